This design comes from an exercise in tuning for a short achievable clock period and few clock cycles on the open sky130 flow, not from production work.
In this exercise RTL edits were held to simulation tests only and were not proved equivalent to the original.
Order is by start time. A run may have started before the one above it ended, and the first run may already hold edits.
Some runs may be left out. An edit can pass the tests and still lose a function that they never use.
Power is estimated from default activity; no workload was simulated.

==> design/flow/run.sh <==
#!/bin/bash
# synth_recipe.tcl (not shown) runs the flow's synth.tcl, then flattens the netlist and writes it again
# the make line also repeats each setting of config.mk as NAME=value (left out here)
make -C /OpenROAD-flow-scripts/flow DESIGN_CONFIG=/design/flow/config.mk WORK_HOME=/design/flow/orfs CLKGATE_MAP_FILE= SYNTH_SCRIPT=/design/flow/synth_recipe.tcl finish
==> design/flow/constraint.sdc <==
create_clock -name core_clock -period 9.0 [get_ports {clk_i}]
set_input_delay 1.8000 -clock core_clock [delete_from_list [all_inputs] [get_ports {clk_i}]]
set_output_delay 1.8000 -clock core_clock [all_outputs]
set_load 0.01 [all_outputs]
==> design/flow/config.mk <==
export PLATFORM = sky130hd
export DESIGN_NAME = core
export DESIGN_NICKNAME = core
export VERILOG_FILES = /design/flow/design.v
export SDC_FILE = /design/flow/constraint.sdc
export NUM_CORES = 4
export LEC_CHECK = 0
export CAP_MARGIN = 20
export CORE_MARGIN = 2
export CORE_UTILIZATION = 40
export SLEW_MARGIN = 20
==> design/flow/design.v <==
package alu_pkg;
  typedef enum logic [2:0] {
    ALU_ADD = 3'b000,
    ALU_SUB = 3'b001,
    ALU_XOR = 3'b100,
    ALU_OR  = 3'b110,
    ALU_AND = 3'b111
  } alu_type_t;
endpackage
package comparer_pkg;
  typedef enum logic [2:0] {
    CMP_EQ   = 3'b000,
    CMP_NE   = 3'b001,
    CMP_LT2  = 3'b010,
    CMP_LTU2 = 3'b011,
    CMP_LT   = 3'b100,
    CMP_GE   = 3'b101,
    CMP_LTU  = 3'b110,
    CMP_GEU  = 3'b111
  } comparer_type_t;
endpackage
package shifter_pkg;
  typedef enum logic [1:0] {
    SHIFT_LEFT  = 2'b00,
    SHIFT_RIGHT = 2'b01,
    SHIFT_ARITH = 2'b10
  } shifter_type_t;
endpackage
package immediate_decoder_pkg;
  typedef enum logic [2:0] {
    IMM_I = 3'b000,
    IMM_S = 3'b001,
    IMM_B = 3'b010,
    IMM_U = 3'b011,
    IMM_J = 3'b100
  } immediate_decoder_type_t;
endpackage
package load_memory_decoder_pkg;
  typedef enum logic [2:0] {
    LOAD_B  = 3'b000,
    LOAD_H  = 3'b001,
    LOAD_W  = 3'b010,
    LOAD_BU = 3'b100,
    LOAD_HU = 3'b101
  } load_memory_decoder_type_t;
endpackage
package store_memory_encoder_pkg;
  typedef enum logic [1:0] {
    STORE_B = 2'b00,
    STORE_H = 2'b01,
    STORE_W = 2'b10
  } store_memory_encoder_type_t;
endpackage
package csr_pkg;
  typedef enum logic [1:0] {
    CSR_READ_ONLY = 2'b00,
    CSR_WRITE     = 2'b01,
    CSR_SET       = 2'b10,
    CSR_CLEAR     = 2'b11
  } csr_access_type_t;
  typedef enum logic [30:0] {
    INSTRUCTION_ADDRESS_MISALIGNED_CODE = 0,
    ILLEGAL_INSTRUCTION_CODE            = 2,
    BREAKPOINT_CODE                     = 3,
    LOAD_ADDRESS_MISALIGNED_CODE        = 4,
    STORE_ADDRESS_MISALIGNED_CODE       = 6,
    ECALL_CODE                          = 11
  } exception_cause_t;
endpackage
package controller_pkg;
  typedef enum logic {
    READ  = 1'b0,
    WRITE = 1'b1
  } memory_command_type_t;
  typedef enum logic {
    ZERO           = 1'b0,
    EXECUTE_RESULT = 1'b1
  } trap_value_type_t;
endpackage
module alu #(
    parameter N = 32
) (
    input  logic [  2:0] type_,
    input  logic [N-1:0] in1,
    input  logic [N-1:0] in2,
    output logic [N-1:0] out
);
  always_comb
    case (type_)
      alu_pkg::ALU_ADD: out = in1 + in2;
      alu_pkg::ALU_SUB: out = in1 - in2;
      alu_pkg::ALU_XOR: out = in1 ^ in2;
      alu_pkg::ALU_OR:  out = in1 | in2;
      alu_pkg::ALU_AND: out = in1 & in2;
      default:          out = 'bx;
    endcase
endmodule
module comparer #(
    parameter N = 32
) (
    input  logic [  2:0] type_,
    input  logic [N-1:0] in1,
    input  logic [N-1:0] in2,
    output logic         out
);
  always_comb
    case (type_)
      comparer_pkg::CMP_EQ:   out = in1 == in2;
      comparer_pkg::CMP_NE:   out = in1 != in2;
      comparer_pkg::CMP_LT2:  out = $signed(in1) < $signed(in2);
      comparer_pkg::CMP_LTU2: out = in1 < in2;
      comparer_pkg::CMP_LT:   out = $signed(in1) < $signed(in2);
      comparer_pkg::CMP_GE:   out = $signed(in1) >= $signed(in2);
      comparer_pkg::CMP_LTU:  out = in1 < in2;
      comparer_pkg::CMP_GEU:  out = in1 >= in2;
    endcase
endmodule
module shifter #(
    parameter N = 32
) (
    input  logic [  1:0] type_,
    input  logic [N-1:0] in,
    input  logic [  4:0] shift,
    output logic [N-1:0] out
);
  always_comb
    case (type_)
      shifter_pkg::SHIFT_LEFT: out = in << shift;
      shifter_pkg::SHIFT_RIGHT: out = in >> shift;
      shifter_pkg::SHIFT_ARITH: out = $signed(in) >>> shift;
      default: out = 'bx;
    endcase
endmodule
module immediate_decoder (
    input  logic [ 2:0] type_,
    input  logic [31:0] in,
    output logic [31:0] out
);
  always_comb
    case (type_)
      immediate_decoder_pkg::IMM_I: out = {{21{in[31]}}, in[30:25], in[24:21], in[20]};
      immediate_decoder_pkg::IMM_S: out = {{21{in[31]}}, in[30:25], in[11:8], in[7]};
      immediate_decoder_pkg::IMM_B: out = {{20{in[31]}}, in[7], in[30:25], in[11:8], 1'b0};
      immediate_decoder_pkg::IMM_U: out = {in[31], in[30:20], in[19:12], 12'b0};
      immediate_decoder_pkg::IMM_J:
      out = {{12{in[31]}}, in[19:12], in[20], in[30:25], in[24:21], 1'b0};
      default: out = 'bx;
    endcase
endmodule
module load_memory_decoder (
    input logic [2:0] type_,
    input logic [1:0] offset,
    input logic [31:0] in,
    output logic [31:0] out,
    output logic misaligned_exception
);
  always_comb begin
    misaligned_exception = 0;
    out = 'bx;
    case (type_)
      load_memory_decoder_pkg::LOAD_B:
      case (offset)
        0: out = {{24{in[7]}}, in[7:0]};
        1: out = {{24{in[15]}}, in[15:8]};
        2: out = {{24{in[23]}}, in[23:16]};
        3: out = {{24{in[31]}}, in[31:24]};
      endcase
      load_memory_decoder_pkg::LOAD_H:
      case (offset)
        0: out = {{16{in[15]}}, in[15:0]};
        1: out = {{16{in[23]}}, in[23:8]};
        2: out = {{16{in[31]}}, in[31:16]};
        default: misaligned_exception = 1;
      endcase
      load_memory_decoder_pkg::LOAD_W:
      case (offset)
        0: out = in;
        default: misaligned_exception = 1;
      endcase
      load_memory_decoder_pkg::LOAD_BU:
      case (offset)
        0: out = {24'b0, in[7:0]};
        1: out = {24'b0, in[15:8]};
        2: out = {24'b0, in[23:16]};
        3: out = {24'b0, in[31:24]};
      endcase
      load_memory_decoder_pkg::LOAD_HU:
      case (offset)
        0: out = {16'b0, in[15:0]};
        1: out = {16'b0, in[23:8]};
        2: out = {16'b0, in[31:16]};
        default: misaligned_exception = 1;
      endcase
      default: ;
    endcase
  end
endmodule
module store_memory_encoder (
    input logic [1:0] type_,
    input logic [1:0] offset,
    input logic [31:0] in,
    output logic [31:0] out,
    output logic [3:0] sel,
    output logic misaligned_exception
);
  always_comb begin
    misaligned_exception = 0;
    out = 'bx;
    sel = 4'bx;
    case (type_)
      store_memory_encoder_pkg::STORE_B:
      case (offset)
        0: begin
          out = {24'bx, in[7:0]};
          sel = 4'b0001;
        end
        1: begin
          out = {16'bx, in[7:0], 8'bx};
          sel = 4'b0010;
        end
        2: begin
          out = {8'bx, in[7:0], 16'bx};
          sel = 4'b0100;
        end
        3: begin
          out = {in[7:0], 24'bx};
          sel = 4'b1000;
        end
      endcase
      store_memory_encoder_pkg::STORE_H:
      case (offset)
        0: begin
          out = {16'bx, in[15:0]};
          sel = 4'b0011;
        end
        1: begin
          out = {8'bx, in[15:0], 8'bx};
          sel = 4'b0110;
        end
        2: begin
          out = {in[15:0], 16'bx};
          sel = 4'b1100;
        end
        default: misaligned_exception = 1;
      endcase
      store_memory_encoder_pkg::STORE_W:
      case (offset)
        0: begin
          out = in;
          sel = 4'b1111;
        end
        default: misaligned_exception = 1;
      endcase
      default: ;
    endcase
  end
endmodule
module regcell #(
    parameter N = 32
) (
    input  logic         clk,
    input  logic [N-1:0] in,
    input  logic         write_enable,
    output logic [N-1:0] out
);
  always_ff @(posedge clk) if (write_enable) out <= in;
endmodule
module regcell_reset #(
    parameter RESET_VALUE = 0
) (
    input  logic        clk,
    input  logic        reset,
    input  logic [31:0] in,
    input  logic        write_enable,
    output logic [31:0] out
);
  always_ff @(posedge clk)
    if (reset) out <= RESET_VALUE;
    else if (write_enable) out <= in;
endmodule
module register_file (
    input  logic        clk,
    input  logic [ 4:0] read_address1,
    input  logic [ 4:0] read_address2,
    input  logic [ 4:0] write_address,
    input  logic [31:0] write_data,
    input  logic        write_enable,
    output logic [31:0] read_data1,
    output logic [31:0] read_data2
);
  logic [31:0] rf[31:0];
  logic [31:0] d1, d2;
  always_ff @(posedge clk)
    if (write_enable) rf[write_address] <= write_data;
    else begin
      d1 <= rf[read_address1];
      d2 <= rf[read_address2];
    end
  assign read_data1 = read_address1 == 0 ? 0 : d1;
  assign read_data2 = read_address2 == 0 ? 0 : d2;
endmodule
typedef enum logic [11:0] {
  MSTATUS   = 12'h300,
  MISA      = 12'h301,
  MIE       = 12'h304,
  MTVEC     = 12'h305,
  MSCRATCH  = 12'h340,
  MEPC      = 12'h341,
  MCAUSE    = 12'h342,
  MTVAL     = 12'h343,
  MVENDORID = 12'hf11,
  MARCHID   = 12'hf12,
  MIMPID    = 12'hf13,
  MHARTID   = 12'hf14
} csr_id_t;
module csr (
    input  logic        clk,
    input  logic        reset,
    input  logic [11:0] csr_id,
    input  logic [ 1:0] access_type,
    input  logic [31:0] in,
    output logic [31:0] out,
    input  logic        external_interrupt,
    input  logic        timer_interrupt,
    input  logic        software_interrupt,
    input  logic        exception,
    input  logic [30:0] exception_cause,
    input  logic [31:0] trap_value,
    input  logic        exit_trap,
    input  logic [31:0] current_pc,
    output logic [31:0] trap_pc,
    output logic [31:0] ret_pc,
    input  logic        handle_trap,
    output logic        interrupted
);
  logic [29:0] mtvec;
  logic [31:0] mscratch;
  logic [29:0] mepc;
  logic [31:0] mcause;
  logic [31:0] mtval;
  logic        mie_meie;
  logic        mie_mtie;
  logic        mie_msie;
  logic        mstatus_mie;
  logic        mstatus_mpie;
  logic        write_enable;
  logic [31:0] current;
  logic [31:0] next;
  assign write_enable = access_type != csr_pkg::CSR_READ_ONLY;
  assign interrupted = (mstatus_mie && (external_interrupt && mie_meie || timer_interrupt &&
                                        mie_mtie || software_interrupt && mie_msie));
  always_ff @(posedge clk)
    if (reset) begin
      mepc <= 0;
      mtvec <= 0;
      mcause <= 0;
      mie_meie <= 0;
      mie_mtie <= 0;
      mie_msie <= 0;
      mstatus_mie <= 0;
      mstatus_mpie <= 0;
    end else if (handle_trap) begin
      mepc <= current_pc[31:2];
      mstatus_mpie <= mstatus_mie;
      mstatus_mie <= 0;
      mcause[31] <= exception ? 0 : 1;
      mtval <= trap_value;
      case (1'b1)
        mstatus_mie && external_interrupt && mie_meie: mcause[30:0] <= 11;
        mstatus_mie && software_interrupt && mie_msie: mcause[30:0] <= 3;
        mstatus_mie && timer_interrupt && mie_mtie: mcause[30:0] <= 7;
        default: mcause[30:0] <= exception_cause;
      endcase
    end else if (exit_trap) begin
      mstatus_mie  <= mstatus_mpie;
      mstatus_mpie <= 1;
    end else if (write_enable)
      case (csr_id)
        MTVEC: mtvec <= next[31:2];
        MSCRATCH: mscratch <= next;
        MEPC: mepc <= next[31:2];
        MCAUSE: mcause <= next;
        MIE: begin
          mie_meie <= next[11];
          mie_mtie <= next[7];
          mie_msie <= next[3];
        end
        MSTATUS: begin
          mstatus_mie  <= next[3];
          mstatus_mpie <= next[7];
        end
        default: ;
      endcase
  assign out = current;
  assign trap_pc = {mtvec, 2'b0};
  assign ret_pc = {mepc, 2'b0};
  always_comb
    case (csr_id)
      MISA: current = 32'h40000000    | (32'b1 << 8)   ;
      MVENDORID: current = 32'b0;
      MARCHID: current = 32'b0;
      MIMPID: current = 32'b0;
      MHARTID: current = 32'b0;
      MSTATUS: begin
        current = 32'b0;
        current[7] = mstatus_mpie;
        current[3] = mstatus_mie;
      end
      MIE: begin
        current = 32'b0;
        current[11] = mie_meie;
        current[7] = mie_mtie;
        current[3] = mie_msie;
      end
      MTVEC: current = {mtvec, 2'b0};
      MSCRATCH: current = mscratch;
      MEPC: current = {mepc, 2'b0};
      MCAUSE: current = mcause;
      MTVAL: current = mtval;
      default: current = 32'b0;
    endcase
  always_comb
    case (access_type)
      csr_pkg::CSR_WRITE: next = in;
      csr_pkg::CSR_SET: next = current | in;
      csr_pkg::CSR_CLEAR: next = current & ~in;
      default: next = 'bx;
    endcase
endmodule
typedef enum logic [6:0] {
  LUI    = 7'b0110111,
  AUIPC  = 7'b0010111,
  JAR    = 7'b1101111,
  JALR   = 7'b1100111,
  BRANCH = 7'b1100011,
  LOAD   = 7'b0000011,
  STORE  = 7'b0100011,
  CALCI  = 7'b0010011,
  CALCR  = 7'b0110011,
  FENCE  = 7'b0001111,
  SYSTEM = 7'b1110011
} opcode_t;
typedef enum logic [31:0] {
  MRET   = 32'b0011000_00010_00000_000_00000_1110011,
  ECALL  = 32'b000000000000_00000_000_00000_1110011,
  EBREAK = 32'b000000000001_00000_000_00000_1110011
} system_instruction_t;
module controller (
    input logic clk,
    input logic reset,
    input logic [31:0] next_pc,
    input logic [31:0] instruction,
    input logic [31:0] read_memory_address,
    input logic [31:0] write_memory_address,
    input logic ack_i,
    input logic interrupted,
    input logic misaligned_exception,
    output logic execute_result_write_enable,
    output logic load_memory_data_write_enable,
    output logic pc_write_enable,
    output logic instruction_write_enable,
    output logic register_file_write_enable,
    output logic memory_command,
    output logic [31:0] adr_o,
    output logic stb_o,
    output logic write_immediate_to_register_file,
    output logic write_pc_inc_to_register_file,
    output logic write_execute_result_to_pc,
    output logic clear_pc_lsb,
    output logic write_execute_result_to_pc_if_compare_met,
    output logic write_load_memory_to_register_file,
    output logic use_execute_result_for_read_memory,
    output logic execute_alu,
    output logic execute_compare,
    output logic execute_shift,
    output logic execute_csr,
    output logic use_immediate,
    output logic use_immediate_for_compare,
    output logic use_pc_for_alu,
    output logic [2:0] immediate_type,
    output logic [2:0] alu_type,
    output logic [1:0] shift_type,
    output logic [2:0] compare_type,
    output logic [2:0] load_memory_decoder_type,
    output logic [1:0] store_memory_encoder_type,
    output logic [1:0] csr_access_type,
    output logic [11:0] csr_id,
    output logic        handle_trap,
    output logic        exit_trap,
    output logic        trap_value_type,
    output logic [ 2:0] debug_state,
    output logic        exception,
    output logic [30:0] exception_cause
);
  logic [6:0] opcode;
  logic [2:0] funct3;
  logic [6:0] funct7;
  typedef enum logic [2:0] {
    state_fetch,
    state_decode,
    state_execute,
    state_memory,
    state_write_back,
    state_trap
  } state;
  state current_state;
  state next_state;
  logic next_exception;
  logic [30:0] next_exception_cause;
  logic next_trap_value_type;
  always_ff @(posedge clk)
    if (reset) begin
      current_state <= state_fetch;
      exception <= 0;
      exception_cause <= 0;
      trap_value_type <= controller_pkg::ZERO;
    end else begin
      current_state <= next_state;
      exception <= next_exception;
      exception_cause <= next_exception_cause;
      trap_value_type <= next_trap_value_type;
    end
  assign opcode = instruction[6:0];
  assign funct3 = instruction[14:12];
  assign funct7 = instruction[31:25];
  always_comb begin
    execute_result_write_enable = 0;
    load_memory_data_write_enable = 0;
    pc_write_enable = 0;
    instruction_write_enable = 0;
    register_file_write_enable = 0;
    memory_command = 1'bx;
    adr_o = 32'bx;
    stb_o = 0;
    write_immediate_to_register_file = 0;
    write_pc_inc_to_register_file = 0;
    write_execute_result_to_pc = 0;
    clear_pc_lsb = 0;
    write_execute_result_to_pc_if_compare_met = 0;
    write_load_memory_to_register_file = 0;
    use_execute_result_for_read_memory = 0;
    execute_alu = 0;
    execute_compare = 0;
    execute_shift = 0;
    execute_csr = 0;
    use_immediate = 0;
    use_immediate_for_compare = 0;
    use_pc_for_alu = 0;
    immediate_type = 3'bx;
    alu_type = 3'bx;
    compare_type = 3'bx;
    shift_type = 2'bx;
    load_memory_decoder_type = funct3;
    store_memory_encoder_type = funct3[1:0];
    csr_access_type = csr_pkg::CSR_READ_ONLY;
    csr_id = instruction[31:20];
    handle_trap = 0;
    exit_trap = 0;
    next_exception = exception;
    next_exception_cause = exception_cause;
    next_trap_value_type = trap_value_type;
    case (current_state)
      state_fetch: begin
        next_state = state_fetch;
        next_exception = 0;
        next_exception_cause = 0;
        next_trap_value_type = controller_pkg::ZERO;
        memory_command = controller_pkg::READ;
        adr_o = read_memory_address;
        stb_o = 1;
        if (ack_i) begin
          next_state = state_decode;
          instruction_write_enable = 1;
        end
      end
      state_decode: begin
        next_state = state_execute;
        if (interrupted) next_state = state_trap;
      end
      state_execute: begin
        next_state = state_write_back;
        execute_result_write_enable = 1;
        case (opcode)
          LUI:   ;
          AUIPC, JAR, BRANCH: begin
            execute_alu = 1;
            alu_type = alu_pkg::ALU_ADD;
            use_pc_for_alu = 1;
            use_immediate = 1;
            case (opcode)
              AUIPC: immediate_type = immediate_decoder_pkg::IMM_U;
              JAR: immediate_type = immediate_decoder_pkg::IMM_J;
              BRANCH: begin
                immediate_type = immediate_decoder_pkg::IMM_B;
                compare_type   = funct3;
              end
              default: immediate_type = 3'bx;
            endcase
          end
          JALR: begin
            execute_alu = 1;
            alu_type = alu_pkg::ALU_ADD;
            use_immediate = 1;
            immediate_type = immediate_decoder_pkg::IMM_I;
          end
          LOAD, STORE: begin
            execute_alu = 1;
            alu_type = alu_pkg::ALU_ADD;
            use_immediate = 1;
            immediate_type = (opcode == LOAD) ? immediate_decoder_pkg::IMM_I :
                immediate_decoder_pkg::IMM_S;
            next_state = state_memory;
          end
          CALCI, CALCR: begin
            if (opcode == CALCI) begin
              use_immediate = 1;
              use_immediate_for_compare = 1;
              immediate_type = immediate_decoder_pkg::IMM_I;
            end
            casez (funct3)
              3'b01?: begin
                execute_compare = 1;
                compare_type = funct3;
              end
              3'b?01: begin
                execute_shift = 1;
                case ({
                  funct3[2], funct7
                })
                  8'b00000000: shift_type = shifter_pkg::SHIFT_LEFT;
                  8'b10000000: shift_type = shifter_pkg::SHIFT_RIGHT;
                  8'b10100000: shift_type = shifter_pkg::SHIFT_ARITH;
                  default: begin
                    next_exception = 1;
                    next_exception_cause = csr_pkg::ILLEGAL_INSTRUCTION_CODE;
                  end
                endcase
              end
              default: begin
                execute_alu = 1;
                alu_type = (opcode == CALCR && funct7 == 7'b0100000) ? alu_pkg::ALU_SUB : funct3;
              end
            endcase
          end
          FENCE: begin
            next_state = state_write_back;
          end
          SYSTEM: begin
            case (funct3)
              3'b000, 3'b100: begin
                case (instruction)
                  MRET: exit_trap = 1;
                  EBREAK: begin
                    next_exception = 1;
                    next_exception_cause = csr_pkg::BREAKPOINT_CODE;
                  end
                  ECALL: begin
                    next_exception = 1;
                    next_exception_cause = csr_pkg::ECALL_CODE;
                  end
                  default: begin
                    next_exception = 1;
                    next_exception_cause = csr_pkg::ILLEGAL_INSTRUCTION_CODE;
                  end
                endcase
              end
              default: begin
                execute_csr   = 1;
                use_immediate = funct3[2];
                case (funct3[1:0])
                  2'b01:   csr_access_type = csr_pkg::CSR_WRITE;
                  2'b10:   csr_access_type = csr_pkg::CSR_SET;
                  2'b11:   csr_access_type = csr_pkg::CSR_CLEAR;
                  default: ;
                endcase
              end
            endcase
            next_state = state_write_back;
          end
          default: begin
            next_exception = 1;
            next_exception_cause = csr_pkg::ILLEGAL_INSTRUCTION_CODE;
          end
        endcase
        if (next_exception) next_state = state_trap;
      end
      state_memory: begin
        next_state = state_memory;
        if (opcode == LOAD) begin
          use_execute_result_for_read_memory = 1;
          memory_command = controller_pkg::READ;
          adr_o = read_memory_address;
        end else begin
          memory_command = controller_pkg::WRITE;
          adr_o = write_memory_address;
        end
        if (misaligned_exception) begin
          next_state = state_trap;
          next_exception = 1;
          next_exception_cause = (opcode == LOAD) ? csr_pkg::LOAD_ADDRESS_MISALIGNED_CODE :
              csr_pkg::STORE_ADDRESS_MISALIGNED_CODE;
          next_trap_value_type = controller_pkg::EXECUTE_RESULT;
        end else begin
          stb_o = 1;
          if (ack_i) begin
            next_state = state_write_back;
            if (opcode == LOAD) begin
              load_memory_data_write_enable = 1;
            end
          end
        end
      end
      state_write_back: begin
        case (opcode)
          LUI: begin
            write_immediate_to_register_file = 1;
            immediate_type = immediate_decoder_pkg::IMM_U;
          end
          JAR, JALR: begin
            write_pc_inc_to_register_file = 1;
            write_execute_result_to_pc = 1;
            clear_pc_lsb = opcode == JALR;
          end
          BRANCH: write_execute_result_to_pc_if_compare_met = 1;
          LOAD: write_load_memory_to_register_file = 1;
          SYSTEM: if (instruction == MRET) write_execute_result_to_pc = 1;
          default: ;
        endcase
        if ((opcode == JAR || opcode == JALR || opcode == BRANCH) && next_pc[1:0] != 0) begin
          next_state = state_trap;
          next_exception = 1;
          next_exception_cause = csr_pkg::INSTRUCTION_ADDRESS_MISALIGNED_CODE;
        end else begin
          next_state = state_fetch;
          pc_write_enable = 1;
          case (opcode)
            LUI, AUIPC, JAR, JALR, LOAD, CALCI, CALCR: register_file_write_enable = 1;
            SYSTEM: begin
              if (funct3 != 3'b000 && funct3 != 3'b100) register_file_write_enable = 1;
            end
            default: ;
          endcase
        end
      end
      state_trap: begin
        next_state = state_fetch;
        pc_write_enable = 1;
        handle_trap = 1;
      end
      default: next_state = state_fetch;   
    endcase
  end
  assign debug_state = current_state;
endmodule
module data_path #(
    parameter START_ADDRESS = 0
) (
    input logic clk,
    input logic reset,
    input logic memory_command,
    input logic [31:0] read_memory_data,
    output logic [31:0] read_memory_address,
    output logic [31:0] write_memory_data,
    output logic [31:0] write_memory_address,
    output logic [3:0] sel_o,
    input logic execute_result_write_enable,
    input logic load_memory_data_write_enable,
    input logic pc_write_enable,
    input logic instruction_write_enable,
    input logic register_file_write_enable,
    input logic write_immediate_to_register_file,
    input logic write_load_memory_to_register_file,
    input logic write_execute_result_to_pc,
    input logic clear_pc_lsb,
    input logic write_execute_result_to_pc_if_compare_met,
    input logic write_pc_inc_to_register_file,
    input logic use_execute_result_for_read_memory,
    input logic execute_alu,
    input logic execute_compare,
    input logic execute_shift,
    input logic execute_csr,
    input logic use_immediate,
    input logic use_immediate_for_compare,
    input logic use_pc_for_alu,
    input logic handle_trap,
    input logic exit_trap,
    input logic [2:0] immediate_type,
    input logic [2:0] alu_type,
    input logic [1:0] shift_type,
    input logic [2:0] compare_type,
    input logic [2:0] load_memory_decoder_type,
    input logic [1:0] store_memory_encoder_type,
    output logic [31:0] instruction,
    output logic [31:0] current_pc,
    output logic [31:0] next_pc,
    input  logic [31:0] csr_trap_pc,
    input  logic [31:0] csr_ret_pc,
    output logic [31:0] csr_in,
    input  logic [31:0] csr_out,
    output logic misaligned_exception,
    input logic trap_value_type,
    output logic [31:0] trap_value,
    output logic [31:0] debug_in1,
    output logic [31:0] debug_in2,
    output logic [31:0] debug_result
);
  logic        use_execute_result_to_pc;
  logic [31:0] pc_inc;
  logic [31:0] register_file_write_data;
  logic [31:0] register_file_read_data1;
  logic [31:0] register_file_read_data2;
  logic [31:0] immediate;
  logic [31:0] alu_in1;
  logic [31:0] alu_in2;
  logic [31:0] alu_out;
  logic [31:0] compare_in2;
  logic        compare_out;
  logic [31:0] compare_out_extended;
  logic        compare_result;
  logic [ 4:0] shift_count;
  logic [31:0] shift_out;
  logic [31:0] execute_result_in;
  logic [31:0] execute_result;
  logic [31:0] load_memory_decoder_out;
  logic [31:0] load_memory_data;
  logic        load_misaligned_exception;
  logic        store_misaligned_exception;
  regcell_reset #(START_ADDRESS) reg_pc (
      clk,
      reset,
      next_pc,
      pc_write_enable,
      current_pc
  );
  regcell reg_instruction (
      clk,
      read_memory_data,
      instruction_write_enable,
      instruction
  );
  register_file register_file (
      clk,
      instruction[19:15],
      instruction[24:20],
      instruction[11:7],
      register_file_write_data,
      register_file_write_enable,
      register_file_read_data1,
      register_file_read_data2
  );
  immediate_decoder immediate_decoder (
      immediate_type,
      instruction,
      immediate
  );
  alu alu (
      alu_type,
      alu_in1,
      alu_in2,
      alu_out
  );
  comparer comparer (
      compare_type,
      register_file_read_data1,
      compare_in2,
      compare_out
  );
  regcell #(1) reg_compare_result (
      clk,
      compare_out,
      execute_result_write_enable,
      compare_result
  );
  shifter shifter (
      shift_type,
      register_file_read_data1,
      shift_count,
      shift_out
  );
  regcell reg_execute_result (
      clk,
      execute_result_in,
      execute_result_write_enable,
      execute_result
  );
  load_memory_decoder load_memory_decoder (
      load_memory_decoder_type,
      execute_result[1:0],
      read_memory_data,
      load_memory_decoder_out,
      load_misaligned_exception
  );
  regcell reg_load_memory_data (
      clk,
      load_memory_decoder_out,
      load_memory_data_write_enable,
      load_memory_data
  );
  store_memory_encoder store_memory_encoder (
      store_memory_encoder_type,
      execute_result[1:0],
      register_file_read_data2,
      write_memory_data,
      sel_o,
      store_misaligned_exception
  );
  assign debug_result = execute_result_in;
  assign debug_in1 = alu_in1;
  assign debug_in2 = alu_in2;
  assign pc_inc = current_pc + 4;
  assign use_execute_result_to_pc = (
      write_execute_result_to_pc || (write_execute_result_to_pc_if_compare_met && compare_result));
  always_comb
    case (1'b1)
      use_execute_result_to_pc: next_pc = {execute_result[31:1], execute_result[0] & ~clear_pc_lsb};
      handle_trap: next_pc = csr_trap_pc;
      default: next_pc = pc_inc;
    endcase
  always_comb
    case (1'b1)
      write_pc_inc_to_register_file: register_file_write_data = pc_inc;
      write_immediate_to_register_file: register_file_write_data = immediate;
      write_load_memory_to_register_file: register_file_write_data = load_memory_data;
      default: register_file_write_data = execute_result;
    endcase
  assign alu_in1 = use_pc_for_alu ? current_pc : register_file_read_data1;
  assign alu_in2 = use_immediate ? immediate : register_file_read_data2;
  assign compare_in2 = use_immediate_for_compare ? immediate : register_file_read_data2;
  assign compare_out_extended = {31'b0, compare_out};
  assign shift_count = use_immediate ? instruction[24:20] : register_file_read_data2[4:0];
  always_comb
    case (1'b1)
      execute_alu: execute_result_in = alu_out;
      execute_compare: execute_result_in = compare_out_extended;
      execute_shift: execute_result_in = shift_out;
      execute_csr: execute_result_in = csr_out;
      exit_trap: execute_result_in = csr_ret_pc;
      default: execute_result_in = 'bx;
    endcase
  assign read_memory_address = use_execute_result_for_read_memory ? execute_result : current_pc;
  assign write_memory_address = execute_result;
  assign csr_in = use_immediate ? {27'b0, instruction[19:15]} : register_file_read_data1;
  assign misaligned_exception = (memory_command == controller_pkg::READ && load_misaligned_exception
      ) || (memory_command == controller_pkg::WRITE && store_misaligned_exception);
  always_comb
    case (trap_value_type)
      controller_pkg::ZERO: trap_value = 0;
      controller_pkg::EXECUTE_RESULT: trap_value = execute_result;
      default: trap_value = 'bx;
    endcase
endmodule
module core #(
    parameter START_ADDRESS = 0
) (
    input logic clk_i,
    input logic rst_i,
    input  logic        ack_i,
    input  logic [31:0] data_i,
    output logic [31:0] adr_o,
    output logic [31:0] data_o,
    output logic [ 3:0] sel_o,
    output logic        we_o,
    output logic        stb_o,
    input logic external_interrupt,
    input logic timer_interrupt,
    input logic software_interrupt
);
  logic [ 2:0] debug_state;
  logic [31:0] debug_in1;
  logic [31:0] debug_in2;
  logic [31:0] debug_result;
  logic                      [31:0] instruction;
  logic                             interrupted;
  logic                             misaligned_exception;
  logic                             memory_command;
  logic                      [31:0] read_memory_address;
  logic                      [31:0] write_memory_address;
  logic                             execute_result_write_enable;
  logic                             load_memory_data_write_enable;
  logic                             pc_write_enable;
  logic                             instruction_write_enable;
  logic                             register_file_write_enable;
  logic                             write_immediate_to_register_file;
  logic                             write_pc_inc_to_register_file;
  logic                             write_execute_result_to_pc;
  logic                             clear_pc_lsb;
  logic                             write_execute_result_to_pc_if_compare_met;
  logic                             write_load_memory_to_register_file;
  logic                             use_execute_result_for_read_memory;
  logic                             execute_alu;
  logic                             execute_compare;
  logic                             execute_shift;
  logic                             execute_csr;
  logic                             use_immediate;
  logic                             use_immediate_for_compare;
  logic                             use_pc_for_alu;
  logic                      [ 2:0] immediate_type;
  logic                      [ 2:0] alu_type;
  logic                      [ 1:0] shift_type;
  logic                      [ 2:0] compare_type;
  logic                      [ 2:0] load_memory_decoder_type;
  logic                      [ 1:0] store_memory_encoder_type;
  csr_pkg::csr_access_type_t        csr_access_type;
  logic                      [11:0] csr_id;
  logic                             handle_trap;
  logic                             exit_trap;
  logic                      [31:0] current_pc;
  logic                      [31:0] next_pc;
  logic                      [31:0] csr_trap_pc;
  logic                      [31:0] csr_ret_pc;
  logic                             exception;
  logic                      [30:0] exception_cause;
  logic                             trap_value_type;
  logic                      [31:0] trap_value;
  logic                      [31:0] csr_in;
  logic                      [31:0] csr_out;
  controller controller (
      clk_i,
      rst_i,
      next_pc,
      instruction,
      read_memory_address,
      write_memory_address,
      ack_i,
      interrupted,
      misaligned_exception,
      execute_result_write_enable,
      load_memory_data_write_enable,
      pc_write_enable,
      instruction_write_enable,
      register_file_write_enable,
      memory_command,
      adr_o,
      stb_o,
      write_immediate_to_register_file,
      write_pc_inc_to_register_file,
      write_execute_result_to_pc,
      clear_pc_lsb,
      write_execute_result_to_pc_if_compare_met,
      write_load_memory_to_register_file,
      use_execute_result_for_read_memory,
      execute_alu,
      execute_compare,
      execute_shift,
      execute_csr,
      use_immediate,
      use_immediate_for_compare,
      use_pc_for_alu,
      immediate_type,
      alu_type,
      shift_type,
      compare_type,
      load_memory_decoder_type,
      store_memory_encoder_type,
      csr_access_type,
      csr_id,
      handle_trap,
      exit_trap,
      trap_value_type,
      debug_state,
      exception,
      exception_cause
  );
  data_path #(START_ADDRESS) data_path (
      clk_i,
      rst_i,
      memory_command,
      data_i,
      read_memory_address,
      data_o,
      write_memory_address,
      sel_o,
      execute_result_write_enable,
      load_memory_data_write_enable,
      pc_write_enable,
      instruction_write_enable,
      register_file_write_enable,
      write_immediate_to_register_file,
      write_load_memory_to_register_file,
      write_execute_result_to_pc,
      clear_pc_lsb,
      write_execute_result_to_pc_if_compare_met,
      write_pc_inc_to_register_file,
      use_execute_result_for_read_memory,
      execute_alu,
      execute_compare,
      execute_shift,
      execute_csr,
      use_immediate,
      use_immediate_for_compare,
      use_pc_for_alu,
      handle_trap,
      exit_trap,
      immediate_type,
      alu_type,
      shift_type,
      compare_type,
      load_memory_decoder_type,
      store_memory_encoder_type,
      instruction,
      current_pc,
      next_pc,
      csr_trap_pc,
      csr_ret_pc,
      csr_in,
      csr_out,
      misaligned_exception,
      trap_value_type,
      trap_value,
      debug_in1,
      debug_in2,
      debug_result
  );
  csr csr (
      clk_i,
      rst_i,
      csr_id,
      csr_access_type,
      csr_in,
      csr_out,
      external_interrupt,
      timer_interrupt,
      software_interrupt,
      exception,
      exception_cause,
      trap_value,
      exit_trap,
      current_pc,
      csr_trap_pc,
      csr_ret_pc,
      handle_trap,
      interrupted
  );
  assign we_o = memory_command == controller_pkg::WRITE;
endmodule
==> results of run 1 <==
## cell families after synthesis
family | after synthesis
flip-flops | 1387
AND/OR/NAND/NOR | 1496
buffers and inverters | 618
adder cells (fa/ha/maj) | 143
multiplexers | 864
AO/OA/AOI/OAI | 1464
XOR/XNOR | 83
## worst max-delay path: cells and delay by family (launching register included)
kind                     cells  cell delay (ns)
adder cells (fa/ha/maj)      3             1.18
flip-flops                   1             0.52
buffers and inverters        1             0.20
AO/OA/AOI/OAI                8             1.92
XOR/XNOR                     2             0.34
AND/OR/NAND/NOR             11             3.33
## per-layer routing
| metal | track usage (%) | up-vias | part of all wire [%] |
|---|---|---|---|
| li1 | - | 23900 | - |
| met1 | 41.0 | 29800 | 37 |
| met2 | 49.3 | 3757 | 45 |
| met3 | 5.87 | 849 | 9.6 |
| met4 | 21.2 | 10 | 8.1 |
| met5 | 0 | - | 0.019 |
## through the flow
step,power [mW],cells
2_1_floorplan,11.4,6055
3_3_place_gp,14.0,8411
3_5_place_dp,14.0,8415
4_1_cts,20.3,8696
5_1_grt,21.1,8700
6_report,20.5,8707
## worst paths after layout
path | endpoint
max | data_path.reg_execute_result.out[26]$_DFFE_PP_
min | csr.mcause[15]$_SDFFE_PP0P_
max reg2reg | data_path.reg_execute_result.out[26]$_DFFE_PP_
min reg2reg | csr.mcause[15]$_SDFFE_PP0P_
## power by group
group          internal (mW)  switching (mW)  leakage (nW)
clock                   3.65            2.74          2.46
sequential              7.25           0.425          12.5
combinational           2.24            4.19          14.2
total                   13.1            7.36          29.2
## flip-flops by register name, indices dropped and copies added (netlist names), 3 cells and up
name                                flops
csr.mscratch                           32
csr.mtvec                              30
data_path.register_file.d2             32
data_path.reg_load_memory_data.out     32
csr.mepc                               30
csr.mcause                             32
csr.mtval                              32
controller.exception_cause              4
data_path.register_file.d1             32
data_path.register_file.rf           1024
data_path.reg_execute_result.out       32
controller.current_state                3
data_path.reg_instruction.out          32
data_path.reg_pc.out                   32
## synthesized netlist by cell type, types with 118 or more instances
library cell / instances
sky130_fd_sc_hd__dfxtp_1: 138
sky130_fd_sc_hd__clkbuf_1: 327
sky130_fd_sc_hd__ha_1: 142
sky130_fd_sc_hd__edfxtp_1: 1249
sky130_fd_sc_hd__a21oi_1: 395
sky130_fd_sc_hd__mux2i_1: 243
sky130_fd_sc_hd__nor2_1: 439
sky130_fd_sc_hd__nand2_1: 631
sky130_fd_sc_hd__mux4_2: 565
sky130_fd_sc_hd__nand3_1: 118
sky130_fd_sc_hd__o21ai_0: 245
sky130_fd_sc_hd__inv_1: 139
## cell type report
| cell class | count | area, sq um | area share, % |
|---|---|---|---|
| antenna | 8 | 20.0 | 0.0230 |
| clock buffer | 190 | 4020 | 4.62 |
| clock inverter | 91 | 1080 | 1.24 |
| inverter | 141 | 536 | 0.615 |
| multi-input combinational | 4050 | 35200 | 40.4 |
| sequential | 1387 | 40300 | 46.2 |
| tap | 2526 | 3160 | 3.63 |
| timing repair buffer | 314 | 2780 | 3.19 |
==> summary.md, run 1 <==
In this run, synthesis inferred 1249 flip-flops with an integrated enable. The run gives 108 as the number of I/O pins. Summed over all failing endpoints, the final setup total negative slack is 0 ns. The final route contains 58300 vias. The clock passes through at most 3 buffers. Routability-driven placement finished with a final weighted congestion of 1.06. In this design, the critical path's most frequently occurring cell is sky130_fd_sc_hd__ha_1.

A synthesized cell averages 12.8 sq um. The H-tree was split into 4 levels. Once detail routing completed, the nets flagged for antenna violations numbered 0.

Setup repair after global routing left no endpoint under its margin. In this run the worst path has a maximum fanout of 18. The starting density of the core came out at 40.2%. The die covers 197000 sq um. The worst hold path depth is 2.

The clock drives 1387 sinks. The category of the worst setup path launch point is a flip-flop. Summing the areas of all and, or, nand and nor instances in the mapped netlist gives 8.54% of the synthesized area.

The xor/xnor share of the synthesized area works out to 0.941%. Global routing used 31.9% of the available tracks. After floorplanning, the core was divided into 161 placement rows. The fraction of the core area covered by cells at the end of the flow came out at 45.3%. The first global-routing pass estimated 443000 um of wire. The proportion of netlist area held by the largest area contributor was 48.6%; the placed standard-cell area was 81900 sq um.

The count of buffers added on input and output ports is 107. Cells with a size suffix above 1 make up 19.3% of the layout. The most common cell after layout, fill and taps aside is sky130_fd_sc_hd__edfxtp_1.

The transition time at the pin with the least slew margin came out at 1.15 ns. On the final layout, the worst hold slack is 0.463 ns. The most used flip-flop cell after synthesis is sky130_fd_sc_hd__edfxtp_1. The count of buffers added by post-CTS timing repair for setup is 0, and the number of distinct standard cells referenced by the synthesized netlist is 107. The power density normalized to cell area works out to 235 nW/um^2. After synthesis, the cell types taking the most area are sky130_fd_sc_hd__edfxtp_1 (49%), sky130_fd_sc_hd__mux4_2 (16%), sky130_fd_sc_hd__dfxtp_1 (3.6%). The total iterations of the first detailed-routing run is 7. The logs give 0 for the overall overflow remaining after global route and 152 for the CTS buffer count. Number of instances in the synthesized netlist: 6055. The biggest cell delay along the critical path was 0.63 ns.

The worst setup path is captured at a flip-flop. The path depth of the worst reg2reg path was 25. Based on the critical path, the design can be clocked at up to 130 MHz.

The cell area that synthesis handed to floorplanning was 77200 sq um. The tools report the headroom to the max-slew limit as 22.8%. Once detailed placement completed, the half-perimeter wirelength came to 222000 um. The area growth from synthesis to layout came out at 12.7%. The max-cap violation count was 0; the area fraction in compound gates after synthesis was 12.5%. After clock tree synthesis, the repair step resized 0 gates. The run gives 56100 as the number of global-route vias before repair. Dividing the detail-routed via count by the number of cells gives 6.70. STA puts the critical path data required time at 9.58 ns.

The worst min-delay path category is flip-flop to flip-flop. Once layout is done, the placed cells without fillers occupy 87100 sq um. Counting the fill cells in the layout gives 17300. For the worst vdd rail ir drop, the log shows 0.168 mV.

Prior to clock tree synthesis, the placed netlist has a worst setup slack of 1.33 ns. The flip-flop and latch count after synthesis is 1387. The register-to-register setup slack was 1.29 ns. On the critical path, the stage with the largest delay is an instance of sky130_fd_sc_hd__or4_1. The tools report the total count of hold-check failures in the final report as 0.

The final net count is 6227, and the share of synthesized cell area in full adder, half adder and majority cells is 2.33%. The pin count of the biggest net entering global routing came out at 119. For this run, design rule violations remaining after detail routing come to 0. The run gives 319000 um as the routed wire length.

The run gives 0.84 ns as the source-to-sink clock delay at the later pin of the worst-skew pair. The flow ran to the end and the layout has no timing, DRC or antenna violations. For this block, the initial DRC count from the detailed router was 8462.

The startpoint identified for the worst hold timing path is csr.mcause[15]$_SDFFE_PP0P_. Between clock sinks in the finished design, the worst skew comes to 0.0801 ns. Counting flops with an async set or reset pin after synthesis yields a share of 0%. After synthesis, the largest family of logic cells by area is multiplexers. The startpoint identified for the worst register-to-register timing path is data_path.reg_instruction.out[13]$_DFFE_PP_.

The worst setup path is of the flip-flop to flip-flop kind. The total of warnings raised by yosys was 13. The number of antenna violations at the first check in global routing came out at 16. The tools report the total count of max-transition violations in the final report as 0. The origin of the worst setup path is data_path.reg_instruction.out[13]$_DFFE_PP_.

The worst path in the final design needs a cycle of 7.71 ns, including I/O delays and setup. Hold repair after CTS inserted 0 buffers. The cell type with the largest total area after synthesis is sky130_fd_sc_hd__edfxtp_1.

TritonCTS built the clock tree. The average wire length per cell after detail routing is 36.6 um. Clock-pin slew was measured on the worst setup and hold paths at 0.06 ns. Data arrives at the worst endpoint at 8.29 ns.

For this run, the register share of the synthesized area comes to 52.1%. The library cell used as clock root buffer was sky130_fd_sc_hd__clkbuf_16. The die is 443 um wide.

From bottom edge to top edge, the die measures 443 um. The number of setup violations in the final report is 0. The library cells used most frequently in the layout, excluding fill and tap cells, are sky130_fd_sc_hd__edfxtp_1 (1249), sky130_fd_sc_hd__nand2_1 (629), sky130_fd_sc_hd__mux4_2 (565).

The post-layout worst setup margin came out at 1.29 ns. The core area is 192000 sq um. The period utilization works out to 85.7%. Multiplexer cells account for 20.4% of the synthesized area. The tools report the total leakage power as 29.2 nW.
Testbench counts, summed over its fixed seeds: cycles 2,376,083.
==> run 2: changes to the inputs <==
==> design/flow/design.v (replaced) <==
module core #(
    parameter START_ADDRESS = 0
) (
    input logic clk_i,
    input logic rst_i,
    input  logic        ack_i,
    input  logic [31:0] data_i,
    output logic [31:0] adr_o,
    output logic [31:0] data_o,
    output logic [ 3:0] sel_o,
    output logic        we_o,
    output logic        stb_o,
    input logic external_interrupt,
    input logic timer_interrupt,
    input logic software_interrupt
);
  localparam logic [31:0] START = START_ADDRESS;
  localparam int IW = 6;   
  localparam int N = 1 << IW;
  localparam int TW = 14 - IW;   
  logic [31:2] fpc;   
  logic        fetch_live;   
  logic        ld_ph;   
  logic [31:0] dc_adr;   
  logic        lm;   
  logic        lm_issued;   
  logic        lm_wr;
  logic [ 4:0] lm_rd;
  logic [ 2:0] lm_f3;
  logic [31:0] lm_adr;
  logic [ 1:0] bus_kind;   
  logic [11:0] idle;   
  logic        ir_valid;
  logic [31:0] ir;
  logic [31:2] xpc;
  logic        ir_pred;   
  logic [31:0] a;
  logic [31:0] op2;   
  logic [31:0] imm;
  logic d_lui, d_auipc, d_jal, d_jalr, d_branch, d_load, d_store, d_calci, d_csr, d_mret;
  logic d_sub, d_wr, d_exc;
  logic [3:0] d_cause;
  logic        wb_we;
  logic [ 4:0] wb_rd;
  logic [31:0] wb_d;
  logic [31:0] rf[32];
  logic [31:0] ic_data[N];
  logic [TW-1:0] ic_tag[N];
  logic [N-1:0] ic_valid;
  logic [N-1:0] ic_pred;   
  logic [15:2] ic_ptgt[N];   
  logic [31:0] dc_data[N];
  logic [TW-1:0] dc_tag[N];
  logic [N-1:0] dc_valid;
  logic [31:2] mtvec;
  logic [31:0] mscratch;
  logic [31:2] mepc;
  logic [31:0] mcause;
  logic [31:0] mtval;
  logic mie_meie, mie_mtie, mie_msie;
  logic mstatus_mie, mstatus_mpie;
  logic [4:0] rd;
  logic [2:0] f3;
  logic [6:0] f7;
  assign rd = ir[11:7];
  assign f3 = ir[14:12];
  assign f7 = ir[31:25];
  logic [31:0] pc;
  assign pc = {xpc, 2'b00};
  logic [32:0] diff;   
  assign diff = {1'b0, a} - {1'b0, op2};
  logic lt_u, lt_s, eq;
  assign lt_u = diff[32];
  assign lt_s = (a[31] ^ op2[31]) ? a[31] : diff[32];
  assign eq   = a == op2;
  logic [4:0] shamt;
  assign shamt = op2[4:0];
  logic [31:0] sll_out, srl_out, sra_out;
  assign sll_out = a << shamt;
  assign srl_out = a >> shamt;
  assign sra_out = $signed(a) >>> shamt;
  logic [31:0] alu_out;
  always_comb
    if (d_sub) alu_out = diff[31:0];
    else
      case (f3)
        3'b000:  alu_out = a + op2;
        3'b001:  alu_out = sll_out;
        3'b010:  alu_out = {31'b0, lt_s};
        3'b011:  alu_out = {31'b0, lt_u};
        3'b100:  alu_out = a ^ op2;
        3'b101:  alu_out = f7[5] ? sra_out : srl_out;
        3'b110:  alu_out = a | op2;
        default: alu_out = a & op2;
      endcase
  logic br_cond;
  always_comb
    case (f3)
      3'b000: br_cond = eq;
      3'b001: br_cond = !eq;
      3'b010, 3'b100: br_cond = lt_s;
      3'b011, 3'b110: br_cond = lt_u;
      3'b101: br_cond = !lt_s;
      default: br_cond = !lt_u;
    endcase
  logic [31:0] tgt, ea, pc4;
  assign tgt = pc + imm;
  assign ea  = a + imm;
  assign pc4 = pc + 4;
  logic [1:0] off;
  assign off = ea[1:0];
  logic ld_misaligned, st_misaligned;
  assign ld_misaligned = ((f3 == 3'b001 || f3 == 3'b101) && off == 2'b11) ||
      (f3 == 3'b010 && off != 2'b00);
  assign st_misaligned = (f3[1:0] == 2'b01 && off == 2'b11) || (f3[1:0] == 2'b10 && off != 2'b00);
  logic [3:0] st_sel;
  logic [31:0] st_data;
  always_comb
    case (f3[1:0])
      2'b00: begin
        st_sel  = 4'b0001 << off;
        st_data = {4{op2[7:0]}};
      end
      2'b01: begin
        st_sel  = 4'b0011 << off;
        st_data = (off == 2'b01) ? {op2[7:0], op2[15:0], op2[15:8]} : {op2[15:0], op2[15:0]};
      end
      default: begin
        st_sel  = 4'b1111;
        st_data = op2;
      end
    endcase
  logic [IW-1:0] dc_idx;
  assign dc_idx = dc_adr[IW+1:2];
  logic dc_hit;
  assign dc_hit = dc_valid[dc_idx] && dc_tag[dc_idx] == dc_adr[15:IW+2] && dc_adr[31:16] == 16'b0;
  logic [31:0] ld_word;
  assign ld_word = dc_data[dc_idx];
  logic [31:0] ld_shifted;
  assign ld_shifted = ld_word >> {dc_adr[1:0], 3'b000};
  logic [31:0] ld_data;
  always_comb
    case (f3)
      3'b000:  ld_data = {{24{ld_shifted[7]}}, ld_shifted[7:0]};
      3'b001:  ld_data = {{16{ld_shifted[15]}}, ld_shifted[15:0]};
      3'b100:  ld_data = {24'b0, ld_shifted[7:0]};
      3'b101:  ld_data = {16'b0, ld_shifted[15:0]};
      default: ld_data = ld_word;
    endcase
  logic [31:0] lm_shifted;
  assign lm_shifted = data_i >> {lm_adr[1:0], 3'b000};
  logic [31:0] lm_data;
  always_comb
    case (lm_f3)
      3'b000:  lm_data = {{24{lm_shifted[7]}}, lm_shifted[7:0]};
      3'b001:  lm_data = {{16{lm_shifted[15]}}, lm_shifted[15:0]};
      3'b100:  lm_data = {24'b0, lm_shifted[7:0]};
      3'b101:  lm_data = {16'b0, lm_shifted[15:0]};
      default: lm_data = data_i;
    endcase
  logic [11:0] csr_id;
  assign csr_id = ir[31:20];
  logic [31:0] csr_cur, csr_in, csr_next;
  always_comb
    case (csr_id)
      12'h300: csr_cur = {24'b0, mstatus_mpie, 3'b0, mstatus_mie, 3'b0};
      12'h301: csr_cur = 32'h40000100;
      12'h304: csr_cur = {20'b0, mie_meie, 3'b0, mie_mtie, 3'b0, mie_msie, 3'b0};
      12'h305: csr_cur = {mtvec, 2'b00};
      12'h340: csr_cur = mscratch;
      12'h341: csr_cur = {mepc, 2'b00};
      12'h342: csr_cur = mcause;
      12'h343: csr_cur = mtval;
      default: csr_cur = 32'b0;
    endcase
  assign csr_in = f3[2] ? {27'b0, ir[19:15]} : a;
  always_comb
    case (f3[1:0])
      2'b01:   csr_next = csr_in;
      2'b10:   csr_next = csr_cur | csr_in;
      default: csr_next = csr_cur & ~csr_in;
    endcase
  logic irq;
  assign irq = mstatus_mie && (external_interrupt && mie_meie || timer_interrupt && mie_mtie ||
                               software_interrupt && mie_msie);
  logic [3:0] irq_cause;
  always_comb
    if (external_interrupt && mie_meie) irq_cause = 4'd11;
    else if (software_interrupt && mie_msie) irq_cause = 4'd3;
    else irq_cause = 4'd7;
  logic ld_trap, st_trap, tgt_trap;
  assign ld_trap  = d_load && ld_misaligned;
  assign st_trap  = d_store && st_misaligned;
  assign tgt_trap = (d_jal && imm[1]) || (d_branch && imm[1] && br_cond) || (d_jalr && ea[1]);
  logic xv;   
  assign xv = ir_valid && !lm;
  logic x_trap, x_int;
  assign x_int  = xv && irq;
  assign x_trap = xv && (irq || d_exc || ld_trap || st_trap || tgt_trap);
  logic [3:0] exc_cause;
  always_comb
    if (d_exc) exc_cause = d_cause;
    else if (ld_trap) exc_cause = 4'd4;
    else if (st_trap) exc_cause = 4'd6;
    else exc_cause = 4'd0;
  logic bus_free;
  assign bus_free = !stb_o || ack_i;
  logic ack_fetch, ack_load;
  assign ack_fetch = stb_o && ack_i && bus_kind == 2'd0;
  assign ack_load  = stb_o && ack_i && bus_kind == 2'd1;
  logic x_ld_go, lm_issue, x_st_issue, x_retire, x_redirect;
  logic [31:2] x_target;
  assign x_ld_go = xv && !x_trap && d_load && ld_ph;   
  assign lm_issue = lm && !lm_issued && bus_free;
  assign x_st_issue = xv && !x_trap && d_store && bus_free;
  logic x_wants_bus;   
  assign x_wants_bus = xv && (d_load || d_store) || lm && !lm_issued;
  assign x_retire = xv && (x_trap || !(d_store && !bus_free || d_load && !ld_ph));
  always_comb begin
    x_redirect = 1'b0;
    x_target   = tgt[31:2];
    if (x_trap) begin
      x_redirect = 1'b1;
      x_target   = mtvec;
    end else if (xv) begin
      if (d_jal) begin
        x_redirect = !ir_pred;
        x_target   = tgt[31:2];
      end else if (d_branch) begin
        x_redirect = br_cond ^ ir_pred;
        x_target   = br_cond ? tgt[31:2] : pc4[31:2];
      end else if (d_jalr) begin
        x_redirect = 1'b1;
        x_target   = ea[31:2];
      end else if (d_mret) begin
        x_redirect = 1'b1;
        x_target   = mepc;
      end
    end
  end
  logic x_fwd;   
  assign x_fwd = xv && d_wr && !d_load;
  logic [31:0] rf_wd;
  always_comb
    if (d_lui) rf_wd = imm;
    else if (d_auipc) rf_wd = tgt;
    else if (d_jal || d_jalr) rf_wd = pc4;
    else if (d_csr) rf_wd = csr_cur;
    else rf_wd = alu_out;
  logic rf_we;
  assign rf_we = xv && d_wr && !x_trap && (!d_load || dc_hit);
  always_ff @(posedge clk_i) begin
    wb_rd <= lm ? lm_rd : rd;
    wb_d  <= lm ? lm_data : d_load ? ld_data : rf_wd;
    if (wb_we) rf[wb_rd] <= wb_d;
  end
  logic [IW-1:0] f_idx;
  assign f_idx = fpc[IW+1:2];
  logic f_hit;
  assign f_hit = ic_valid[f_idx] && ic_tag[f_idx] == fpc[15:IW+2] && fpc[31:16] == 16'b0 && !idle[11];
  logic st_block;
  assign st_block = x_st_issue && ea[IW+1:2] == f_idx;
  logic ir_free;
  assign ir_free = !ir_valid || x_retire;
  logic fill_pred;
  logic [31:2] fill_tgt;
  assign fill_pred = (data_i[6:0] == 7'b1101111 || (data_i[6:0] == 7'b1100011 && data_i[31])) &&
      fill_tgt[31:16] == 16'b0;
  assign fill_tgt = adr_o[31:2] + ((data_i[2]) ?
      {{12{data_i[31]}}, data_i[19:12], data_i[20], data_i[30:22]} :
      {{19{data_i[31]}}, data_i[31], data_i[7], data_i[30:25], data_i[11:9]});
  logic f_bypass;   
  assign f_bypass = fetch_live && ack_fetch;
  logic [31:0] w;
  assign w = f_bypass ? data_i : ic_data[f_idx];
  logic [6:0] w_op;
  logic [2:0] w_f3;
  logic [6:0] w_f7;
  logic [4:0] w_rd, w_rs1, w_rs2;
  assign w_op  = w[6:0];
  assign w_rd  = w[11:7];
  assign w_f3  = w[14:12];
  assign w_rs1 = w[19:15];
  assign w_rs2 = w[24:20];
  assign w_f7  = w[31:25];
  logic w_lui, w_auipc, w_jal, w_jalr, w_branch, w_load, w_store, w_calci, w_calcr, w_fence;
  logic w_system;
  assign w_lui    = w_op == 7'b0110111;
  assign w_auipc  = w_op == 7'b0010111;
  assign w_jal    = w_op == 7'b1101111;
  assign w_jalr   = w_op == 7'b1100111;
  assign w_branch = w_op == 7'b1100011;
  assign w_load   = w_op == 7'b0000011;
  assign w_store  = w_op == 7'b0100011;
  assign w_calci  = w_op == 7'b0010011;
  assign w_calcr  = w_op == 7'b0110011;
  assign w_fence  = w_op == 7'b0001111;
  assign w_system = w_op == 7'b1110011;
  logic w_priv, w_mret, w_ecall, w_ebreak, w_csr;
  assign w_priv   = w_system && w_f3[1:0] == 2'b00;   
  assign w_mret   = w == 32'b0011000_00010_00000_000_00000_1110011;
  assign w_ecall  = w == 32'b000000000000_00000_000_00000_1110011;
  assign w_ebreak = w == 32'b000000000001_00000_000_00000_1110011;
  assign w_csr    = w_system && !w_priv;
  logic w_shift_illegal;
  assign w_shift_illegal = (w_f3 == 3'b001 && w_f7 != 7'b0000000) ||
      (w_f3 == 3'b101 && w_f7 != 7'b0000000 && w_f7 != 7'b0100000);
  logic w_illegal;
  assign w_illegal = !(w_lui || w_auipc || w_jal || w_jalr || w_branch || w_load || w_store ||
                       w_calci || w_calcr || w_fence || w_system) ||
      ((w_calci || w_calcr) && w_shift_illegal) || (w_priv && !w_mret && !w_ecall && !w_ebreak);
  logic [3:0] w_cause;
  always_comb
    if (w_illegal) w_cause = 4'd2;
    else if (w_ebreak) w_cause = 4'd3;
    else w_cause = 4'd11;
  logic [31:0] w_imm;
  always_comb
    if (w_lui || w_auipc) w_imm = {w[31:12], 12'b0};
    else if (w_jal) w_imm = {{12{w[31]}}, w[19:12], w[20], w[30:21], 1'b0};
    else if (w_branch) w_imm = {{20{w[31]}}, w[7], w[30:25], w[11:8], 1'b0};
    else if (w_store) w_imm = {{21{w[31]}}, w[30:25], w[11:7]};
    else w_imm = {{21{w[31]}}, w[30:20]};
  logic w_sub;
  assign w_sub = w_calcr && w_f7 == 7'b0100000 &&
      (w_f3 == 3'b000 || w_f3 == 3'b100 || w_f3[2:1] == 2'b11);
  logic w_wr;
  assign w_wr = w_rd != 0 && (w_lui || w_auipc || w_jal || w_jalr || w_calci || w_calcr || w_csr ||
                              w_load);
  logic [31:0] f_a, f_b;
  always_comb begin
    if (w_rs1 == 0) f_a = 32'b0;
    else if (x_fwd && rd == w_rs1) f_a = rf_wd;
    else if (wb_we && wb_rd == w_rs1) f_a = wb_d;
    else f_a = rf[w_rs1];
    if (w_rs2 == 0) f_b = 32'b0;
    else if (x_fwd && rd == w_rs2) f_b = rf_wd;
    else if (wb_we && wb_rd == w_rs2) f_b = wb_d;
    else f_b = rf[w_rs2];
  end
  logic ld_use;
  assign ld_use = xv && d_load && d_wr && (rd == w_rs1 || rd == w_rs2);
  logic f_take_hit, f_take_bus, f_take;
  assign f_take_hit = ir_free && !lm && !ld_use && !x_redirect && !st_block && f_hit;
  assign f_take_bus = ir_free && !lm && !ld_use && !x_redirect && !st_block && f_bypass;
  assign f_take = f_take_hit || f_take_bus;
  logic f_issue;
  assign f_issue = !f_hit && !fetch_live && bus_free && !x_wants_bus;
  always_ff @(posedge clk_i)
    if (rst_i) begin
      fpc <= START[31:2];
      fetch_live <= 1'b0;
      ir_valid <= 1'b0;
      lm <= 1'b0;
      ld_ph <= 1'b0;
      stb_o <= 1'b0;
      idle <= 0;
      ic_valid <= 0;
      dc_valid <= 0;
      wb_we <= 1'b0;
    end else begin
      idle  <= (stb_o && ack_i) ? 12'd0 : idle + {11'd0, !idle[11]};
      wb_we <= lm ? ack_load && lm_wr : rf_we;
      if (stb_o && ack_i) stb_o <= 1'b0;
      if (lm_issue) begin
        stb_o <= 1'b1;
        we_o <= 1'b0;
        adr_o <= lm_adr;
        bus_kind <= 2'd1;
      end else if (x_st_issue) begin
        stb_o <= 1'b1;
        we_o <= 1'b1;
        adr_o <= ea;
        sel_o <= st_sel;
        data_o <= st_data;
        bus_kind <= 2'd2;
      end else if (f_issue) begin
        stb_o <= 1'b1;
        we_o <= 1'b0;
        adr_o <= {fpc, 2'b00};
        bus_kind <= 2'd0;
      end
      if (xv && !x_trap && d_load) ld_ph <= !ld_ph;
      if (x_ld_go && !dc_hit) begin
        lm <= 1'b1;
        lm_issued <= 1'b0;
      end else if (lm) begin
        if (lm_issue) lm_issued <= 1'b1;
        if (ack_load) lm <= 1'b0;
      end
      if (ack_fetch) ic_valid[adr_o[IW+1:2]] <= adr_o[31:16] == 16'b0;
      if (x_st_issue) ic_valid[ea[IW+1:2]] <= 1'b0;
      if (ack_load) dc_valid[adr_o[IW+1:2]] <= adr_o[31:16] == 16'b0;
      if (x_st_issue) dc_valid[ea[IW+1:2]] <= st_sel == 4'b1111 && ea[31:16] == 16'b0;
      if (x_redirect) begin
        fpc <= x_target;
        ir_valid <= 1'b0;
        fetch_live <= 1'b0;
      end else if (f_take_hit && ic_pred[f_idx]) begin
        fpc <= {16'b0, ic_ptgt[f_idx]};
        ir_valid <= 1'b1;
        fetch_live <= 1'b0;
      end else if (f_take) begin
        fpc <= fpc + 1'b1;
        ir_valid <= 1'b1;
        fetch_live <= 1'b0;
      end else begin
        if (ir_free) ir_valid <= 1'b0;
        if (f_issue) fetch_live <= 1'b1;
        else if (ack_fetch) fetch_live <= 1'b0;
      end
    end
  always_ff @(posedge clk_i) begin
    if (ack_load) begin
      dc_data[adr_o[IW+1:2]] <= data_i;
      dc_tag[adr_o[IW+1:2]]  <= adr_o[15:IW+2];
    end else if (x_st_issue) begin
      for (int k = 0; k < 4; k++) if (st_sel[k]) dc_data[ea[IW+1:2]][8*k+:8] <= st_data[8*k+:8];
      dc_tag[ea[IW+1:2]] <= ea[15:IW+2];
    end
    if (xv && d_load && !ld_ph) dc_adr <= ea;
    if (x_ld_go) begin
      lm_wr  <= d_wr;
      lm_rd  <= rd;
      lm_f3  <= f3;
      lm_adr <= dc_adr;
    end
    if (ack_fetch) begin
      ic_data[adr_o[IW+1:2]] <= data_i;
      ic_tag[adr_o[IW+1:2]]  <= adr_o[15:IW+2];
      ic_pred[adr_o[IW+1:2]] <= fill_pred;
      ic_ptgt[adr_o[IW+1:2]] <= fill_tgt[15:2];
    end
    if (f_take) begin
      ir <= w;
      xpc <= fpc;
      ir_pred <= f_take_hit && ic_pred[f_idx];
      a <= f_a;
      op2 <= w_calci ? w_imm : f_b;
      imm <= w_imm;
      d_lui <= w_lui;
      d_auipc <= w_auipc;
      d_jal <= w_jal;
      d_jalr <= w_jalr;
      d_branch <= w_branch;
      d_load <= w_load;
      d_store <= w_store;
      d_calci <= w_calci;
      d_csr <= w_csr;
      d_mret <= w_mret;
      d_sub <= w_sub;
      d_wr <= w_wr;
      d_exc <= w_illegal || w_ecall || w_ebreak;
      d_cause <= w_cause;
    end
  end
  always_ff @(posedge clk_i)
    if (rst_i) begin
      mepc <= 0;
      mtvec <= 0;
      mcause <= 0;
      mie_meie <= 0;
      mie_mtie <= 0;
      mie_msie <= 0;
      mstatus_mie <= 0;
      mstatus_mpie <= 0;
    end else if (x_trap) begin
      mepc <= xpc;
      mstatus_mpie <= mstatus_mie;
      mstatus_mie <= 1'b0;
      mcause <= x_int ? {1'b1, 27'b0, irq_cause} : {28'b0, exc_cause};
      mtval <= (!x_int && (ld_trap || st_trap)) ? ea : 32'b0;
    end else if (xv && d_mret) begin
      mstatus_mie  <= mstatus_mpie;
      mstatus_mpie <= 1'b1;
    end else if (xv && d_csr)
      case (csr_id)
        12'h305: mtvec <= csr_next[31:2];
        12'h340: mscratch <= csr_next;
        12'h341: mepc <= csr_next[31:2];
        12'h342: mcause <= csr_next;
        12'h304: begin
          mie_meie <= csr_next[11];
          mie_mtie <= csr_next[7];
          mie_msie <= csr_next[3];
        end
        12'h300: begin
          mstatus_mie  <= csr_next[3];
          mstatus_mpie <= csr_next[7];
        end
        default: ;
      endcase
endmodule
--- a/design/flow/config.mk
+++ b/design/flow/config.mk
@@ -6,6 +6,8 @@
 export NUM_CORES = 4
 export LEC_CHECK = 0
+export ABC_CLOCK_PERIOD_IN_PS = 3500
 export CAP_MARGIN = 20
 export CORE_MARGIN = 2
 export CORE_UTILIZATION = 40
+export SETUP_SLACK_MARGIN = 4.0
 export SLEW_MARGIN = 20
==> run 2 against run 1 <==
Net effect:
- via count grew to 3.7 times the previous value
- register-to-register slack gained 2.5 ns
- global-route usage shrank 4.1 points
- still clean
- routed wire length grew to 3.8 times the previous value
- synthesized area grew to 4.3 times the previous value
- critical endpoint is now wb_d[12]$_DFF_P_
- critical path type unchanged
==> summary.md, run 2 <==
The total count of hold-check failures in the final report was 0. Number of enable-type register cells in the synthesized netlist: 7477. The run finished with no timing, DRC or antenna violations. The top cell types in the final layout, fill and taps aside, are sky130_fd_sc_hd__edfxtp_1 (7477), sky130_fd_sc_hd__nand2_1 (2769), sky130_fd_sc_hd__mux4_2 (1907). The largest fanout on the critical path was 26; the endpoint arrival time on the critical path was 6.22 ns. The tools report the number of distinct standard cells referenced by the synthesized netlist as 109. The tools report the critical register-to-register path startpoint as op2[0]$_DFFE_PP_. The total of warnings raised by yosys came out at 1.

Worst setup path category: flip-flop to flip-flop. At the end of routability-driven placement, the weighted congestion stood at 0.997. Of the post-synthesis cell area, the dominant cell type holds 67.0%. For hold timing, the worst endpoint is lm_adr[16]$_DFFE_PP_.

The clock sink count is 7799. In the routed design, unresolved DRC markers number 0. Power density normalized to cell area: 201 nW/um^2.

STA classifies the critical path startpoint as a flip-flop. Total via count after detailed routing: 217000. Buffers placed on the I/O ports in this run total 107. Counting instances, the worst hold path has a depth of 0. The tools report the number of global-route vias before repair as 204000.

Final net count: 22300. The library cell used as clock root buffer was sky130_fd_sc_hd__clkbuf_16. Once the floorplan was initialized, standard cells occupied 40.1% of the core.

The register-to-register setup slack came out at 3.82 ns. Setup repair after global routing could not meet its margin everywhere. In the final layout, the multi-input gates occupy 103000 sq um. The CTS buffer count came out at 779. Across the routed clock network, the largest skew measured is 0.0727 ns. The final HPWL from detailed placement was 721000 um. TritonCTS built the clock tree.

Maximum frequency from static timing analysis: 193 MHz. Leaving out fill and tap cells, the most frequent cell in the layout is sky130_fd_sc_hd__edfxtp_1. The commonest cells after synthesis are sky130_fd_sc_hd__edfxtp_1 (7477), sky130_fd_sc_hd__nand2_1 (2821), sky130_fd_sc_hd__mux4_2 (1907).

Sorting the synthesized cells by area gives the leading types as sky130_fd_sc_hd__edfxtp_1 (67%), sky130_fd_sc_hd__mux4_2 (13%), sky130_fd_sc_hd__nand2_1 (3.2%). Traced cell by cell, the critical path runs through buf_12 > o21ai_0 > mux2i_1 > o21ai_0 > mux2i_1 > o221ai_1 > o22ai_1 > mux2_2 > nor3_1 > o22a_1 > nor2_1 > o31ai_1. The die boundary height works out to 919 um. Global routing used 27.8% of the available tracks across all layers.

Cell type with the largest total area after synthesis: sky130_fd_sc_hd__edfxtp_1. The later pin in the worst-skew pair is clocked with a latency of 1.20 ns. The register area is 231000 sq um.

During I/O placement, the number of pins put on the boundary was 108. Summed over all failing endpoints, the final setup total negative slack is 0 ns. Each instance of the synthesized netlist takes up on average 16.0 sq um.

The transition time at the pin with the least slew margin was 1.30 ns; the residual antenna-violating net count after detailed routing was 0. Global routing finished with a remaining overflow of 0. The total leakage power came out at 127 nW. Entering global routing, the biggest net connects 117 pins. The average wire length per cell after detail routing was 36.1 um; the floorplan die area was 845000 sq um. For this run, the leading register cell type out of synthesis is sky130_fd_sc_hd__edfxtp_1. Measured against its own limit, the worst slew margin works out to 11.0%.

The post-route netlist has 24.9% of its cells at a drive strength greater than 1. The buffering stage count on the worst path with inverters included was 1; the post-synthesis instance area was 335000 sq um. The site row count is 336. Sequential cells were found to cover 68.9% of the synthesized design area. Among all stages on the critical path, the largest delay is contributed by sky130_fd_sc_hd__o21ai_0. The clock passes through at most 4 buffers. The total area inside the core boundary comes to 836000 sq um.

The path depth of the worst reg2reg path is 12. The worst-case IR drop observed on VDD is 0.241 mV. The number of antenna violations at the first check in global routing is 81, and the total of hold buffers inserted after clock tree synthesis is 0. The tool flagged a number of max-cap violations equal to 0. The worst setup path is captured at a flip-flop. The die is 919 um wide.

The startpoint identified for the worst hold timing path is dc_adr[16]$_DFFE_PP_. For the wire length of the first global-routing pass, the log shows 1660000 um. Synthesis handed over a netlist of 21000 instances.

At the worst endpoint, the required time is 10.04 ns. The worst register-to-register path ends at wb_d[12]$_DFF_P_. The cell class contributing the biggest share of worst-path delay was compound AO/OA/AOI/OAI gates.

The run gives 6 as the number of H-tree levels. The cell with the most instances after synthesis was sky130_fd_sc_hd__edfxtp_1. The total count of max-transition violations in the final report is 0, and the minimum period implied by the final worst setup slack is 5.18 ns. Counting the fill cells in the layout gives 70500.

For the fraction of the core area covered by cells at the end of the flow, the log shows 47.1%. The clock slew at the register clock pins of the worst setup and hold paths came out at 0.06 ns. The worst path uses 57.5% of the clock period.

The largest single stage delay on the critical path is 0.76 ns. For this block, the initial DRC count from the detailed router was 35300. Dividing the detail-routed via count by the number of cells gives 6.38. Before antenna repair, the detailed router went through 9 iterations. Counting flops and latches in the post-synthesis netlist gives 7799. Wires add up to 1220000 um. The worst min-delay path category is flip-flop to flip-flop. The share of async-settable or async-resettable flops after synthesis is 0%. From synthesis to final layout, the design area changed by 17.4%.

Setup violations remaining at the end of the flow were counted as 0.
==> run 2: cell type report <==
cell class | count | share of cell area, %
Clock inverter | 467 | 1.28
Timing Repair Buffer | 1686 | 4.74
Antenna cell | 67 | 0.0426
Tap cell | 11200 | 3.55
Timing Repair inverter | 5 | 0.0111
Sequential cell | 7799 | 58.7
Clock buffer | 968 | 5.18
Inverter | 277 | 0.307
Multi-Input combinational cell | 11500 | 26.2
==> run 2: how the worst max path moves through the flow <==
stage               cells past startpoint        startpoint             endpoint  slack, ns
global route                           20         flip-flop  a[23]$_SDFFCE_PN0P_       3.86
global placement                       17             ack_i   a[8]$_SDFFCE_PN0P_       0.94
CTS                                    16  ir[13]$_DFFE_PP_    op2[24]$_DFFE_PP_       3.89
detailed placement                     17             ack_i   a[8]$_SDFFCE_PN0P_       0.92
floorplan                              17             ack_i   a[0]$_SDFFCE_PN0P_       2.05
finish                                 12  op2[0]$_DFFE_PP_     wb_d[12]$_DFF_P_       3.82
==> run 2: repair_timing <==
action | in CTS | in global routing
endpoints found under the setup margin | 6713 | 5092
gates cloned | 61 | 26
pin swaps | 90 | 126
setup buffers | 268 | 175
gates resized for setup | 694 | 603
==> run 2: through the flow <==
stage / area (sq um) / std cells / hold slack [ns] / total power, mW / setup WS [ns]
2_1_floorplan: 336000 / 21000 / 0.406 / 44.0 / 2.05
3_3_place_gp: 355000 / 31900 / 0.429 / 46.4 / 0.940
3_5_place_dp: 356000 / 31900 / 0.437 / 46.4 / 0.923
4_1_cts: 388000 / 33700 / 0.448 / 79.1 / 3.89
5_1_grt: 393000 / 33900 / 0.469 / 81.1 / 3.86
6_report: 393000 / 34000 / 0.445 / 79.3 / 3.82
==> run 2: logic make-up after synthesis <==
group | share of synthesized area [%]
flip-flops | 68.9
AND/OR/NAND/NOR | 7.59
AO/OA/AOI/OAI | 5.56
multiplexers | 14.4
buffers and inverters | 2.13
XOR/XNOR | 0.565
adder cells (fa/ha/maj) | 0.784
==> run 2: metal layers <==
layer / up-vias / wire [um] / GRT usage (%)
met5: - / 612 / 0.174
met4: 56 / 74500 / 13.5
met3: 3060 / 153000 / 7.32
met2: 15300 / 540000 / 41.6
met1: 113000 / 456000 / 37.8
li1: 85400 / - / -
==> run 2: power breakdown <==
part	internal (mW)	switching [mW]	total (mW)
logic	1.92	4.43	6.36
clock network	18.3	14.5	32.7
registers	40.1	0.0990	40.2
Testbench counts for the RTL of run 2, summed over its fixed seeds: cycles 523,299.
==> run 3: changes to the inputs <==
--- a/design/flow/design.v
+++ b/design/flow/design.v
@@ -211,7 +211,7 @@
   logic x_ld_go, lm_issue, x_st_issue, x_retire, x_redirect;
   logic [31:2] x_target;
-  assign x_ld_go = xv && !x_trap && d_load && ld_ph;   
+  assign x_ld_go = xv && d_load && ld_ph;
   assign lm_issue = lm && !lm_issued && bus_free;
-  assign x_st_issue = xv && !x_trap && d_store && bus_free;
+  assign x_st_issue = xv && d_store && !irq && !st_misaligned && bus_free;
   logic x_wants_bus;   
   assign x_wants_bus = xv && (d_load || d_store) || lm && !lm_issued;
@@ -381,5 +381,5 @@
         bus_kind <= 2'd0;
       end
-      if (xv && !x_trap && d_load) ld_ph <= !ld_ph;
+      if (xv && d_load && (ld_ph || !irq && !ld_misaligned)) ld_ph <= !ld_ph;
       if (x_ld_go && !dc_hit) begin
         lm <= 1'b1;
--- a/design/flow/config.mk
+++ b/design/flow/config.mk
@@ -6,8 +6,9 @@
 export NUM_CORES = 4
 export LEC_CHECK = 0
-export ABC_CLOCK_PERIOD_IN_PS = 3500
+export ABC_CLOCK_PERIOD_IN_PS = 3000
 export CAP_MARGIN = 20
 export CORE_MARGIN = 2
 export CORE_UTILIZATION = 40
-export SETUP_SLACK_MARGIN = 4.0
+export SETUP_SLACK_MARGIN = 5.0
 export SLEW_MARGIN = 20
+export TNS_END_PERCENT = 20
==> run 3 against run 2 <==
Net effect:
- critical path type unchanged
- cell area rose by 4.9%
- clock power barely moved
- total power rose by 4.8%
- critical endpoint is now a[16]$_SDFFCE_PN0P_
- critical path depth rose by 5
- register-to-register slack barely moved
- synthesized cell count rose by 1.0%
- routed wire length rose by 12%
- maximum frequency barely moved
- setup slack improved by 0.0030 ns
- non-clock buffer count rose by 670
- clock skew rose by 0.0093 ns
- final cell count rose by 2.6%
==> summary.md, run 3 <==
Input and output buffers added on the ports amount to 107. Clock slew at the register clock pins of the worst setup and hold paths: 0.07 ns. In this run the count of I/O pins placed on the die edge is 108. For this block, the initial DRC count from the detailed router was 39100. The path class of the tightest hold or removal check is flip-flop to flip-flop. Timing would allow up to 193 MHz. The worst setup path is launched from a flip-flop. The most common cell after layout, fill and taps aside was sky130_fd_sc_hd__edfxtp_1. The largest single stage delay on the critical path is 0.51 ns. TritonCTS built the clock tree. The H-tree was split into 6 levels. The floorplan step set the die width to 920 um.

The total iterations of the first detailed-routing run came out at 12. The initial utilization of the core area, before any placement, comes to 40.1%. In the finished design, the share of the clock period the worst path needs comes to 57.5%. For the worst-skew pair, the clock arrives at the later sink with an insertion delay of 1.24 ns. In the layout the commonest cells are sky130_fd_sc_hd__edfxtp_1 (7477), sky130_fd_sc_hd__nand2_1 (2927), sky130_fd_sc_hd__mux4_2 (1801). The largest fanout on the critical path is 6.

For the total of warnings raised by yosys, the log shows 1. Cell with the largest stage delay on the worst path: sky130_fd_sc_hd__mux4_2. Among all flip-flop cells after synthesis, the most frequent one is sky130_fd_sc_hd__edfxtp_1. The clock period could shrink to 5.17 ns. The final estimated routing congestion in global placement is 1.00, and the proportion of netlist area held by the largest area contributor is 66.9%. The number of global-route vias before repair was 212000. The tools report the total leakage power as 134 nW.

In the final timing run, aggregate negative setup slack is 0 ns. The run gives 774000 um as the final HPWL from detailed placement. From synthesis to final layout, the design area changed by 23.0%. After detailed routing, the total wire length is 1370000 um.

Dividing the detail-routed wire length by the instance count gives 39.2 um. The number of instances in the synthesized netlist came out at 21200. The setup check on the worst reg-to-reg path leaves a slack of 3.83 ns.

In the routed layout, each cell is associated on average with a via count of 6.53. Clock tree synthesis found a total of 7799 sinks. The die is 920 um tall. Across the routed clock network, the largest skew measured is 0.0820 ns. For the number of setup violations in the final report, the log shows 0. Cell with the most instances after synthesis: sky130_fd_sc_hd__edfxtp_1. At the pin with the least slew margin, the transition time is 1.29 ns.

The logs give 102 for the number of antenna violations at the first check in global routing and 0 for the total count of max-transition violations in the final report. The number of different library cells used by synthesis comes to 102. The worst setup path category is flip-flop to flip-flop.

Buffers inserted to repair hold after CTS numbered 0. Buffers inserted during clock tree synthesis total 779. The commonest cells after synthesis are sky130_fd_sc_hd__edfxtp_1 (7477), sky130_fd_sc_hd__nand2_1 (3078), sky130_fd_sc_hd__mux4_2 (1791). The tools report the pin count of the biggest net entering global routing as 105. The synthesized design spends more area on one cell type than any other, namely sky130_fd_sc_hd__edfxtp_1. For the total count of hold-check failures in the final report, the log shows 0. The region available for standard cell placement spans 836000 sq um. Overall overflow remaining after global route: 0. The data required time of the critical path is 10.06 ns. In this design, the largest share of critical-path delay is due to simple AND/OR/NAND/NOR gates. The average instance area after synthesis was 15.8 sq um. The share of post-route cells with drive strength above 1 was 29.8%; the flip-flop and latch count after synthesis was 7799.

For the worst setup path, the data arrival time is 6.23 ns. Ranked by total cell area, the synthesized netlist is headed by sky130_fd_sc_hd__edfxtp_1 (67%), sky130_fd_sc_hd__mux4_2 (12%), sky130_fd_sc_hd__nand2_1 (3.4%). For the sequential fraction of the synthesis area, the log shows 68.9%. After synthesis the cells add up to 335000 sq um. The root buffer cell chosen for the clock tree is sky130_fd_sc_hd__clkbuf_16.

Setup repair after global routing could not meet its margin everywhere. In this run, synthesis inferred 7477 flip-flops with an integrated enable. The buffering stage count on the worst path with inverters included is 5. For the worst vdd rail ir drop, the log shows 0.200 mV.

The total via count after detailed routing is 228000. Total power for the finished layout comes to 83.1 mW. The first global-routing pass estimated 1810000 um of wire. The share of async-settable or async-resettable flops after synthesis came out at 0%. The floorplan step defined a die boundary enclosing 846000 sq um. The run gives 0 as the residual antenna-violating net count after detailed routing. Traced cell by cell, the critical path runs through buf_12 > buf_6 > buf_16 > mux4_2 > a22o_4 > a31oi_2 > nand4_1 > nand3_4 > and2_4 > buf_12 > xnor2_2 > nor4_4 > buf_4 > or3_4 > nor2_4 > o211ai_1 > o211ai_1. The tool flagged a number of max-cap violations equal to 0. The power density normalized to cell area works out to 201 nW/um^2. The critical path endpoint category was a flip-flop. In the routed design, unresolved DRC markers number 0.

Headroom to the max-slew limit came out at 13.1%. The flow ran to the end and the layout has no timing, DRC or antenna violations. In the global route stage, overall resource usage came out at 30.6%. The run gives 336 as the site row count. Counting along the longest clock path gives a buffer depth of 4. The net count of the finished layout is 23200.
[run 3: changes by cell type after synthesis, moves of 63 or more]
cell / delta
sky130_fd_sc_hd__a311o_1: +63
sky130_fd_sc_hd__buf_2: -140
sky130_fd_sc_hd__a311oi_1: +103
sky130_fd_sc_hd__nor3_1: -71
sky130_fd_sc_hd__nand2_1: +257
sky130_fd_sc_hd__clkbuf_1: +116
sky130_fd_sc_hd__nand3_1: -209
sky130_fd_sc_hd__mux4_2: -116
sky130_fd_sc_hd__a21oi_1: +69
sky130_fd_sc_hd__and3_1: +70
[run 3: layout make-up]
type	count	area (sq um)
fill	68500	424000
sequential	7799	231000
multi-input combinational	11700	109000
timing repair buffer	2356	31700
clock buffer	960	20500
tap	11200	14000
clock inverter	486	4910
inverter	307	1560
antenna	70	175
timing repair inverter	5	43.8
[run 3: cell families (layout without fill, tap and decap cells)]
group	after synthesis	count (layout)	share of synthesized area (%)
AOI/OAI and AO/OA	3077	3080	6.14
other	0	70	0
buffers and inverters	1710	4114	2.18
muxes	2358	2358	14.0
adders and majority gates	207	207	0.783
xor gates and xnor gates	220	220	0.575
and+or+nand+nor	5827	5835	7.46
DFF	7799	7799	68.9
[run 3: timing repair]
action	CTS	global route
gates cloned	212	84
setup endpoints to repair	9834	7383
setup buffers	693	397
resized for setup	2081	1286
pin swaps	437	449
[run 3: worst register-to-register path: cells and delay by family, from the launching register on]
family	cells	cell delay [ns]
and+or+nand+nor	6	2.03
buffers and inverters	5	0.91
xor gates and xnor gates	1	0.15
AOI/OAI and AO/OA	4	1.03
DFF	1	0.43
muxes	1	0.52
[run 3: routing by layer]
metal / vias up / part of all wire, % / track usage [%]
li1: 87700 / - / -
met1: 117000 / 35 / 40.1
met2: 17900 / 43 / 44.8
met3: 4495 / 13 / 9.22
met4: 60 / 8.3 / 19.4
met5: - / 0.038 / 0.118
[run 3: through the flow]
stage | setup slack [ns] | hold WS [ns] | instances | utilization, % | instance area [sq um]
after floorplan | 0.277 | 0.406 | 21200 | - | 335000
after global placement | 0.468 | 0.432 | 31900 | 42.3 | 354000
after detailed placement | 0.607 | 0.444 | 31900 | 42.3 | 354000
after CTS | 4.11 | 0.407 | 34300 | 48.0 | 402000
after global routing | 3.83 | 0.451 | 34800 | 49.3 | 413000
final | 3.83 | 0.462 | 34800 | 49.4 | 413000
[run 3: where the power goes]
part           switching (mW)  total [mW]  internal, mW
Sequential              0.131        40.3          40.2
Clock                    14.6        32.9          18.3
Combinational            6.44        9.85          3.41
[run 3: final timing paths]
kind,cells past startpoint,from,to
min reg2reg,0,dc_adr[18]$_DFFE_PP_,lm_adr[18]$_DFFE_PP_
min,0,dc_adr[18]$_DFFE_PP_,lm_adr[18]$_DFFE_PP_
max reg2reg,17,flip-flop,a[16]$_SDFFCE_PN0P_
max,17,flip-flop,a[16]$_SDFFCE_PN0P_
Testbench counts for the RTL of run 3, summed over its fixed seeds: cycles 523,299.
==> run 4: changes to the inputs <==
--- a/design/flow/design.v
+++ b/design/flow/design.v
@@ -31,4 +31,8 @@
   logic [ 1:0] bus_kind;   
   logic [11:0] idle;   
+  logic        f2_valid;
+  logic [31:0] f2_w;
+  logic [31:2] f2_pc;
+  logic        f2_pred;
   logic        ir_valid;
   logic [31:0] ir;
@@ -236,4 +240,7 @@
         x_redirect = 1'b1;
         x_target   = mepc;
+      end else if (d_store) begin
+        x_redirect = x_st_issue && st_hazard;
+        x_target   = pc4[31:2];
       end
     end
@@ -259,6 +266,6 @@
   logic f_hit;
   assign f_hit = ic_valid[f_idx] && ic_tag[f_idx] == fpc[15:IW+2] && fpc[31:16] == 16'b0 && !idle[11];
-  logic st_block;
-  assign st_block = x_st_issue && ea[IW+1:2] == f_idx;
+  logic st_hazard;
+  assign st_hazard = ea[IW+1:2] == f_idx || f2_valid && ea[IW+1:2] == f2_pc[IW+1:2];
   logic ir_free;
   assign ir_free = !ir_valid || x_retire;
@@ -272,6 +279,8 @@
   logic f_bypass;   
   assign f_bypass = fetch_live && ack_fetch;
+  logic [31:0] w1;
+  assign w1 = f_bypass ? data_i : ic_data[f_idx];
   logic [31:0] w;
-  assign w = f_bypass ? data_i : ic_data[f_idx];
+  assign w = f2_w;
   logic [6:0] w_op;
   logic [2:0] w_f3;
@@ -341,8 +350,11 @@
   logic ld_use;
   assign ld_use = xv && d_load && d_wr && (rd == w_rs1 || rd == w_rs2);
-  logic f_take_hit, f_take_bus, f_take;
-  assign f_take_hit = ir_free && !lm && !ld_use && !x_redirect && !st_block && f_hit;
-  assign f_take_bus = ir_free && !lm && !ld_use && !x_redirect && !st_block && f_bypass;
-  assign f_take = f_take_hit || f_take_bus;
+  logic x_stall, ir_en;
+  assign x_stall = lm || d_store && !bus_free || d_load && !ld_ph;
+  assign ir_en = !ir_valid || !x_stall;
+  logic f2_take, f2_free, f1_fire;
+  assign f2_take = f2_valid && ir_free && !lm && !ld_use && !x_redirect;
+  assign f2_free = !f2_valid || f2_take;
+  assign f1_fire = (f_hit || f_bypass) && f2_free && !x_redirect;
   logic f_issue;
   assign f_issue = !f_hit && !fetch_live && bus_free && !x_wants_bus;
@@ -352,4 +364,5 @@
       fetch_live <= 1'b0;
       ir_valid <= 1'b0;
+      f2_valid <= 1'b0;
       lm <= 1'b0;
       ld_ph <= 1'b0;
@@ -395,19 +408,15 @@
       if (x_redirect) begin
         fpc <= x_target;
-        ir_valid <= 1'b0;
         fetch_live <= 1'b0;
-      end else if (f_take_hit && ic_pred[f_idx]) begin
-        fpc <= {16'b0, ic_ptgt[f_idx]};
-        ir_valid <= 1'b1;
+      end else if (f1_fire) begin
+        fpc <= (!f_bypass && ic_pred[f_idx]) ? {16'b0, ic_ptgt[f_idx]} : fpc + 1'b1;
         fetch_live <= 1'b0;
-      end else if (f_take) begin
-        fpc <= fpc + 1'b1;
-        ir_valid <= 1'b1;
-        fetch_live <= 1'b0;
-      end else begin
-        if (ir_free) ir_valid <= 1'b0;
-        if (f_issue) fetch_live <= 1'b1;
-        else if (ack_fetch) fetch_live <= 1'b0;
-      end
+      end else if (f_issue) fetch_live <= 1'b1;
+      else if (ack_fetch) fetch_live <= 1'b0;
+      if (x_redirect) f2_valid <= 1'b0;
+      else if (f2_free) f2_valid <= f1_fire;
+      if (x_redirect) ir_valid <= 1'b0;
+      else if (f2_take) ir_valid <= 1'b1;
+      else if (ir_free) ir_valid <= 1'b0;
     end
   always_ff @(posedge clk_i) begin
@@ -432,8 +441,13 @@
       ic_ptgt[adr_o[IW+1:2]] <= fill_tgt[15:2];
     end
-    if (f_take) begin
+    if (f2_free) begin
+      f2_w <= w1;
+      f2_pc <= fpc;
+      f2_pred <= !f_bypass && ic_pred[f_idx];
+    end
+    if (ir_en) begin
       ir <= w;
-      xpc <= fpc;
-      ir_pred <= f_take_hit && ic_pred[f_idx];
+      xpc <= f2_pc;
+      ir_pred <= f2_pred;
       a <= f_a;
       op2 <= w_calci ? w_imm : f_b;
==> run 4 against run 3 <==
Net effect:
- register-to-register slack better by 0.35 ns
- setup slack improved by 0.34 ns
- still clean on timing, DRC and antenna
- clock skew is 0.024 ns higher
- routed wire length is 13% lower
- highest routed layer unchanged
- die area is 0.19% lower
- synthesized cell count is 16% lower
- sequential share of layout area increased by 2.1 points
- maximum frequency increased by 7.0%
==> summary.md, run 4 <==
The flow ran to the end and the layout has no timing, DRC or antenna violations. The clock skew came out at 0.106 ns. The total leakage power is 127 nW. Data arrives at the worst endpoint at 5.85 ns.

In this run, post-CTS hold repair placed 0 buffers. The number of setup violations in the final report is 0. Headroom to the max-slew limit came out at 12.4%. The first global-routing pass estimated 1580000 um of wire.

Die boundary height: 919 um. The die is 919 um wide. Category of the worst setup path launch point: an input port. TritonCTS built the clock tree. The cell type with the largest total area after synthesis was sky130_fd_sc_hd__edfxtp_1. sky130_fd_sc_hd__edfxtp_1 is the most common cell in the netlist. The logs give 73 for the number of antenna violations at the first check in global routing and 4.16 ns for the post-layout worst setup margin. Sorting the synthesized cells by how often they occur yields sky130_fd_sc_hd__edfxtp_1 (7540), sky130_fd_sc_hd__mux4_2 (2681), sky130_fd_sc_hd__nor2_1 (1138).

Yosys mapped the design onto 105 distinct sky130hd cell types. The setup slack after placement came out at 0.723 ns. The average instance area after synthesis was 18.7 sq um; the count of filler cells inserted in the layout was 68700. The run gives 138 as the pin count of the biggest net entering global routing.

For this run, asynchronously set or reset flops after synthesis account for 0%. The tool flagged a number of max-cap violations equal to 0. The floorplan step defined a core boundary enclosing 836000 sq um. The logs give 785 for the CTS buffer count and 108 for the number of I/O pins. After synthesis, the cell types taking the most area are sky130_fd_sc_hd__edfxtp_1 (68%), sky130_fd_sc_hd__mux4_2 (18%), sky130_fd_sc_hd__dfxtp_1 (2.0%). Timing would allow up to 207 MHz. Cell with the largest stage delay on the worst path: sky130_fd_sc_hd__buf_2. The library cells used most frequently in the layout, excluding fill and tap cells, are sky130_fd_sc_hd__edfxtp_1 (7540), sky130_fd_sc_hd__mux4_2 (2681), sky130_fd_sc_hd__buf_4 (1128).

At the end of routability-driven placement, the weighted congestion stood at 1.01. The overall overflow remaining after global route came out at 0. The count of nets left with antenna violations once routing finished came out at 0. The first detailed-routing pass ran for 9 iterations. Clock-pin slew was measured on the worst setup and hold paths at 0.06 ns. After legalization and detailed placement, the total HPWL measured 709000 um. Worst-case hold slack: 0.419 ns.

The worst min-delay path category is flip-flop to flip-flop. The total of warnings raised by yosys was 1; the total via count after detailed routing was 200000. The worst setup path is captured at a flip-flop. Most used flip-flop cell after synthesis: sky130_fd_sc_hd__edfxtp_1. The sequential fraction of the synthesis area came out at 69.6%. The total count of hold-check failures in the final report was 0. At the worst endpoint, the required time is 10.02 ns. The tools report the fraction of the core area covered by cells at the end of the flow as 48.1%. For the maximum root-to-sink buffer count, the log shows 4. Dividing the detail-routed via count by the number of cells gives 6.39. Traced cell by cell, the critical path runs through buf_2 > nand2_1 > nand2_1 > ha_1 > nand4_1 > or4_4 > a211o_4 > a21oi_4 > buf_6 > a31oi_1 > a21boi_1 > o22ai_2 > nor4b_4 > buf_6 > nand4_1 > buf_6 > o21ai_0.

Cells with a size suffix above 1 make up 36.1% of the layout. The flip-flop and latch count after synthesis was 7873; the floorplan die area was 844000 sq um. The largest fanout on the critical path is 10, and the total track usage is 26.7%. Relative to the synthesized area, the layout overhead comes to 20.0%. Across the VDD grid, the largest voltage drop is 0.315 mV. Number of enable-type register cells in the synthesized netlist: 7540. For this design, the sink count on the clock tree is 7873.

The post-synthesis instance area came out at 335000 sq um. Power density normalized to cell area: 208 nW/um^2. In this design, the stage delay of the slowest critical-path cell is 0.58 ns. Final net count: 19600.

Setup repair after global routing could not meet its margin everywhere. The number of global-route vias before repair was 189000; the site row count was 336. The total count of max-transition violations in the final report is 0, and the period utilization is 53.8%.

The library cell used most frequently in the layout, excluding fill and tap cells, is sky130_fd_sc_hd__edfxtp_1. The logs give 1190000 um for the routed wire length and 31100 for the number of DRC violations after detailed-routing iteration 0. Clock latency on the worst-skew pair, taken at its later pin, is 1.24 ns. The transition time at the pin with the least slew margin was 1.31 ns; the number of instances in the synthesized netlist was 17900. For this configuration, the core starts out at a cell density of 40.1%. The number of buffer cells added on primary ports came out at 107. In the final timing run, aggregate negative setup slack is 0 ns.

The critical path is of the input port to flip-flop type. The tree is rooted in a sky130_fd_sc_hd__clkbuf_16. The average wire length per cell after detail routing is 38.2 um, and the number of H-tree levels is 6. The proportion of netlist area held by the largest area contributor is 67.6%, and the minimum period implied by the final worst setup slack is 4.84 ns. The library cell appearing most often on the critical path was sky130_fd_sc_hd__buf_6.

Total DRC errors in the routed layout: 0.
-- run 4: cells by family (layout without fill, tap and decap cells) --
| group | count (synthesis) | after routing | synth area share, % |
|---|---|---|---|
| simple gates | 3054 | 3086 | 4.02 |
| mux | 3057 | 3057 | 19.2 |
| xor+xnor | 222 | 222 | 0.587 |
| flops | 7873 | 7873 | 69.6 |
| buf+inv | 1355 | 3508 | 1.62 |
| compound gates | 2105 | 2109 | 4.15 |
| fa+ha+maj | 207 | 207 | 0.785 |
| other cells | 0 | 45 | 0 |
-- run 4: repair_timing --
item / in CTS / in global routing
buffers inserted: 549 / 450
gates resized for setup: 1204 / 1317
pin swaps: 327 / 416
cloned: 56 / 100
endpoints found under the setup margin: 9831 / 8735
-- run 4: final timing paths --
check / depth (start not counted) / slack, ns / end / startpoint
min reg2reg: 0 / 0.42 / xpc[23]$_DFFE_PP_ / f2_pc[23]$_DFFE_PN_
min: 0 / 0.42 / xpc[23]$_DFFE_PP_ / f2_pc[23]$_DFFE_PN_
max reg2reg: 18 / 4.18 / dc_valid[6]$_SDFF_PP0_ / a[3]$_SDFFCE_PN0P_
max: 17 / 4.16 / ic_pred[46]$_DFFE_PP_ / data_i[13]
-- run 4: layout make-up --
type                            instances  area [sq um]  share of cell area (%)
Multi-Input combinational cell       8681        106000                    26.5
Clock buffer                          969         20700                    5.15
Timing Repair Buffer                 1860         21400                    5.34
Clock inverter                        477          5010                    1.25
Tap cell                            11200         14000                    3.47
Sequential cell                      7873        233000                    58.0
Inverter                              202           915                   0.228
Antenna cell                           45           113                  0.0280
-- run 4: routing by layer --
layer	part of all wire [%]	global-route usage (%)
met1	38	37.2
met2	44	39.5
met3	12	6.44
met4	6.1	13.0
met5	0.043	0
-- run 4: power by group --
part	internal (mW)	switching [mW]
clock network	18.6	14.5
logic	2.94	5.90
registers	40.9	0.545
total	62.4	21.0
-- run 4: worst max-delay path, delay by kind of cell --
kind,cells,cell delay (ns)
AND/OR/NAND/NOR,6,1.42
adder cells (fa/ha/maj),1,0.22
buffers and inverters,4,1.10
AO/OA/AOI/OAI,6,1.25
-- run 4: metrics by stage --
step	std cells	total power [mW]	instance area [sq um]
after floorplan	17900	45.6	335000
after global placement	28600	49.1	352000
after detailed placement	28600	49.1	353000
after CTS	30700	82.4	390000
after global routing	31200	85.2	402000
final	31300	83.4	402000
Testbench counts for the RTL of run 4, summed over its fixed seeds: cycles 539,886.

==> re-timing with driven ports <==
The flow's constraints put no driver on any port. The routed layouts listed below were extracted and timed again, unchanged, in two steps. Step 1 (the two cells are an assumption about what drives the block):
set clk [get_ports {clk_i}]
set_driving_cell -lib_cell sky130_fd_sc_hd__clkbuf_16 $clk
set_driving_cell -lib_cell sky130_fd_sc_hd__buf_2 [delete_from_list [all_inputs] $clk]
Step 2, shift: input delay + t, output delay - t, t = (earliest + latest rising clock arrival at the registers) / 2. This alone moves slack from input paths to output paths. a / b / c = no drivers / after step 1 / after step 2; a / b = the first two.
run	shift t [ns]	slack for setup (ns)	cell pins on the clock port's net
run 1	0.898	1.290 / 1.290 / 1.290	1
run 2	1.305	3.823 / 3.823 / 2.618	1
run 3	1.350	3.826 / 3.826 / 2.518	1
run 4	1.328	4.162 / 4.022 / 2.695	1
After both steps every run listed still meets setup and hold. For run 4, which loses most, drivers alone change the setup slack by -0.140 ns; drivers and shift together by -1.467 ns.
